Background: an optimization exercise with open tools, aiming at small area. Do not read the settings as production practice.
Function was checked by simulation only, so behaviour that the tests miss may differ from the original.
Order is by start time. A run may have started before the one above it ended, and the first run may already hold edits.
Some runs may be left out. An edit can pass the tests and still lose a function that they never use.
The clock cells of runs 8 to 13 come from the design's own scripts or RTL, not from TritonCTS.
No driver is modelled on the clock port, so clock power and skew are understated where the tree is cut down; a real chip needs a root buffer or a tree.
Power is estimated from default activity; no workload was simulated.

File: design/flow/design.v
`timescale 1ns / 1ps
module tp_ram
#(				
    parameter   ADDR_WIDTH   =   9 ,
    parameter   DATA_WIDTH   =   8   
)
(
    input                               rst_n       ,
    input                               clka        ,
    input                               clkb        ,
    input                               wr_en       ,
    input   [ADDR_WIDTH - 1:0]          wr_addr     ,
    input   [DATA_WIDTH - 1:0]          din         ,        
    input                               rd_en       ,
    input   [ADDR_WIDTH - 1:0]          rd_addr     ,
    output  [DATA_WIDTH - 1:0]          dout        
);
localparam  depth   =   1 << ADDR_WIDTH ;
integer     i   ;
reg     [DATA_WIDTH - 1:0]  data_buffer[depth - 1:0]   ;                    
reg                         wr_conflict                ;
reg     [DATA_WIDTH - 1:0]  din_d1                     ;  
reg     [DATA_WIDTH - 1:0]  dout_buff                  ;
assign  dout = (wr_conflict == 1'b1) ? din_d1 : dout_buff   ;
always @(posedge clkb or negedge rst_n)begin
if(!rst_n)
    din_d1                   <= 0                 ;       
else
    din_d1                   <= din               ;   
end
always @(posedge clkb or negedge rst_n)begin
if(!rst_n)
    wr_conflict              <= 1'b0              ;       
else if(wr_en && rd_en && (wr_addr == rd_addr) )
    wr_conflict              <= 1'b1              ;  
else
    wr_conflict              <= 1'b0              ;  
end
always @(posedge clka or negedge rst_n)begin
if(!rst_n)
    for(i = 0; i < depth ;i = i + 1)
        data_buffer[i]          <= 0                   ;
else if(wr_en) 
    data_buffer[wr_addr]     <= din                 ;
else
    data_buffer[wr_addr]     <= data_buffer[wr_addr];  
end
always @(posedge clkb or negedge rst_n)begin
if(!rst_n)
    dout_buff             <=  0                   ;
else if(rd_en)   
    dout_buff             <= data_buffer[rd_addr] ;
else
    dout_buff             <=  dout_buff           ;  
end
endmodule
`timescale 1ns / 1ps
module sync_fifo
#(				
    parameter   ADDR_WIDTH   =   4 ,
    parameter   DATA_WIDTH   =   8   
)
(
    input                               i_rst_n  		,
    input                               i_clk    		,
    input                               i_wr_en  		,
    input                               i_rd_en  		,			 
    input   [DATA_WIDTH - 1:0]          i_din    		,
    output  [DATA_WIDTH - 1:0]     		o_dout   		,
	output   						    o_empty			,
  	output   						    o_full		 
);
localparam  depth   =   1 << ADDR_WIDTH ;
integer     i   ;
reg		[ADDR_WIDTH    :0]	count					   ;
reg		[ADDR_WIDTH - 1:0]	wr_addr					   ;
reg		[ADDR_WIDTH - 1:0]	rd_addr					   ;
wire						ram_wr_en				   ;
wire							ram_rd_en				   ;
wire						full					   ;
wire						empty					   ;
tp_ram
#(				
    .ADDR_WIDTH   (ADDR_WIDTH			) ,
    .DATA_WIDTH   (DATA_WIDTH			)   
)
u_tp_ram( 
    .rst_n       (i_rst_n	),
    .clka        (i_clk		),
    .clkb        (i_clk		),
    .wr_en       (ram_wr_en	),
    .wr_addr     (wr_addr	),
    .din         (i_din		),       
    .rd_en       (ram_rd_en	),
    .rd_addr     (rd_addr	),
    .dout        (o_dout	)
);
assign empty = (count == 0) ? 1'b1 : 1'b0 		;
assign full  = (count == depth) ? 1'b1 : 1'b0 	;
assign ram_wr_en = (i_wr_en && (~full))  ? 1'b1 : 1'b0 ;
assign ram_rd_en = (i_rd_en && (~empty)) ? 1'b1 : 1'b0 ;
assign o_empty   = empty ;
assign o_full    = full  ;
always @(posedge i_clk or negedge i_rst_n)begin
if(!i_rst_n)
    count             <=  0                   ;
else if(ram_wr_en && ram_rd_en)
    count             <= count   			  ;
else if(ram_wr_en)
    count             <= count   + 1'b1		  ;
else if(ram_rd_en)
    count             <= count   - 1'b1		  ;
else    
    count             <= count   			  ;	
end
always @(posedge i_clk or negedge i_rst_n)begin
if(!i_rst_n) 
    wr_addr          <=  0                    ;	 
else if(full == 0 && i_wr_en == 1 )   
    wr_addr          <=  wr_addr  + 1'b1      ; 
else    
    wr_addr          <=  wr_addr              ;
end
always @(posedge i_clk or negedge i_rst_n)begin
if(!i_rst_n) 
    rd_addr          <=  0                    ;	 
else if(empty == 0 && i_rd_en == 1 )   
    rd_addr          <=  rd_addr  + 1'b1      ; 
else    
    rd_addr          <=  rd_addr              ;
end
endmodule
module sync_fifo_top (
    input         i_clk,
    input         i_rst_n,
    input         i_wr_en,
    input         i_rd_en,
    input  [15:0] i_din,
    output [15:0] o_dout,
    output        o_empty,
    output        o_full
);
sync_fifo #(
    .ADDR_WIDTH (5),
    .DATA_WIDTH (16)
) u_fifo (
    .i_rst_n (i_rst_n),
    .i_clk   (i_clk),
    .i_wr_en (i_wr_en),
    .i_rd_en (i_rd_en),
    .i_din   (i_din),
    .o_dout  (o_dout),
    .o_empty (o_empty),
    .o_full  (o_full)
);
endmodule
File: design/flow/config.mk
export PLATFORM = sky130hd
export DESIGN_NAME = sync_fifo_top
export DESIGN_NICKNAME = sync_fifo_top
export VERILOG_FILES = /design/flow/design.v
export SDC_FILE = /design/flow/constraint.sdc
export NUM_CORES = 4
export LEC_CHECK = 0
export CAP_MARGIN = 20
export CORE_MARGIN = 2
export CORE_UTILIZATION = 30
export SLEW_MARGIN = 20
File: design/flow/constraint.sdc
create_clock -name core_clock -period 10.0 [get_ports {i_clk}]
set_input_delay 2.0000 -clock core_clock [delete_from_list [all_inputs] [get_ports {i_clk}]]
set_output_delay 2.0000 -clock core_clock [all_outputs]
set_load 0.01 [all_outputs]
File: design/flow/run.sh
#!/bin/bash
# synth_recipe.tcl (not shown) runs the flow's synth.tcl, then flattens the netlist and writes it again
# the make line also repeats each setting of config.mk as NAME=value (left out here)
make -C /OpenROAD-flow-scripts/flow DESIGN_CONFIG=/design/flow/config.mk WORK_HOME=/design/flow/orfs CLKGATE_MAP_FILE= SYNTH_SCRIPT=/design/flow/synth_recipe.tcl finish
==> qor.yml, run 1 <==
crit_cells: 8
cts_tree: "built"
path_clk_slew_ns: 0.06
final_core_util: 0.3462
p_int_uw: 7061
swShare: 0.4906
power.leakage_uw: 0.01428
nets: 3039
ant_nets: 0
drive_above_1_share: 0.1206
cts_root_buffer: "clkbuf_16"
setup_ws_ns: 4.742
critical-path-top-delay-family: "compound AO/OA/AOI/OAI gates"
wire_per_inst_um: 33.12
dpl.cell_count: 4206
timing.hold.ws_ns: 0.4836
synth_cells: 3088
hold_buffers: 0
clockBufferDepth: 3
power_switching_uw: 6802
synth_edf_count: 0
die_height_um: 315.0
layout_commonest_cell: "nand2_1"
synth.avg_cell_area_um2: 9.395
crit_path_start_kind: "flip-flop"
num-fill-cells: 9810
pre_cts_ws_ns: 5.002
post-route-min-period_ns: 5.258
rsz0062_at_grt: "false"
via_per_inst: 6.374
syn_to_final_growth_pct: 14.90
ys_ff_latch: 561
drtIter0Drc: 4786
fin_crit_sh: 0.5258
reg2regPathDepth: 8
cts_resized: 0
clock-sinks: 561
pwr_density_cell_nw_per_um2: 415.9
crit_buf_inv: 2
pwr-share-clk: 0.182
grt-ovfl-total: 0
clk_latency_ns: 0.67
track_usage: 0.2832
syn-cell-area_um2: 29010
vias: 27590
pwr-share-seq: 0.335
crit_path_end_kind: "flip-flop"
start_util: 0.3013
die_w_um: 315.0
synth_async_sr_flop_share: 1.000
synth-main-ff-cell: "dfrtp_1"
worstHoldPathType: "reg2reg"
dieArea_um2: 99210
ys_types: 80
grt_pass1_wl_um: 199900
min_path_cells: 2
yosysSeqAreaShare: 0.4839
slew_violations: 0
final_cells: 4329
antenna_found_initial: 6
timing.fmax_mhz: 190.2
cp_common_cell: "buf_4"
required_ns: 10.50
grt_max_degree: 163
ctsHtreeMaxLevel: 2
grt_pass1_vias: 25610
fin_setup_tns_ns: 0
crit_chain: "buf_4 -> nand3b_1 -> buf_4 -> o22ai_1 -> a2111oi_0 -> o2111ai_1 -> o32ai_4 -> o21ai_0"
drt_first_pass_iters: 9
finClkSkew_ns: 0.02793
std_cell_rows: 114
portBuffers: 37
power_frac_comb: 0.483
critPathArrivalTime_ns: 5.76
crit_fanout: 48
setup_viol: 0
drc: 0
io_pins: 38
criticalPathCategory: "reg2reg"
layout_common_cells: "nand2_1 (593), dfrtp_1 (555), o21ai_0 (500)"
max_cap_violations: 0
gp_congestion: 1.017
outcome: "finished clean"
hpwlAfterDp_um: 88650
core_um2: 96280
finalHoldViolCount: 0
numCtsBuffers: 61
critPathMaxStageDelay_ns: 1.01
drt_wl_total_um: 143400
irDropWorstVdd_v: 0.0002093
relSlewSlack: 0.1490
worst_slew_pin_slew_ns: 1.258
postCtsSetupRepairBufs: 0
ys_warn_count: 3
crit_slowest_cell: "dfrtp_4"
-- final timing paths --
check                                              from  slack, ns                             endpoint
min in group asynchronous                       i_rst_n       1.33                    u_fifo.wr_addr[1]
setup reg to reg                      u_fifo.wr_addr[3]       4.74  u_fifo.u_tp_ram.data_buffer[10][10]
hold / removal             u_fifo.u_tp_ram.dout_buff[4]       0.48         u_fifo.u_tp_ram.dout_buff[4]
setup / recovery                      u_fifo.wr_addr[3]       4.74  u_fifo.u_tp_ram.data_buffer[10][10]
hold reg to reg            u_fifo.u_tp_ram.dout_buff[4]       0.48         u_fifo.u_tp_ram.dout_buff[4]
max in group asynchronous                       i_rst_n       7.00                    u_fifo.rd_addr[2]
-- flip-flops by register name, indices dropped and copies added (netlist names) --
| signal | flops |
|---|---|
| u_fifo.count | 6 |
| u_fifo.rd_addr | 5 |
| u_fifo.u_tp_ram.wr_conflict | 1 |
| u_fifo.wr_addr | 5 |
| u_fifo.u_tp_ram.din_d1 | 16 |
| u_fifo.u_tp_ram.dout_buff | 16 |
| u_fifo.u_tp_ram.data_buffer | 512 |
-- final cells by class --
class	count	area [µm²]	area share
inverters	51	191.4	0.005743
flip-flops and latches	561	14060	0.4217
clock inverters	27	379.1	0.01137
repair buffers	163	1424	0.04271
well taps	1276	1597	0.04789
clock buffers	86	1833	0.05499
diodes	2	5.005	0.0001501
multi-input cells	2163	13850	0.4154
-- layer usage --
metal,vias to the layer above,track usage,share of wire
met4,6,0.1856,0.081
met1,13440,0.3600,0.37
met5,-,0.004836,0.00038
li1,11110,-,-
met3,641,0.1173,0.15
met2,2394,0.3910,0.40
-- worst reg2reg max path, delay by kind of cell (launching register included) --
family                 cells  cell delay (ns)
flip-flops                 1             1.01
AO/OA/AOI/OAI              5             2.27
buffers and inverters      2             1.24
AND/OR/NAND/NOR            1             0.60
-- kinds of logic (layout without fill, tap and decap cells) --
group	after synthesis	in the layout	synth area share
simple gates	855	855	0.1335
flops	561	561	0.4839
buf+inv	364	327	0.05326
fa+ha+maj	18	18	0.008022
compound gates	1082	1082	0.2451
other cells	0	2	0
mux	191	191	0.07107
xor+xnor	17	17	0.005132
-- power by group through the flow --
| stage | Clock (µW) | Combinational (µW) | Sequential [µW] |
|---|---|---|---|
| after floorplan | 0 | 3990 | 3990 |
| after global placement | 0 | 6150 | 4570 |
| after detailed placement | 0 | 6260 | 4590 |
| after CTS | 2520 | 6260 | 4560 |
| after global routing | 2610 | 6920 | 4720 |
| final | 2520 | 6700 | 4650 |
-- synthesized netlist by cell type (21+ instances only) --
cell type	count	area, µm²
buf_2	40	200.2
a22o_1	49	429.2
a22oi_1	162	1216
a21oi_1	55	275.3
dfrtp_1	561	14040
mux2_2	50	563.0
inv_1	48	180.2
o22ai_1	42	262.8
nand2_1	593	2226
nand4_1	23	143.9
and3_1	21	131.4
o221ai_1	24	210.2
o21ai_1	24	120.1
o21ai_0	500	2502
mux2i_1	134	1341
nor2_1	41	153.9
a32oi_1	37	324.1
nand3_1	47	235.2
clkbuf_1	237	889.6
-- per-stage QoR --
| stage | total power (µW) | area (µm²) |
|---|---|---|
| floorplan | 7986 | 29010 |
| global placement | 10710 | 30940 |
| detailed placement | 10850 | 30980 |
| CTS | 13340 | 33190 |
| global route | 14250 | 33330 |
| finish | 13860 | 33330 |
==> run 2: changes to the inputs <==
==> design/flow/design.v (replaced) <==
module sync_fifo_top (
    input         i_clk,
    input         i_rst_n,
    input         i_wr_en,
    input         i_rd_en,
    input  [15:0] i_din,
    output [15:0] o_dout,
    output        o_empty,
    output        o_full
);
reg  [511:0] mem;    
reg          p;      
reg  [5:0]   c;      
reg  [15:0]  dq;     
wire empty = c[5];
wire full  = ~c[5] & (&c[4:0]);
wire wr    = i_wr_en & ~full;
wire rd    = i_rd_en & ~empty;
assign o_empty = empty;
assign o_full  = full;
assign o_dout  = dq ^ {16{p}};
wire [511:0] above = {mem[495:0], i_din ^ {16{p}}};
wire [511:0] mem_nxt;
fifo_hold #(.W(512)) u_mem_nxt (
    .q(mem), .d(above), .ld(wr), .hd(~wr), .nxt(mem_nxt));
wire [32:0] sel;
genvar k, b;
generate
    for (k = 0; k < 32; k = k + 1) begin : g_sel
        assign sel[k] = rd & (c[4:0] == k);
    end
endgenerate
assign sel[32] = 1'b0;
wire [15:0] dq_nxt;
generate
    for (b = 0; b < 16; b = b + 1) begin : g_bit
        wire [32:0] col;
        wire [10:0] y;
        for (k = 0; k < 32; k = k + 1) begin : g_col
            assign col[k] = mem[16*k + b];
        end
        assign col[32] = 1'b0;
        for (k = 0; k < 11; k = k + 1) begin : g_aoi
            fifo_aoi3 u_aoi (.s(sel[3*k +: 3]), .d(col[3*k +: 3]), .y(y[k]));
        end
        fifo_dqn u_dqn (.y(y), .q(dq[b]), .hd(~rd), .nxt(dq_nxt[b]));
    end
endgenerate
always @(posedge i_clk)
    mem <= mem_nxt;
always @(posedge i_clk or negedge i_rst_n) begin
    if (!i_rst_n) begin
        p  <= 1'b0;
        c  <= 6'h3f;
        dq <= 16'h0000;
    end else begin
        p  <= ~p;
        c  <= c + {5'b0, wr} - {5'b0, rd};
        dq <= dq_nxt;
    end
end
endmodule
module fifo_hold #(parameter W = 16) (
    input  [W-1:0] q,
    input  [W-1:0] d,
    input          ld,
    input          hd,
    output [W-1:0] nxt
);
assign nxt = ~((q | {W{ld}}) & (d | {W{hd}}));
endmodule
module fifo_aoi3 (
    input  [2:0] s,
    input  [2:0] d,
    output       y
);
assign y = ~|(s & d);
endmodule
module fifo_dqn (
    input  [10:0] y,
    input         q,
    input         hd,
    output        nxt
);
assign nxt = ~((hd & q) | ~&y[3:0] | ~&y[7:4] | ~&y[10:8]);
endmodule
--- a/design/flow/config.mk
+++ b/design/flow/config.mk
@@ -7,5 +7,7 @@
 export LEC_CHECK = 0
 export CAP_MARGIN = 20
 export CORE_MARGIN = 2
-export CORE_UTILIZATION = 30
+export CORE_UTILIZATION = 60
 export SLEW_MARGIN = 20
+export SYNTH_HIERARCHICAL = 1
+export SYNTH_MINIMUM_KEEP_SIZE = 0
==> qor.yml, run 2 <==
crit_fanout: 233  # +390%
layout_common_cells: "o22ai_1 (512), dfxtp_1 (512), a222oi_1 (176)"
swShare: 0.2954  # -0.1953
fin_setup_tns_ns: 0  # unchanged
syn-cell-area_um2: 18060  # -38%
antenna_found_initial: 0  # -6
grt_max_degree: 281  # +72%
top_register: "mem"
drt_first_pass_iters: 6  # -3
slew_violations: 0  # unchanged
synth_edf_count: 0  # unchanged
ys_warn_count: 7  # +4
synth_top_cells_by_count: "dfxtp_1 (512), o22ai_1 (512), a222oi_1 (176)"
drt_wl_total_um: 49390  # -66%
outcome: "finished clean"
track_usage: 0.3101  # +0.02696
cts_tree: "built"
io_pins: 38  # unchanged
ctsHtreeMaxLevel: 2  # unchanged
criticalPathCategory: "in2reg"
irDropWorstVdd_v: 0.0002061  # -1.5%
synth.avg_cell_area_um2: 11.84  # +26%
synth-main-ff-cell: "dfxtp_1"
vias: 13990  # -49%
power_switching_uw: 1889  # -72%
crit_path_end_kind: "flip-flop"
final_core_util: 0.6810  # +0.3348
finClkSkew_ns: 0.02428  # -0.003641 ns
setup_viol: 0  # unchanged
crit_slowest_cell: "clkinv_8"
critical-path-top-delay-family: "buffers and inverters"
critPathArrivalTime_ns: 5.57  # -0.19 ns
nets: 1578  # -48%
power_frac_comb: 0.167  # -0.316
synth_async_sr_flop_share: 0.04299  # -0.9570
finalHoldViolCount: 0  # unchanged
max_cap_violations: 0  # unchanged
crit_path_start_kind: "primary input"
power.total_uw: 6397  # -54%
portBuffers: 37  # unchanged
wire_per_inst_um: 24.92  # -25%
required_ns: 10.48  # -0.02 ns
die_w_um: 177.5  # -44%
cts_resized: 0  # unchanged
grt_pass1_vias: 12700  # -50%
worstHoldPathType: "reg2reg"
drc: 0  # unchanged
cts_root_buffer: "clkbuf_16"
pwr-share-clk: 0.310  # +0.128
start_util: 0.6094  # +0.3081
post-route-min-period_ns: 5.095  # -0.1627 ns
dieArea_um2: 31510  # -68%
relSlewSlack: 0.2010  # +0.05198
worst_slew_pin_slew_ns: 1.197  # -0.06119 ns
pre_cts_ws_ns: 4.394  # -0.6088 ns
crit_chain: "clkdlybuf4s50_1 -> nand2_8 -> clkinv_8 -> buf_12 -> buf_16 -> o22ai_1"
largest_reg_flops: 512  # unchanged
synth_top_area_frac: 0.5675  # +0.08362
fin_crit_sh: 0.5095  # -0.01627
grt-ovfl-total: 0  # unchanged
path_clk_slew_ns: 0.06  # about the same
setup_ws_ns: 4.905  # +0.1627 ns
pwr-share-seq: 0.522  # +0.187
ys_ff_latch: 535  # -4.6%
ys_types: 32  # -60%
p_int_uw: 4508  # -36%
layout_top_registers: "mem: 512 flops, dq: 16 flops, c: 6 flops"
numCtsBuffers: 52  # -15%
via_per_inst: 7.060  # +11%
grt_pass1_wl_um: 75110  # -62%
postCtsSetupRepairBufs: 0  # unchanged
drive_above_1_share: 0.1030  # -0.01760
num-fill-cells: 2287  # -77%
crit_buf_inv: 4  # +2
rsz0062_at_grt: "false"
drtIter0Drc: 2005  # -58%
core_um2: 29640  # -69%
gp_congestion: 0.8235  # -19%
hpwlAfterDp_um: 27810  # -69%
yosysSeqAreaShare: 0.5998  # +0.1159
die_height_um: 177.5  # -44%
ant_nets: 0  # unchanged
power.leakage_uw: 0.007331  # -49%
pwr_density_cell_nw_per_um2: 317.0  # -24%
critPathMaxStageDelay_ns: 0.80  # -0.21 ns
syn_to_final_growth_pct: 11.75
antennaDiodeCount: 0  # -2
clockBufferDepth: 3  # unchanged
std_cell_rows: 63  # -45%
hold_buffers: 0  # unchanged
yosys.area.top_type: "dfxtp_1"
synth.area.top_cells: "dfxtp_1 (57%), o22ai_1 (18%), a222oi_1 (9.8%)"
clock-sinks: 535  # -4.6%
clk_latency_ns: 0.58  # -0.09 ns
synth_cells: 1525  # -51%
timing.fmax_mhz: 196.3  # +3.2%
==> run 2: layout make-up <==
cell class / count / area [µm²] / area share
clock buffers: 85 / 1608 / 0.07966
clock inverters: 13 / 157.7 / 0.007811
inverters: 11 / 53.80 / 0.002666
multi-input cells: 889 / 6474 / 0.3207
flip-flops and latches: 535 / 10830 / 0.5368
well taps: 390 / 488.0 / 0.02418
repair buffers: 59 / 568.0 / 0.02814
==> run 2: per-module statistics from Yosys (local to each module, per instance), a selection <==
| module | area (µm²) | cells |
|---|---|---|
| fifo_aoi3 | 10.01 | 1 |
| sync_fifo_top | 11640 | 659 |
| fifo_dqn | 32.53 | 4 |
==> run 2: logic make-up after synthesis <==
| kind of cell | share of synthesized area |
|---|---|
| buffers and inverters | 0.05611 |
| adder cells (fa/ha/maj) | 0.007343 |
| flip-flops | 0.5998 |
| AND/OR/NAND/NOR | 0.02778 |
| XOR/XNOR | 0.01794 |
| other | 0.0002076 |
| AO/OA/AOI/OAI | 0.2908 |
==> run 2: worst paths after layout <==
path	depth (start not counted)	slack [ns]	start	endpoint
setup / recovery	6	4.90	i_wr_en	mem[87]
setup reg to reg	8	5.53	c[2]	mem[87]
hold / removal	1	0.44	mem[511]	mem[511]
hold reg to reg	1	0.44	mem[511]	mem[511]
max in group asynchronous	2	7.77	i_rst_n	p
min in group asynchronous	2	1.86	i_rst_n	dq[13]
==> run 2: per-layer routing <==
layer / routed length [µm] / vias to the layer above / global-route usage / part of all wire
met5: 0 / - / 0 / 0
met3: 4161 / 87 / 0.06512 / 0.084
met4: 1134 / 0 / 0.08709 / 0.023
li1: - / 6503 / - / -
met1: 21360 / 6824 / 0.4340 / 0.43
met2: 22730 / 579 / 0.4871 / 0.46
==> run 2: worst reg2reg max path, stage by stage (launching register included) <==
cell and delay [ns]:
dfstp_2 0.55, ha_1 0.20, nand3_1 0.16, or3_4 0.40
nand2_8 0.63, clkinv_8 0.86, buf_12 0.70, buf_16 0.34
o22ai_1 0.54
==> run 2: stage by stage <==
| stage | hold WS, ns | cell area (µm²) | cells |
|---|---|---|---|
| after CTS | 0.4453 | 20150 | 1981 |
| after detailed placement | 0.4384 | 18390 | 1883 |
| after floorplan | 0.4219 | 18180 | 1556 |
| after global routing | 0.4561 | 20180 | 1982 |
| after global placement | 0.4301 | 18390 | 1883 |
| final | 0.4424 | 20180 | 1982 |
==> run 2: power by group through the flow <==
stage | combinational, µW | sequential, µW | clock, µW
6_report | 1070 | 3340 | 1990
5_1_grt | 1170 | 3430 | 2100
4_1_cts | 1060 | 3330 | 2010
3_5_place_dp | 1060 | 3360 | 0
3_3_place_gp | 1020 | 3350 | 0
2_1_floorplan | 824 | 3220 | 0
==> run 3: changes to the inputs <==
--- a/design/flow/design.v
+++ b/design/flow/design.v
@@ -30,7 +30,7 @@
         assign sel[k] = rd & (c[4:0] == k);
     end
 endgenerate
-assign sel[32] = 1'b0;
+assign sel[32] = ~rd;
 wire [15:0] dq_nxt;
 generate
     for (b = 0; b < 16; b = b + 1) begin : g_bit
@@ -39,11 +39,11 @@
         for (k = 0; k < 32; k = k + 1) begin : g_col
             assign col[k] = mem[16*k + b];
         end
-        assign col[32] = 1'b0;
+        assign col[32] = dq[b];
         for (k = 0; k < 11; k = k + 1) begin : g_aoi
             fifo_aoi3 u_aoi (.s(sel[3*k +: 3]), .d(col[3*k +: 3]), .y(y[k]));
         end
-        fifo_dqn u_dqn (.y(y), .q(dq[b]), .hd(~rd), .nxt(dq_nxt[b]));
+        fifo_and11 u_and (.y(y), .a(dq_nxt[b]));
     end
 endgenerate
 always @(posedge i_clk)
@@ -76,11 +76,9 @@
 );
 assign y = ~|(s & d);
 endmodule
-module fifo_dqn (
+module fifo_and11 (
     input  [10:0] y,
-    input         q,
-    input         hd,
-    output        nxt
+    output        a
 );
-assign nxt = ~((hd & q) | ~&y[3:0] | ~&y[7:4] | ~&y[10:8]);
+assign a = ~(~&y[3:0] | ~&y[7:4] | ~&y[10:8]);
 endmodule
--- a/design/flow/config.mk
+++ b/design/flow/config.mk
@@ -8,6 +8,9 @@
 export CAP_MARGIN = 20
 export CORE_MARGIN = 2
 export CORE_UTILIZATION = 60
+export CTS_BUF_LIST = sky130_fd_sc_hd__clkbuf_8
+export CTS_CLUSTER_DIAMETER = 50
+export CTS_CLUSTER_SIZE = 20
 export SLEW_MARGIN = 20
 export SYNTH_HIERARCHICAL = 1
 export SYNTH_MINIMUM_KEEP_SIZE = 0
==> qor.yml, run 3 <==
portBuffers: 37  # unchanged
fin_crit_sh: 0.5547  # +0.04513
crit_path_end_kind: "flip-flop"
drive_above_1_share: 0.09682  # -0.006199
via_per_inst: 7.068  # +0.11%
grt_pass1_wl_um: 72220  # -3.8%
die_w_um: 177.1  # -0.23%
crit_chain: "clkdlybuf4s50_1 -> nand2_8 -> buf_4 -> buf_12 -> buf_4 -> o22ai_1"
crit_cells: 6  # unchanged
die_height_um: 177.1  # -0.23%
track_usage: 0.2976  # -0.01254
syn_to_final_growth_pct: 6.591
slew_violations: 0  # unchanged
outcome: "finished clean"
std_cell_rows: 63  # unchanged
ctsHtreeMaxLevel: 2  # unchanged
power.leakage_uw: 0.006859  # -6.4%
rsz0062_at_grt: "false"
clk_latency_ns: 0.60  # +0.02 ns
drt_wl_total_um: 47590  # -3.6%
setup_viol: 0  # unchanged
critical-path-top-delay-family: "buffers and inverters"
criticalPathCategory: "in2reg"
drt_first_pass_iters: 9  # +3
max_cap_violations: 0  # unchanged
reg2regPathDepth: 8  # unchanged
synth_top_area_frac: 0.5702  # +0.002646
io_pins: 38  # unchanged
worst_slew_pin_slew_ns: 1.194  # -0.003660 ns
min_path_cells: 1  # unchanged
top_register: "mem"
path_clk_slew_ns: 0.12  # +0.06 ns
pwr_density_cell_nw_per_um2: 304.1  # -4.0%
wire_per_inst_um: 24.66  # -1.0%
post-route-min-period_ns: 5.547  # +0.4513 ns
crit_buf_inv: 4  # unchanged
cts_root_buffer: "clkbuf_8"
final-seq-area_um2: 10830  # unchanged
r2r_slack_ns: 5.05  # -0.48 ns
vias: 13640  # -2.5%
fin_setup_tns_ns: 0  # unchanged
finalHoldViolCount: 0  # unchanged
drc: 0  # unchanged
core_um2: 29560  # -0.27%
synth_cells: 1524  # -0.066%
relSlewSlack: 0.2035  # +0.002443
timing.fmax_mhz: 180.3  # -8.1%
finClkSkew_ns: 0.03717  # +0.01288 ns
pre_cts_ws_ns: 4.039  # -0.3547 ns
start_util: 0.6082  # -0.001211
cts_tree: "built"
crit_path_start_kind: "primary input"
synth.avg_cell_area_um2: 11.80  # -0.40%
ys_ff_latch: 535  # unchanged
critPathMaxStageDelay_ns: 0.90  # +0.10 ns
yosysSeqAreaShare: 0.6026  # +0.002797
gp_congestion: 0.8023  # -2.6%
hold_buffers: 0  # unchanged
crit_slowest_cell: "buf_4"
postCtsSetupRepairBufs: 0  # unchanged
ys_warn_count: 7  # unchanged
clockBufferDepth: 3  # unchanged
largest_reg_flops: 512  # unchanged
cts_resized: 0  # unchanged
layout_top_registers: "mem: 512 flops, dq: 16 flops, c: 6 flops"
grt_max_degree: 230  # -18%
hpwlAfterDp_um: 28820  # +3.7%
dieArea_um2: 31360  # -0.46%
synth_top_cells_by_count: "dfxtp_1 (512), o22ai_1 (512), a222oi_1 (176)"
clock-sinks: 535  # unchanged
nets: 1538  # -2.5%
crit_fanout: 229  # -1.7%
ant_nets: 0  # unchanged
layout_common_cells: "o22ai_1 (512), dfxtp_1 (512), a222oi_1 (176)"
synth_edf_count: 0  # unchanged
drtIter0Drc: 2129  # +6.2%
synth.area.top_cells: "dfxtp_1 (57%), o22ai_1 (18%), a222oi_1 (9.8%)"
grt-ovfl-total: 0  # unchanged
cp_common_cell: "buf_4"
num-fill-cells: 2373  # +3.8%
required_ns: 10.44  # -0.04 ns
setup_ws_ns: 4.453  # -0.4513 ns
ys_types: 31  # -3.1%
yosys.area.top_type: "dfxtp_1"
antenna_found_initial: 2  # +2
numCtsBuffers: 43  # -17%
grt_pass1_vias: 12060  # -5.1%
synth_async_sr_flop_share: 0.04299  # unchanged
worstHoldPathType: "reg2reg"
syn-cell-area_um2: 17980  # -0.46%
multi_input_area_um2: 6213  # -4.0%
synth-main-ff-cell: "dfxtp_1"
critPathArrivalTime_ns: 5.99  # +0.42 ns
irDropWorstVdd_v: 0.0001560  # -24%
## run 3: changes by cell type in the layout (fill, tap and decap cells not counted), moves of 7 or more
cell,delta
nor3_2,+16
nor2_4,-8
clkbuf_1,-17
conb_1,-32
a2111oi_2,-16
nor2_1,+7
clkbuf_8,+30
clkbuf_16,-54
inv_6,+7
## run 3: worst paths after layout
check	start	to
worst max-delay path	i_wr_en	mem[328]
min in group asynchronous	i_rst_n	dq[5]
worst min-delay path	mem[124]	mem[140]
max in group asynchronous	i_rst_n	c[3]
worst max register to register	c[2]	mem[328]
worst min register to register	mem[124]	mem[140]
## run 3: kinds of logic (layout without fill, tap and decap cells)
logic type               Yosys count  count (layout)  share of synthesized area
buffers and inverters            132             147                    0.05638
AND/OR/NAND/NOR                  115             115                    0.03682
adder cells (fa/ha/maj)           10              10                   0.007378
XOR/XNOR                          37              37                    0.01803
flip-flops                       535             535                     0.6026
AO/OA/AOI/OAI                    695             695                     0.2788
other                              0               1                          0
## run 3: area by class of cell
type	count	share of cell area
Antenna cell	1	0.0001306
Multi-Input combinational cell	857	0.3243
Sequential cell	535	0.5654
Clock buffer	44	0.03160
Timing Repair Buffer	60	0.02984
Clock inverter	32	0.02050
Inverter	11	0.002808
Tap cell	390	0.02547
## run 3: power breakdown
| part | internal [µW] | switching, µW | leakage [µW] | total, µW |
|---|---|---|---|---|
| Clock | 582 | 765 | 0.000502 | 1350 |
| Sequential | 2810 | 530 | 0.00457 | 3340 |
| Combinational | 528 | 618 | 0.00178 | 1150 |
| Total | 3920 | 1910 | 0.00686 | 5830 |
## run 3: stage by stage
stage	util	hold slack (ns)	instance area, µm²	std cells	power [µW]
floorplan	-	0.4219	17980	1524	4055
global placement	0.6138	0.4326	18140	1852	4436
detailed placement	0.6138	0.4370	18140	1852	4496
CTS	0.6476	0.4517	19140	1928	5824
global route	0.6482	0.4648	19160	1929	6114
finish	0.6483	0.4510	19160	1930	5828
## run 3: worst register-to-register path, cell delays in order (launching register included)
cell     delay [ns]
dfstp_2        0.57
ha_1           0.20
nand3_1        0.16
or3_4          0.41
nand2_8        0.39
buf_4          0.92
buf_12         0.76
buf_4          1.14
o22ai_1        0.26
## run 3: layer usage
layer | up-vias | track usage | wire [µm] | part of all wire
li1 | 6409 | - | - | -
met1 | 6588 | 0.4575 | 21840 | 0.46
met2 | 590 | 0.4306 | 20240 | 0.43
met3 | 54 | 0.06830 | 4889 | 0.10
met4 | 0 | 0.04959 | 618 | 0.013
met5 | - | 0 | 0 | 0
## run 3: modules after synthesis (local to each module, per instance), a selection
| module | copies in the design | flip-flops and latches | cell area (µm²) |
|---|---|---|---|
| fifo_aoi3 | 176 | 0 | 10.01 |
| fifo_and11 | 16 | 0 | 27.53 |
| sync_fifo_top | 1 | 535 | 11640 |
==> run 4: changes to the inputs <==
==> design/flow/flow/run.sh (new file) <==
#!/bin/bash
# Layout: the standard flow (standard.sh), with two changes passed to
# ORFS through its own variables:
#  - clock tree synthesis without dummy loads,
#  - port buffers of the smallest buffer cell.
# The full output goes to flow.log; ORFS's per-step logs are under orfs/logs.
set -euo pipefail
export CTS_ARGS="-sink_clustering_enable -repair_clock_nets -dont_use_dummy_load -buf_list sky130_fd_sc_hd__clkbuf_8 -sink_clustering_size 20 -sink_clustering_max_diameter 50"
export BUFFER_PORTS_ARGS="-buffer_cell sky130_fd_sc_hd__buf_1"
bash standard.sh finish > flow.log 2>&1
==> design/flow/standard.sh (new file) <==
#!/bin/bash
# synth_recipe.tcl (not shown) runs the flow's synth.tcl, then flattens the netlist and writes it again
# the make line also repeats each setting of config.mk as NAME=value (left out here)
make -C /OpenROAD-flow-scripts/flow DESIGN_CONFIG=/design/flow/config.mk WORK_HOME=/design/flow/orfs CLKGATE_MAP_FILE= SYNTH_SCRIPT=/design/flow/synth_recipe.tcl "${@:-finish}"
removed: design/flow/run.sh
==> qor.yml, run 4 <==
outcome: "finished clean"
die_w_um: 177.1  # unchanged
timing.fmax_mhz: 243.4  # +35%
clk_latency_ns: 0.59  # about the same
postCtsSetupRepairBufs: 0  # unchanged
crit_chain: "ha_1 -> nand3_1 -> or3_4 -> inv_1 -> buf_1"
track_usage: 0.3095  # +0.01194
critPathMaxStageDelay_ns: 0.56  # -0.34 ns
dieArea_um2: 31360  # unchanged
rsz0062_at_grt: "false"
rr_endpoint: "mem[270]"
pwr_density_cell_nw_per_um2: 295.0  # -3.0%
antennaDiodeCount: 0  # -1
worstHoldPathType: "reg2reg"
wl_met1_um: 22390  # +2.5%
met2_wirelength_um: 21050  # +4.0%
drt_wl_total_um: 48970  # +2.9%
min_path_cells: 1  # unchanged
nets: 1536  # -0.13%
grt_pass1_vias: 12300  # +2.0%
max_cap_violations: 0  # unchanged
yosysSeqAreaShare: 0.6026  # unchanged
routed-wl-met3_um: 4570  # -6.5%
r2r_start: "c[3]"
die_height_um: 177.1  # unchanged
start_util: 0.6082  # unchanged
drive_above_1_share: 0.07979  # -0.01703
gp_congestion: 0.8120  # +1.2%
crit_path_end_kind: "output port"
reg2regPathDepth: 7  # -1
fin_setup_tns_ns: 0  # unchanged
synth_async_sr_flop_share: 0.04299  # unchanged
synth.avg_cell_area_um2: 11.80  # unchanged
pre_cts_ws_ns: 5.483  # +1.444 ns
synth-main-ff-cell: "dfxtp_1"
multi_input_area_um2: 6236  # +0.36%
worst_slew_pin_slew_ns: 1.218  # +0.02439 ns
r2r_slack_ns: 6.42  # +1.37 ns
setup_ws_ns: 5.892  # +1.439 ns
largest_reg_flops: 512  # unchanged
portBuffers: 37  # unchanged
drt_first_pass_iters: 8  # -1
critPathArrivalTime_ns: 2.11  # -3.88 ns
syn_to_final_growth_pct: 3.083
layout_top_registers: "mem: 512 flops, dq: 16 flops, c: 6 flops"
clock-sinks: 535  # unchanged
grt_pass1_wl_um: 74620  # +3.3%
relSlewSlack: 0.1880  # -0.01541
cts_root_buffer: "clkbuf_8"
core_um2: 29560  # unchanged
hold_buffers: 0  # unchanged
criticalPathCategory: "reg2out"
std_cell_rows: 63  # unchanged
cts_tree: "built"
yosys.area.top_type: "dfxtp_1"
synth_top_area_frac: 0.5702  # unchanged
ys_types: 31  # unchanged
setup_viol: 0  # unchanged
slew_violations: 0  # unchanged
irDropWorstVdd_v: 0.0001371  # -12%
grt-ovfl-total: 0  # unchanged
numCtsBuffers: 41  # -4.7%
worstHoldEndpoint: "mem[399]"
clockBufferDepth: 3  # unchanged
synth_edf_count: 0  # unchanged
crit_slowest_cell: "dfstp_2"
power.leakage_uw: 0.006558  # -4.4%
wire_per_inst_um: 25.85  # +4.8%
ctsHtreeMaxLevel: 2  # unchanged
ys_warn_count: 7  # unchanged
finalHoldViolCount: 0  # unchanged
drc: 0  # unchanged
syn-cell-area_um2: 17980  # unchanged
via_per_inst: 7.198  # +1.8%
routed.top_layer: "met5"
final-seq-area_um2: 10830  # unchanged
layout_common_cells: "o22ai_1 (512), dfxtp_1 (512), a222oi_1 (176)"
grt_max_degree: 223  # -3.0%
synth_cells: 1524  # unchanged
finClkSkew_ns: 0.04927  # +0.01210 ns
ant_nets: 0  # unchanged
io_pins: 38  # unchanged
vias: 13630  # -0.059%
min_from: "mem[383]"
required_ns: 8.00  # -2.44 ns
post-route-min-period_ns: 4.108  # -1.439 ns
fin_crit_sh: 0.4108  # -0.1439
hpwlAfterDp_um: 29720  # +3.1%
ys_ff_latch: 535  # unchanged
path_clk_slew_ns: 0.11  # about the same
synth_top_cells_by_count: "dfxtp_1 (512), o22ai_1 (512), a222oi_1 (176)"
cts_resized: 0  # unchanged
crit_fanout: 4  # -98%
synth.area.top_cells: "dfxtp_1 (57%), o22ai_1 (18%), a222oi_1 (9.8%)"
drtIter0Drc: 2253  # +5.8%
antenna_found_initial: 2  # unchanged
num-fill-cells: 2453  # +3.4%
crit_path_start_kind: "flip-flop"
top_register: "mem"
## run 4: worst max-delay path by stage
stage	start	endpoint	slack [ns]
finish	c[3]	o_full	5.89
global route	p	o_dout[0]	5.81
CTS	p	o_dout[0]	5.84
floorplan	i_rd_en	c[4]	6.04
global placement	i_rd_en	c[4]	5.57
detailed placement	i_rd_en	c[4]	5.48
## run 4: worst max-delay path: cells and delay by family (launching register included)
kind,cells,cell delay (ns)
DFF,1,0.56
adders and majority gates,1,0.21
buffers and inverters,2,0.22
and+or+nand+nor,2,0.57
## run 4: Yosys stat by module, one instance, submodules excluded, a selection
module / cells inside / flip-flops and latches / times used / cell area [µm²]
fifo_and11: 4 / 0 / 16 / 27.53
fifo_aoi3: 1 / 0 / 176 / 10.01
sync_fifo_top: 658 / 535 / 1 / 11640
## run 4: where the power goes
| group | leakage (µW) | total, µW | internal [µW] | switching (µW) |
|---|---|---|---|---|
| Clock | 0.000295 | 1000 | 369 | 636 |
| Combinational | 0.00169 | 1110 | 482 | 626 |
| Sequential | 0.00457 | 3350 | 2810 | 547 |
| Total | 0.00656 | 5470 | 3660 | 1810 |
## run 4: logic make-up (layout without fill, tap and decap cells)
kind of cell,after synthesis,count (layout),synth area share
flops,535,535,0.6026
simple gates,115,115,0.03682
xor+xnor,37,37,0.01803
compound gates,695,695,0.2788
fa+ha+maj,10,10,0.007378
buf+inv,132,112,0.05638
## run 4: area by class of cell
type | instances | share of cell area
sequential | 535 | 0.5846
multi-input combinational | 857 | 0.3365
clock buffer | 41 | 0.03045
tap | 390 | 0.02633
timing repair buffer | 60 | 0.01945
inverter | 11 | 0.002633
## run 4: routing by layer
layer,vias to the layer above,global-route usage
met5,-,0
met4,2,0.06543
met3,78,0.06529
met2,584,0.4538
met1,6606,0.4692
li1,6363,-
## run 4: through the flow
stage	utilization	hold slack, ns	std cells	power, µW	instance area (µm²)
after global routing	0.6269	0.4353	1894	5751	18530
after floorplan	-	0.4219	1524	4055	17980
final	0.6269	0.4333	1894	5466	18530
after detailed placement	0.6065	0.4377	1851	4466	17930
after CTS	0.6256	0.4355	1892	5447	18490
after global placement	0.6060	0.4319	1851	4412	17910
==> run 5: changes to the inputs <==
--- a/design/flow/design.v
+++ b/design/flow/design.v
@@ -43,7 +43,9 @@
         for (k = 0; k < 11; k = k + 1) begin : g_aoi
             fifo_aoi3 u_aoi (.s(sel[3*k +: 3]), .d(col[3*k +: 3]), .y(y[k]));
         end
-        fifo_and11 u_and (.y(y), .a(dq_nxt[b]));
+        wire [2:0] z;
+        fifo_nand u_nand (.y(y), .z(z));
+        assign dq_nxt[b] = ~|z;
     end
 endgenerate
 always @(posedge i_clk)
@@ -76,9 +78,9 @@
 );
 assign y = ~|(s & d);
 endmodule
-module fifo_and11 (
+module fifo_nand (
     input  [10:0] y,
-    output        a
+    output [2:0]  z
 );
-assign a = ~(~&y[3:0] | ~&y[7:4] | ~&y[10:8]);
+assign z = {~&y[10:8], ~&y[7:4], ~&y[3:0]};
 endmodule
==> design/flow/flow/run.sh (replaced) <==
#!/bin/bash
# Layout: the standard flow (standard.sh), with two changes passed to
# ORFS through its own variables:
#  - clock tree synthesis without dummy loads,
#  - port buffers of the smallest buffer cell.
# The full output goes to flow.log; ORFS's per-step logs are under orfs/logs.
set -euo pipefail
export CTS_ARGS="-sink_clustering_enable -repair_clock_nets -dont_use_dummy_load -buf_list sky130_fd_sc_hd__clkbuf_16 -sink_clustering_size 35 -sink_clustering_max_diameter 60"
export BUFFER_PORTS_ARGS="-buffer_cell sky130_fd_sc_hd__buf_1"
bash standard.sh finish > flow.log 2>&1
==> qor.yml, run 5 <==
ctsHtreeMaxLevel: 2  # unchanged
ant_nets: 0  # unchanged
gp_congestion: 0.7959  # -2.0%
die_w_um: 176.7  # -0.22%
rsz0062_at_grt: "false"
cts_resized: 0  # unchanged
pwr_density_cell_nw_per_um2: 304.9  # +3.4%
fin_setup_tns_ns: 0  # unchanged
fin_crit_sh: 0.4160  # +0.005204
syn_to_final_growth_pct: 4.873
postCtsSetupRepairBufs: 0  # unchanged
drt_first_pass_iters: 9  # +1
die_height_um: 176.7  # -0.22%
layout_top_registers: "mem: 512 flops, dq: 16 flops, c: 6 flops"
irDropWorstVdd_v: 0.0002029  # +48%
cts_tree: "built"
critPathArrivalTime_ns: 4.52  # +2.41 ns
ys_types: 30  # -3.2%
ys_warn_count: 7  # unchanged
slew_violations: 0  # unchanged
drc: 0  # unchanged
yosysSeqAreaShare: 0.6053  # +0.002696
via_per_inst: 7.143  # -0.76%
yosys.area.top_type: "dfxtp_1"
track_usage: 0.2866  # -0.02290
grt_pass1_wl_um: 70090  # -6.1%
grt_max_degree: 226  # +1.3%
synth_cells: 1524  # unchanged
synth_async_sr_flop_share: 0.04299  # unchanged
clockBufferDepth: 3  # unchanged
antenna_found_initial: 0  # -2
synth_top_cells_by_count: "dfxtp_1 (512), o22ai_1 (512), a222oi_1 (176)"
setup_viol: 0  # unchanged
ys_ff_latch: 535  # unchanged
layout_common_cells: "o22ai_1 (512), dfxtp_1 (512), a222oi_1 (176)"
core_um2: 29480  # -0.27%
finalHoldViolCount: 0  # unchanged
clk_latency_ns: 0.53  # -0.06 ns
hpwlAfterDp_um: 27590  # -7.2%
worst_slew_pin_slew_ns: 1.100  # -0.1177 ns
crit_path_start_kind: "primary input"
post-route-min-period_ns: 4.160  # +0.05204 ns
max_cap_violations: 0  # unchanged
drt_wl_total_um: 45950  # -6.2%
wire_per_inst_um: 24.26  # -6.2%
hold_buffers: 0  # unchanged
cts_root_buffer: "clkbuf_16"
synth.avg_cell_area_um2: 11.74  # -0.45%
crit_path_end_kind: "flip-flop"
vias: 13530  # -0.76%
pre_cts_ws_ns: 5.395  # -0.08852 ns
drtIter0Drc: 1966  # -13%
timing.hold.ws_ns: 0.4441  # +0.01077 ns
outcome: "finished clean"
path_clk_slew_ns: 0.09  # -0.02 ns
worstHoldPathType: "reg2reg"
io_pins: 38  # unchanged
dpl.cell_count: 1857  # +0.32%
portBuffers: 37  # unchanged
setup_ws_ns: 5.840  # -0.05204 ns
synth-main-ff-cell: "dfxtp_1"
synth.area.top_cells: "dfxtp_1 (57%), o22ai_1 (18%), a222oi_1 (9.8%)"
final_cells: 1894  # unchanged
required_ns: 10.36  # +2.36 ns
std_cell_rows: 63  # unchanged
crit_fanout: 225  # +221
criticalPathCategory: "in2reg"
synth_edf_count: 0  # unchanged
syn-cell-area_um2: 17900  # -0.45%
top_register: "mem"
grt_pass1_vias: 12080  # -1.7%
final_core_util: 0.6367  # +0.009740
num-fill-cells: 2399  # -2.2%
numCtsBuffers: 37  # -9.8%
clock-sinks: 535  # unchanged
grt-ovfl-total: 0  # unchanged
antennaDiodeCount: 0  # unchanged
dieArea_um2: 31230  # -0.43%
nets: 1536  # unchanged
relSlewSlack: 0.2665  # +0.07844
start_util: 0.6071  # -0.001090
finClkSkew_ns: 0.03409  # -0.01517 ns
power.leakage_uw: 0.006695  # +2.1%
timing.fmax_mhz: 240.4  # -1.3%
largest_reg_flops: 512  # unchanged
drive_above_1_share: 0.05984  # -0.01995
synth_top_area_frac: 0.5727  # +0.002551
run 5: area by class of cell:
cell class | instances | area [µm²] | share of cell area
tap | 390 | 488.0 | 0.02600
sequential | 535 | 10830 | 0.5772
multi-input combinational | 857 | 6106 | 0.3253
inverter | 11 | 48.80 | 0.002600
clock buffer | 37 | 925.9 | 0.04933
timing repair buffer | 64 | 366.6 | 0.01953
run 5: layer usage:
layer	share of wire	vias to the layer above	track usage	wire length [µm]
met4	0.027	0	0.08884	1243
met3	0.068	61	0.03501	3113
met2	0.46	461	0.4523	21280
met1	0.44	6633	0.4129	20310
li1	-	6374	-	-
met5	0	-	0	0
run 5: metrics by stage:
step                power (µW)  instance area [µm²]
global placement          4370                17840
global route              6009                18770
CTS                       5733                18770
finish                    5724                18770
detailed placement        4422                17840
floorplan                 4032                17900
run 5: power by group:
group / switching (µW) / total (µW) / internal, µW
registers: 541 / 3350 / 2810
logic: 578 / 1050 / 470
clock network: 669 / 1330 / 657
run 5: worst max-delay path, cell delays in order:
cell and delay, ns:
buf_1 0.19, nand2_8 0.28, inv_8 0.80, buf_12 0.64
o22ai_1 0.21
run 5: path summary, 6_finish.rpt:
kind                           from        to  slack [ns]  cells past startpoint
max                         i_wr_en   mem[34]        5.84                      5
min reg2reg                mem[268]  mem[284]        0.44                      1
min in group asynchronous   i_rst_n    dq[10]        1.46                      2
max reg2reg                    c[3]  mem[119]        6.33                      7
max in group asynchronous   i_rst_n      c[5]        8.18                      2
min                        mem[268]  mem[284]        0.44                      1
run 5: cells by family after synthesis:
family	count (synthesis)	synth area share
compound gates	695	0.2801
xor+xnor	37	0.01811
flops	535	0.6053
simple gates	115	0.03251
buf+inv	132	0.05663
fa+ha+maj	10	0.007411
run 5: per-module statistics from Yosys, one instance, submodules excluded, a selection:
module         cells  flip-flops and latches  area [µm²]  copies in the design
sync_fifo_top    674                     535       11720                     1
fifo_aoi3          1                       0       10.01                   176
fifo_nand          3                       0       17.52                    16
==> run 6: changes to the inputs <==
==> design/flow/flow/run.sh (replaced) <==
#!/bin/bash
# Layout: the standard flow (standard.sh), with these changes passed to
# ORFS through its own variables:
#  - clock tree synthesis without dummy loads, with clkbuf_8 leaf buffers of
#    up to 24 flip-flops, then post_cts.tcl sizes up clock buffers whose
#    flip-flop clock slew would be high,
#  - port buffers of the smallest buffer cell.
# The full output goes to flow.log; ORFS's per-step logs are under orfs/logs.
set -euo pipefail
export CTS_ARGS="-sink_clustering_enable -repair_clock_nets -dont_use_dummy_load -buf_list sky130_fd_sc_hd__clkbuf_8 -sink_clustering_size 24 -sink_clustering_max_diameter 60"
export BUFFER_PORTS_ARGS="-buffer_cell sky130_fd_sc_hd__buf_1"
export POST_CTS_TCL="$PWD/flow/post_cts.tcl"
bash standard.sh finish > flow.log 2>&1
==> design/flow/flow/post_cts.tcl (new file) <==
set clk_slew_limit 0.110
set big sky130_fd_sc_hd__clkbuf_16

proc clk_sink_slew { inst } {
  set opin [get_pins -of_objects $inst -filter "direction == output"]
  set net [get_nets -of_objects $opin]
  set m 0.0
  set leaf 1
  foreach p [get_pins -of_objects $net -filter "direction == input"] {
    set s [get_property $p slew_max]
    if { $s > $m } { set m $s }
    set c [get_cells -of_objects $p]
    if { [string match "sky130_fd_sc_hd__clkbuf*" [get_property $c ref_name]] } {
      set leaf 0
    }
  }
  return [list $m $leaf]
}

estimate_parasitics -placement
set bufs [get_cells -filter "ref_name =~ sky130_fd_sc_hd__clkbuf_*"]
foreach inst $bufs {
  lassign [clk_sink_slew $inst] m leaf
  if { !$leaf && [get_property $inst ref_name] ne $big } {
    puts "post_cts: [get_full_name $inst] (not a leaf) -> $big"
    replace_cell $inst $big
  }
}
estimate_parasitics -placement
foreach inst $bufs {
  lassign [clk_sink_slew $inst] m leaf
  if { $leaf && $m > $clk_slew_limit && [get_property $inst ref_name] ne $big } {
    puts "post_cts: [get_full_name $inst] sink slew [format %.4f $m] -> $big"
    replace_cell $inst $big
  }
}
estimate_parasitics -placement
set worst 0.0
foreach inst $bufs {
  lassign [clk_sink_slew $inst] m leaf
  if { $leaf && $m > $worst } { set worst $m }
}
puts "post_cts: worst estimated flip-flop clock slew [format %.4f $worst]"
detailed_placement
check_placement -verbose
==> design/flow/config.mk (replaced) <==
export PLATFORM = sky130hd
export DESIGN_NAME = sync_fifo_top
export DESIGN_NICKNAME = sync_fifo_top
export VERILOG_FILES = /design/flow/design.v
export SDC_FILE = /design/flow/constraint.sdc
export NUM_CORES = 4
export LEC_CHECK = 0
export CAP_MARGIN = 20
export CORE_MARGIN = 2
export CORE_UTILIZATION = 70
export PLACE_DENSITY = 0.72
export SLEW_MARGIN = 20
export SYNTH_HIERARCHICAL = 1
export SYNTH_MINIMUM_KEEP_SIZE = 0
==> qor.yml, run 6 <==
post-route-min-period_ns: 4.306  # +0.1457 ns
syn_to_final_growth_pct: 2.517
fin_setup_tns_ns: 0  # unchanged
crit_slowest_cell: "nor3_4"
io_pins: 38  # unchanged
portBuffers: 37  # unchanged
drtIter0Drc: 2528  # +29%
setup_viol: 0  # unchanged
synth_cells: 1524  # unchanged
finalHoldViolCount: 0  # unchanged
cts_tree: "built"
crit_buf_inv: 1  # -2
max_cap_violations: 0  # unchanged
layout_common_cells: "o22ai_1 (512), dfxtp_1 (512), a222oi_1 (176)"
worst_slew_pin_slew_ns: 1.129  # +0.02876 ns
ys_ff_latch: 535  # unchanged
std_cell_rows: 58  # -7.9%
drc: 0  # unchanged
synth_top_area_frac: 0.5727  # unchanged
track_usage: 0.3276  # +0.04096
synth_top_cells_by_count: "dfxtp_1 (512), o22ai_1 (512), a222oi_1 (176)"
largest_reg_flops: 512  # unchanged
critPathArrivalTime_ns: 4.74  # +0.22 ns
synth_edf_count: 0  # unchanged
clk_latency_ns: 0.57  # +0.04 ns
synth_top_family_by_area: "compound AO/OA/AOI/OAI gates"
synth.area.top_cells: "dfxtp_1 (57%), o22ai_1 (18%), a222oi_1 (9.8%)"
grt_max_degree: 260  # +15%
die_w_um: 163.9  # -7.2%
fin_crit_sh: 0.4306  # +0.01457
rsz0062_at_grt: "false"
grt_pass1_vias: 12340  # +2.1%
relSlewSlack: 0.2473  # -0.01917
start_util: 0.7128  # +0.1057
crit_fanout: 18  # -92%
gp_congestion: 0.8711  # +9.4%
synth_async_sr_flop_share: 0.04299  # unchanged
grt-ovfl-total: 0  # unchanged
dieArea_um2: 26860  # -14%
path_clk_slew_ns: 0.09  # about the same
synth_compound_area_frac: 0.2801  # unchanged
dpl.cell_count: 1794  # -3.4%
pwr_density_cell_nw_per_um2: 295.5  # -3.1%
drive_above_1_share: 0.05418  # -0.005660
pwr-share-clk: 0.191  # -0.041
yosys.area.top_type: "dfxtp_1"
critical-path-top-delay-family: "simple AND/OR/NAND/NOR gates"
core_um2: 25110  # -15%
via_per_inst: 7.487  # +4.8%
slew_violations: 0  # unchanged
synth.avg_cell_area_um2: 11.74  # unchanged
muxShareOfSynthArea: 0  # unchanged
ys_warn_count: 7  # unchanged
worstHoldPathType: "reg2reg"
yosysSeqAreaShare: 0.6053  # unchanged
synth-xor-area-share: 0.01811  # unchanged
layout_top_registers: "mem: 512 flops, dq: 16 flops, c: 6 flops"
final_core_util: 0.7307  # +0.09406
wire_per_inst_um: 24.64  # +1.6%
nets: 1527  # -0.59%
vias: 13670  # +1.1%
top_register: "mem"
critPathMaxStageDelay_ns: 1.02  # +0.22 ns
yosys.area_share.simple: 0.03251  # unchanged
syn-cell-area_um2: 17900  # unchanged
required_ns: 10.43  # +0.07 ns
crit_path_end_kind: "flip-flop"
crit_path_start_kind: "primary input"
antenna_found_initial: 1  # +1
power_switching_uw: 1736  # -2.9%
final-seq-area_um2: 10830  # unchanged
crit_chain: "buf_1 -> nand2b_1 -> nor3_4 -> a222oi_1 -> nand4_1 -> nor3_1"
power_frac_comb: 0.190  # +0.007
p_int_uw: 3686  # -6.3%
power.leakage_uw: 0.006526  # -2.5%
yosys.area_share.adder: 0.007411  # unchanged
grt_pass1_wl_um: 69200  # -1.3%
hpwlAfterDp_um: 27100  # -1.8%
swShare: 0.3202  # +0.007651
timing.fmax_mhz: 232.3  # -3.4%
die_height_um: 163.9  # -7.2%
multi_input_area_um2: 6106  # unchanged
clock-sinks: 535  # unchanged
num-fill-cells: 1802  # -25%
drt_wl_total_um: 44990  # -2.1%
pwr-share-seq: 0.619  # +0.034
ant_nets: 0  # unchanged
synth-main-ff-cell: "dfxtp_1"
finClkSkew_ns: 0.02773  # -0.006361 ns
irDropWorstVdd_v: 0.0002166  # +6.8%
drt_first_pass_iters: 10  # +1
final_cells: 1826  # -3.6%
outcome: "finished clean"
criticalPathCategory: "in2reg"
ys_types: 30  # unchanged
[run 6: changes by cell type in the layout (fill, tap and decap cells not counted), sizes merged]
cell | previous run | this run
clkbuf | 37 | 31
diode | 0 | 1
buf | 64 | 61
[run 6: through the flow]
step                      setup WS, ns  hold WS (ns)  power, µW  cell area [µm²]
after floorplan                  6.043        0.4219       4032            17900
after global placement           5.209        0.4296       4337            17750
after detailed placement         5.135        0.4378       4409            17750
after global routing             5.415        0.4597       5686            18350
final                            5.694        0.4509       5422            18350
[run 6: modules after synthesis (local to each module, per instance), excerpt]
| module | copies in the design | cell area (µm²) |
|---|---|---|
| fifo_nand | 16 | 17.52 |
| fifo_aoi3 | 176 | 10.01 |
| sync_fifo_top | 1 | 11720 |
[run 6: logic make-up (layout without fill, tap and decap cells)]
family | count (synthesis) | count (layout)
adders and majority gates | 10 | 10
other | 0 | 1
DFF | 535 | 535
buffers and inverters | 132 | 103
AOI/OAI and AO/OA | 695 | 695
and+or+nand+nor | 115 | 115
xor gates and xnor gates | 37 | 37
[run 6: power by group through the flow]
stage	Clock, µW	Combinational, µW	Sequential, µW
after global routing	1120	1130	3440
final	1030	1030	3360
after detailed placement	0	1020	3390
after global placement	0	975	3360
after floorplan	0	821	3210
[run 6: cell type report]
| type | instances | share of cell area |
|---|---|---|
| Timing Repair Buffer | 61 | 0.01896 |
| Sequential cell | 535 | 0.5905 |
| Tap cell | 330 | 0.02250 |
| Clock buffer | 31 | 0.03246 |
| Multi-Input combinational cell | 857 | 0.3328 |
| Antenna cell | 1 | 0.0001364 |
| Inverter | 11 | 0.002660 |
[run 6: worst paths after layout]
path	start	end	slack (ns)	cells past startpoint
min in group asynchronous	i_rst_n	dq[0]	1.43	2
hold / removal	mem[508]	mem[508]	0.45	1
setup / recovery	i_rd_en	dq[11]	5.69	6
setup reg to reg	c[2]	mem[457]	6.37	7
hold reg to reg	mem[508]	mem[508]	0.45	1
max in group asynchronous	i_rst_n	c[3]	8.25	2
[run 6: layer usage]
layer,share of wire,routed length (µm),track usage
met1,0.41,18600,0.4567
met5,0,0,0
met3,0.079,3561,0.04242
met4,0.046,2067,0.1443
met2,0.46,20760,0.5155
==> run 7: changes to the inputs <==
==> design/flow/flow/run.sh (replaced) <==
#!/bin/bash
# Layout: the standard flow (standard.sh), with these changes passed to
# ORFS through its own variables:
#  - clock tree synthesis without dummy loads, with clkbuf_8 leaf buffers of
#    up to 24 flip-flops, then post_cts.tcl sizes up clock buffers whose
#    flip-flop clock slew would be high,
#  - port buffers of the smallest buffer cell,
#  - power recovery (downsizing gates off the critical paths) after global
#    routing.
# The full output goes to flow.log; ORFS's per-step logs are under orfs/logs.
set -euo pipefail
export CTS_ARGS="-sink_clustering_enable -repair_clock_nets -dont_use_dummy_load -buf_list sky130_fd_sc_hd__clkbuf_8 -sink_clustering_size 24 -sink_clustering_max_diameter 60"
export BUFFER_PORTS_ARGS="-buffer_cell sky130_fd_sc_hd__buf_1"
export POST_CTS_TCL="$PWD/flow/post_cts.tcl"
export RECOVER_POWER=100
bash standard.sh finish > flow.log 2>&1
--- a/design/flow/flow/post_cts.tcl
+++ b/design/flow/flow/post_cts.tcl
@@ -1,4 +1,4 @@
-set clk_slew_limit 0.110
+set clk_slew_limit 0.122
 set big sky130_fd_sc_hd__clkbuf_16
 
 proc clk_sink_slew { inst } {
@@ -21,7 +21,7 @@
 set bufs [get_cells -filter "ref_name =~ sky130_fd_sc_hd__clkbuf_*"]
 foreach inst $bufs {
   lassign [clk_sink_slew $inst] m leaf
-  if { !$leaf && [get_property $inst ref_name] ne $big } {
+  if { !$leaf && $m > 0.1 && [get_property $inst ref_name] ne $big } {
     puts "post_cts: [get_full_name $inst] (not a leaf) -> $big"
     replace_cell $inst $big
   }
==> qor.yml, run 7 <==
dpl.cell_count: 1794  # unchanged
slew_violations: 165  # +165
crit_chain: "buf_1 -> nand2_8 -> inv_8 -> clkbuf_1 -> o22ai_1"
required_ns: 10.31  # -0.12 ns
path_clk_slew_ns: 0.12  # +0.03 ns
criticalPathCategory: "in2reg"
r2r_start: "c[5]"
setup_viol: 0  # unchanged
antennaDiodeCount: 0  # -1
clk_latency_ns: 0.58  # about the same
drt_wl_total_um: 44860  # -0.28%
crit_path_start_kind: "primary input"
relSlewSlack: -1.365  # -1.612
drive_above_1_share: 0.04950  # -0.004682
yosys.area_share.adder: 0.007411  # unchanged
largest_reg_flops: 512  # unchanged
clock-sinks: 535  # unchanged
critPathArrivalTime_ns: 6.57  # +1.83 ns
core_um2: 25110  # unchanged
final_cells: 1825  # -0.055%
synth_top_family_by_area: "compound AO/OA/AOI/OAI gates"
synth.area.top_cells: "dfxtp_1 (57%), o22ai_1 (18%), a222oi_1 (9.8%)"
drtIter0Drc: 2416  # -4.4%
critPathMaxStageDelay_ns: 2.55  # +1.53 ns
muxShareOfSynthArea: 0  # unchanged
violatedChecks: "capacitance limit, slew limit"
multi_input_area_um2: 6085  # -0.35%
die_height_um: 163.9  # unchanged
io_pins: 38  # unchanged
ys_types: 30  # unchanged
reg2regPathDepth: 5  # -2
worst_slew_pin_slew_ns: 3.548  # +2.418 ns
synth.avg_cell_area_um2: 11.74  # unchanged
final-seq-area_um2: 10830  # about the same
crit_path_end_kind: "flip-flop"
top_register: "mem"
ys_warn_count: 7  # unchanged
finalHoldViolCount: 0  # unchanged
syn-cell-area_um2: 17900  # unchanged
cts_tree: "built"
rsz0062_at_grt: "false"
std_cell_rows: 58  # unchanged
syn_to_final_growth_pct: 2.146
drt_first_pass_iters: 9  # -1
critPathCapture: "mem[342]"
num-fill-cells: 1814  # +0.67%
max_cap_violations: 4  # +4
synth_compound_area_frac: 0.2801  # unchanged
yosys.area_share.simple: 0.03251  # unchanged
nets: 1527  # unchanged
via_per_inst: 7.515  # +0.37%
synth_top_area_frac: 0.5727  # unchanged
timing.fmax_mhz: 159.9  # -31%
ys_ff_latch: 535  # unchanged
yosysSeqAreaShare: 0.6053  # unchanged
hpwlAfterDp_um: 27100  # unchanged
synth_top_cells_by_count: "dfxtp_1 (512), o22ai_1 (512), a222oi_1 (176)"
grt_max_degree: 260  # unchanged
crit_fanout: 166  # +148
pwr_density_cell_nw_per_um2: 294.7  # -0.28%
track_usage: 0.3269  # -0.0006574
outcome: "failed layout checks"
power.leakage_uw: 0.006494  # -0.49%
synth-main-ff-cell: "dfxtp_1"
crit_slowest_cell: "clkbuf_1"
synth_cells: 1524  # unchanged
synth_async_sr_flop_share: 0.04299  # unchanged
ant_nets: 0  # unchanged
start_util: 0.7128  # unchanged
grt_pass1_wl_um: 69140  # about the same
fin_setup_tns_ns: 0  # unchanged
cp-startpoint: "i_wr_en"
r2r_slack_ns: 4.31  # -2.06 ns
rr_endpoint: "mem[342]"
grt_pass1_vias: 12350  # +0.057%
drc: 0  # unchanged
vias: 13720  # +0.31%
antenna_found_initial: 1  # unchanged
yosys.area.top_type: "dfxtp_1"
gp_congestion: 0.8711  # unchanged
worstHoldPathType: "reg2reg"
post-route-min-period_ns: 6.255  # +1.950 ns
wire_per_inst_um: 24.58  # -0.23%
portBuffers: 37  # unchanged
fin_crit_sh: 0.6255  # +0.1950
layout_top_registers: "mem: 512 flops, dq: 16 flops, c: 6 flops"
finClkSkew_ns: 0.03324  # +0.005509 ns
synth_edf_count: 0  # unchanged
grt-ovfl-total: 0  # unchanged
synth-xor-area-share: 0.01811  # unchanged
irDropWorstVdd_v: 0.0002183  # +0.79%
layout_common_cells: "o22ai_1 (512), dfxtp_1 (512), a222oi_1 (176)"
die_w_um: 163.9  # unchanged
dieArea_um2: 26860  # unchanged
## run 7: worst min path at each step
stage | from | to | slack (ns) | cells after the start
2_1_floorplan | mem[496] | mem[496] | 0.42 | 1
3_3_place_gp | mem[498] | mem[498] | 0.43 | 1
3_5_place_dp | mem[499] | mem[499] | 0.44 | 1
5_1_grt | mem[420] | mem[436] | 0.44 | 1
6_report | mem[420] | mem[436] | 0.45 | 1
## run 7: metrics by stage
stage,instance area (µm²),worst slack (ns),util,hold slack (ns),power (µW)
finish,18280,3.745,0.7281,0.4451,5387
global route,18280,3.236,0.7281,0.4368,5651
detailed placement,17750,5.135,0.7067,0.4378,4409
global placement,17750,5.209,0.7067,0.4296,4337
floorplan,17900,6.043,-,0.4219,4032
## run 7: Yosys stat by module (local to each module, per instance), a selection
| module | area (µm²) | flip-flops and latches | times used | cells inside |
|---|---|---|---|---|
| fifo_aoi3 | 10.01 | 0 | 176 | 1 |
| fifo_nand | 17.52 | 0 | 16 | 3 |
| sync_fifo_top | 11720 | 535 | 1 | 674 |
## run 7: routing by layer
metal  vias up  global-route usage  wire [µm]
met2       616              0.5124      20670
met1      6661              0.4548      18250
li1       6335                   -          -
met5         -                   0          0
met3       103             0.04545       3803
met4         0              0.1459       2137
## run 7: cell type report
| class | instances | area share |
|---|---|---|
| sequential | 535 | 0.5926 |
| tap | 330 | 0.02259 |
| inverter | 11 | 0.002669 |
| clock buffer | 31 | 0.03073 |
| multi-input combinational | 857 | 0.3328 |
| timing repair buffer | 61 | 0.01862 |
## run 7: critical path, delay by kind of cell
family	cells	cell delay, ns
AOI/OAI and AO/OA	1	0.36
buffers and inverters	3	3.54
and+or+nand+nor	1	0.46
## run 7: kinds of logic (layout without fill, tap and decap cells)
kind of cell / count (synthesis) / count (layout)
buffers and inverters: 132 / 103
AOI/OAI and AO/OA: 695 / 695
DFF: 535 / 535
adders and majority gates: 10 / 10
xor gates and xnor gates: 37 / 37
and+or+nand+nor: 115 / 115
## run 7: power by group
group	internal, µW	total (µW)	leakage (µW)	switching [µW]
clock network	386	1000	0.000284	617
logic	466	1030	0.00164	561
registers	2810	3360	0.00457	551
total	3660	5390	0.00649	1730
==> run 8: changes to the inputs <==
==> design/flow/flow/run.sh (replaced) <==
#!/bin/bash
# Layout: the standard flow (standard.sh), with these changes passed to
# ORFS through its own variables:
#  - after clock_tree_synthesis, clock_tree.tcl (POST_CTS_TCL) replaces its
#    tree with a two-level tree of clkbuf_8 group buffers under a clkbuf_16,
#  - port buffers of the smallest buffer cell,
#  - power recovery (downsizing gates off the critical paths) after global
#    routing.
# The full output goes to flow.log; ORFS's per-step logs are under orfs/logs.
set -euo pipefail
export CTS_ARGS="-sink_clustering_enable -repair_clock_nets -dont_use_dummy_load -buf_list sky130_fd_sc_hd__clkbuf_8 -sink_clustering_size 20 -sink_clustering_max_diameter 60"
export BUFFER_PORTS_ARGS="-buffer_cell sky130_fd_sc_hd__buf_1"
export POST_CTS_TCL="$PWD/flow/clock_tree.tcl"
export RECOVER_POWER=100
bash standard.sh finish > flow.log 2>&1
==> design/flow/flow/clock_tree.tcl (new file) <==
# Runs at the end of ORFS's CTS step (POST_CTS_TCL): replaces the clock tree
# that clock_tree_synthesis built with a two-level tree.
#  - The flip-flops are split into compact groups of at most clk_group_size:
#    vertical strips of equal count, each cut into groups along y.
#  - A group buffer whose estimated flip-flop clock slew is over
#    clk_slew_limit becomes a clkbuf_16.
set clk_group_size 20
set clk_roots 1
set clk_slew_limit 0.118
if { [info exists ::env(CLK_GROUP_SIZE)] } { set clk_group_size $::env(CLK_GROUP_SIZE) }
if { [info exists ::env(CLK_ROOTS)] } { set clk_roots $::env(CLK_ROOTS) }
if { [info exists ::env(CLK_SLEW_LIMIT)] } { set clk_slew_limit $::env(CLK_SLEW_LIMIT) }
set leaf_master sky130_fd_sc_hd__clkbuf_8
if { [info exists ::env(CLK_LEAF)] } { set leaf_master $::env(CLK_LEAF) }
set big_master sky130_fd_sc_hd__clkbuf_16

set db [ord::get_db]
set block [ord::get_db_block]
set clk_port_net [$block findNet i_clk]

# Walk the existing tree from the clock port: its buffers, their nets and the
# flip-flop clock pins it reaches.
set old_bufs {}
set old_nets {}
set sinks {}
set todo [list $clk_port_net]
while { [llength $todo] > 0 } {
  set net [lindex $todo 0]
  set todo [lrange $todo 1 end]
  foreach it [$net getITerms] {
    if { [$it getIoType] ne "INPUT" } { continue }
    set inst [$it getInst]
    set mname [[$inst getMaster] getName]
    if { [string match "sky130_fd_sc_hd__clkbuf_*" $mname] } {
      lappend old_bufs $inst
      set onet [[$inst findITerm X] getNet]
      lappend old_nets $onet
      lappend todo $onet
    } else {
      lappend sinks $it
    }
  }
}
puts "clock_tree: [llength $old_bufs] old buffers, [llength $sinks] sinks"

foreach it $sinks { $it disconnect }
foreach inst $old_bufs { odb::dbInst_destroy $inst }
foreach net $old_nets { odb::dbNet_destroy $net }

# Sink positions (centre of each flip-flop).
set pts {}
foreach it $sinks {
  set bb [[$it getInst] getBBox]
  set x [expr { ([$bb xMin] + [$bb xMax]) / 2 }]
  set y [expr { ([$bb yMin] + [$bb yMax]) / 2 }]
  lappend pts [list $x $y $it]
}
set n [llength $pts]
set k [expr { int(ceil(double($n) / $clk_group_size)) }]
set ncol [expr { int(round(sqrt($k))) }]
set groups {}
set sorted [lsort -integer -index 0 $pts]
for { set c 0 } { $c < $ncol } { incr c } {
  # strip c holds groups g0..g1-1 of the k, and their share of the sinks
  set g0 [expr { $c * $k / $ncol }]
  set g1 [expr { ($c + 1) * $k / $ncol }]
  set lo [expr { $g0 * $n / $k }]
  set hi [expr { $g1 * $n / $k }]
  set strip [lsort -integer -index 1 [lrange $sorted $lo [expr { $hi - 1 }]]]
  set m [llength $strip]
  set g [expr { $g1 - $g0 }]
  for { set j 0 } { $j < $g } { incr j } {
    set glo [expr { $j * $m / $g }]
    set ghi [expr { ($j + 1) * $m / $g }]
    lappend groups [lrange $strip $glo [expr { $ghi - 1 }]]
  }
}
puts "clock_tree: [llength $groups] groups"

set leaf_m [$db findMaster $leaf_master]
set big_m [$db findMaster $big_master]
set leaves {}
set lpos {}
set i 0
foreach grp $groups {
  set gx 0
  set gy 0
  foreach p $grp {
    incr gx [lindex $p 0]
    incr gy [lindex $p 1]
  }
  set gx [expr { $gx / [llength $grp] }]
  set gy [expr { $gy / [llength $grp] }]
  set inst [odb::dbInst_create $block $leaf_m clk_leaf_$i]
  set net [odb::dbNet_create $block clk_leaf_net_$i]
  $net setSigType CLOCK
  [$inst findITerm X] connect $net
  foreach p $grp { [lindex $p 2] connect $net }
  $inst setLocation $gx $gy
  $inst setPlacementStatus PLACED
  lappend leaves $inst
  lappend lpos [list $gx $gy]
  incr i
}
# The group buffers, in strip order, are split into clk_roots runs; each run
# is driven by a clkbuf_16 at its centre, and the clock port drives those.
set nl [llength $leaves]
for { set r 0 } { $r < $clk_roots } { incr r } {
  set lo [expr { $r * $nl / $clk_roots }]
  set hi [expr { ($r + 1) * $nl / $clk_roots }]
  set rnet [odb::dbNet_create $block clk_root_net_$r]
  $rnet setSigType CLOCK
  set sx 0
  set sy 0
  for { set j $lo } { $j < $hi } { incr j } {
    [[lindex $leaves $j] findITerm A] connect $rnet
    incr sx [lindex $lpos $j 0]
    incr sy [lindex $lpos $j 1]
  }
  set root [odb::dbInst_create $block $big_m clk_root_$r]
  [$root findITerm A] connect $clk_port_net
  [$root findITerm X] connect $rnet
  $root setLocation [expr { $sx / ($hi - $lo) }] [expr { $sy / ($hi - $lo) }]
  $root setPlacementStatus PLACED
}

detailed_placement

proc clk_leaf_slew { inst } {
  set m 0.0
  set net [get_nets -of_objects [get_pins -of_objects [get_cells [$inst getName]] -filter "direction == output"]]
  foreach p [get_pins -of_objects $net -filter "direction == input"] {
    set s [get_property $p slew_max]
    if { $s > $m } { set m $s }
  }
  return $m
}

set_propagated_clock [all_clocks]
estimate_parasitics -placement
set resized 0
foreach inst $leaves {
  set m [clk_leaf_slew $inst]
  if { $m > $clk_slew_limit } {
    if { [[$inst getMaster] getName] ne $big_master } {
      puts "clock_tree: [$inst getName] slew [format %.4f $m] -> $big_master"
      replace_cell [get_cells [$inst getName]] $big_master
      incr resized
    }
  }
}
if { $resized > 0 } {
  detailed_placement
  estimate_parasitics -placement
}
set worst 0.0
foreach inst $leaves {
  set m [clk_leaf_slew $inst]
  if { $m > $worst } { set worst $m }
}
puts "clock_tree: worst estimated flip-flop clock slew [format %.4f $worst]"
report_clock_skew
check_placement -verbose
removed: design/flow/flow/post_cts.tcl
==> qor.yml, run 8 <==
outcome: "failed layout checks"
violatedChecks: "capacitance limit, slew limit"
antenna_found_initial: 0  # -1
portBuffers: 37  # unchanged
ys_types: 30  # unchanged
crit_chain: "buf_1 -> nand2_8 -> clkbuf_2 -> o22ai_1"
setup_ws_ns: 3.417  # -0.3273 ns
reg2regPathDepth: 6  # +1
wl_met1_um: 18360  # +0.62%
irDropWorstVdd_v: 0.0001793  # -18%
core_um2: 25110  # unchanged
final_core_util: 0.7213  # -0.006728
start_util: 0.7128  # unchanged
die_w_um: 163.9  # unchanged
r2r_slack_ns: 3.61  # -0.70 ns
synth_top_cells_by_count: "dfxtp_1 (512), o22ai_1 (512), a222oi_1 (176)"
synth_cells: 1524  # unchanged
crit_buf_inv: 2  # -1
max_cap_violations: 5  # +1
crit_cells: 4  # -1
synth-main-ff-cell: "dfxtp_1"
wire_per_inst_um: 24.50  # -0.34%
met2_wirelength_um: 20660  # about the same
synth.area.top_cells: "dfxtp_1 (57%), o22ai_1 (18%), a222oi_1 (9.8%)"
fin_setup_tns_ns: 0  # unchanged
worstHoldEndpoint: "mem[474]"
post-route-min-period_ns: 6.583  # +0.3273 ns
crit_slowest_cell: "clkbuf_2"
pre_cts_ws_ns: 5.135  # unchanged
timing.fmax_mhz: 151.9  # -5.0%
final-seq-area_um2: 10830  # unchanged
synth.avg_cell_area_um2: 11.74  # unchanged
layout_common_cells: "o22ai_1 (512), dfxtp_1 (512), a222oi_1 (176)"
via_per_inst: 7.471  # -0.59%
pwr_density_cell_nw_per_um2: 289.7  # -1.7%
routed-wl-met3_um: 3564  # -6.3%
grt_pass1_wl_um: 68720  # -0.62%
rsz0062_at_grt: "false"
routed.top_layer: "met4"
slew_violations: 423  # +160%
clock-sinks: 535  # unchanged
path_clk_slew_ns: 0.11  # about the same
antennaDiodeCount: 0  # unchanged
finalHoldViolCount: 0  # unchanged
critPathMaxStageDelay_ns: 3.40  # +0.85 ns
die_height_um: 163.9  # unchanged
ant_nets: 0  # unchanged
io_pins: 38  # unchanged
setup_viol: 0  # unchanged
required_ns: 10.20  # -0.11 ns
crit_fanout: 257  # +55%
syn-cell-area_um2: 17900  # unchanged
rr_endpoint: "mem[388]"
relSlewSlack: -2.322  # -0.9574
power.leakage_uw: 0.006416  # -1.2%
std_cell_rows: 58  # unchanged
multi_input_area_um2: 6085  # unchanged
synth_top_area_frac: 0.5727  # unchanged
syn_to_final_growth_pct: 1.203
crit_path_end_kind: "flip-flop"
grt-ovfl-total: 0  # unchanged
synth_edf_count: 0  # unchanged
grt_pass1_vias: 12290  # -0.47%
dieArea_um2: 26860  # unchanged
clk_latency_ns: 0.54  # -0.04 ns
crit_path_start_kind: "primary input"
vias: 13610  # -0.75%
synth_async_sr_flop_share: 0.04299  # unchanged
ys_warn_count: 7  # unchanged
yosys.area.top_type: "dfxtp_1"
largest_reg_flops: 512  # unchanged
critical-path-top-delay-family: "buffers and inverters"
drive_above_1_share: 0.04759  # -0.001911
hpwlAfterDp_um: 27100  # unchanged
num-fill-cells: 1850  # +2.0%
finClkSkew_ns: 0.02782  # -0.005424 ns
worst_slew_pin_slew_ns: 4.984  # +1.436 ns
criticalPathCategory: "in2reg"
worstHoldPathType: "reg2reg"
drt_wl_total_um: 44640  # -0.51%
min_from: "mem[458]"
drc: 0  # unchanged
nets: 1524  # -0.20%
top_register: "mem"
critPathArrivalTime_ns: 6.78  # +0.21 ns
drtIter0Drc: 2156  # -11%
track_usage: 0.3240  # -0.002923
grt_max_degree: 260  # unchanged
layout_top_registers: "mem: 512 flops, dq: 16 flops, c: 6 flops"
r2r_start: "c[3]"
ys_ff_latch: 535  # unchanged
drt_first_pass_iters: 9  # unchanged
gp_congestion: 0.8711  # unchanged
fin_crit_sh: 0.6583  # +0.03273
yosysSeqAreaShare: 0.6053  # unchanged
min_path_cells: 1  # unchanged
## run 8: cell count changes in the layout (fill, tap and decap cells not counted), sizes merged
cell | before | now
clkbuf | 34 | 32
buf | 58 | 57
## run 8: per-layer routing
layer,GRT usage,vias up
met2,0.5120,561
met4,0.1340,0
met3,0.03333,106
met5,0,-
met1,0.4592,6625
li1,-,6320
## run 8: modules after synthesis, one instance, submodules excluded, excerpt
module	times used	cells inside
sync_fifo_top	1	674
fifo_nand	16	3
fifo_aoi3	176	1
## run 8: layout make-up
cell class	instances	share of cell area
buffer	28	0.02252
tap	330	0.02280
inverter	11	0.002694
multi-input combinational	857	0.3359
sequential	535	0.5981
timing repair buffer	61	0.01796
## run 8: cells by family after synthesis
group	after synthesis	share of synthesized area
buffers and inverters	132	0.05663
AND/OR/NAND/NOR	115	0.03251
adder cells (fa/ha/maj)	10	0.007411
AO/OA/AOI/OAI	695	0.2801
XOR/XNOR	37	0.01811
flip-flops	535	0.6053
## run 8: power by group
group | internal (µW) | switching [µW] | total, µW | leakage (µW)
Clock | 268 | 588 | 856 | 0.000212
Sequential | 2810 | 550 | 3360 | 0.00457
Combinational | 474 | 559 | 1030 | 0.00163
Total | 3550 | 1700 | 5250 | 0.00642
## run 8: worst max-delay path by stage
stage / from / to
final: i_wr_en / mem[388]
after global routing: i_wr_en / mem[276]
after detailed placement: i_wr_en / mem[353]
after global placement: i_wr_en / mem[323]
after floorplan: i_rd_en / c[4]
## run 8: stage by stage
stage / total power, µW / area (µm²) / hold WS [ns] / std cells
floorplan: 4032 / 17900 / 0.4219 / 1524
global placement: 4337 / 17750 / 0.4296 / 1794
detailed placement: 4409 / 17750 / 0.4378 / 1794
global route: 5513 / 18110 / 0.4641 / 1822
finish: 5248 / 18110 / 0.4516 / 1822
## run 8: worst reg2reg max path, stage by stage (launching register included)
cell      delay, ns
dfstp_2        0.57
ha_1           0.21
nand3_1        0.13
or3_1          0.46
nand2_8        0.62
clkbuf_2       3.52
o22ai_1        0.56
==> run 9: changes to the inputs <==
==> design/flow/flow/run.sh (replaced) <==
#!/bin/bash
# Layout: the standard flow (standard.sh), with these changes passed to
# ORFS through its own variables:
#  - after clock_tree_synthesis, clock_tree.tcl (POST_CTS_TCL) replaces its
#    tree with a two-level tree of clkbuf_8 group buffers under a clkbuf_16,
#  - port buffers of the smallest buffer cell.
# The full output goes to flow.log; ORFS's per-step logs are under orfs/logs.
set -euo pipefail
export CTS_ARGS="-sink_clustering_enable -repair_clock_nets -dont_use_dummy_load -buf_list sky130_fd_sc_hd__clkbuf_8 -sink_clustering_size 20 -sink_clustering_max_diameter 60"
export BUFFER_PORTS_ARGS="-buffer_cell sky130_fd_sc_hd__buf_1"
export POST_CTS_TCL="$PWD/flow/clock_tree.tcl"
bash standard.sh finish > flow.log 2>&1
--- a/design/flow/config.mk
+++ b/design/flow/config.mk
@@ -7,8 +7,8 @@
 export LEC_CHECK = 0
 export CAP_MARGIN = 20
 export CORE_MARGIN = 2
-export CORE_UTILIZATION = 70
-export PLACE_DENSITY = 0.72
+export CORE_UTILIZATION = 76
+export PLACE_DENSITY = 0.8
 export SLEW_MARGIN = 20
 export SYNTH_HIERARCHICAL = 1
 export SYNTH_MINIMUM_KEEP_SIZE = 0
==> qor.yml, run 9 <==
outcome: "finished clean"
yosysSeqAreaShare: 0.6053  # unchanged
yosys.area.top_type: "dfxtp_1"
pwr_density_cell_nw_per_um2: 288.8  # -0.31%
synth-main-ff-cell: "dfxtp_1"
synth.avg_cell_area_um2: 11.74  # unchanged
gp_congestion: 0.9020  # +3.5%
setup_ws_ns: 5.709  # +2.292 ns
timing.hold.ws_ns: 0.4556  # +0.004000 ns
core_um2: 23260  # -7.4%
syn-cell-area_um2: 17900  # unchanged
critPathMaxStageDelay_ns: 0.84  # -2.56 ns
slew_violations: 0  # -100%
synth_top_cells_by_count: "dfxtp_1 (512), o22ai_1 (512), a222oi_1 (176)"
largest_reg_flops: 512  # unchanged
grt_max_degree: 220  # -15%
crit_path_end_kind: "flip-flop"
drt_first_pass_iters: 8  # -1
layout_top_registers: "mem: 512 flops, dq: 16 flops, c: 6 flops"
io_pins: 38  # unchanged
clock-sinks: 535  # unchanged
finClkSkew_ns: 0.02815  # +0.0003349 ns
post-route-min-period_ns: 4.291  # -2.292 ns
crit_chain: "buf_1 -> nand2_8 -> inv_8 -> buf_4 -> o22ai_1"
relSlewSlack: 0.2321  # +2.555
antennaDiodeCount: 0  # unchanged
nets: 1521  # -0.20%
grt_pass1_wl_um: 67210  # -2.2%
setup_viol: 0  # unchanged
dieArea_um2: 24790  # -7.7%
synth_cells: 1524  # unchanged
synth_edf_count: 0  # unchanged
crit_path_start_kind: "primary input"
antenna_found_initial: 0  # unchanged
top_register: "mem"
grt-ovfl-total: 0  # unchanged
ant_nets: 0  # unchanged
drive_above_1_share: 0.05440  # +0.006812
clk_latency_ns: 0.54  # about the same
synth_async_sr_flop_share: 0.04299  # unchanged
fin_crit_sh: 0.4291  # -0.2292
finalHoldViolCount: 0  # unchanged
layout_common_cells: "o22ai_1 (512), dfxtp_1 (512), a222oi_1 (176)"
die_height_um: 157.5  # -3.9%
crit_slowest_cell: "buf_4"
max_cap_violations: 0  # -5
hpwlAfterDp_um: 26760  # -1.3%
track_usage: 0.3448  # +0.02080
rsz0062_at_grt: "false"
criticalPathCategory: "in2reg"
wire_per_inst_um: 24.29  # -0.83%
start_util: 0.7694  # +0.05659
std_cell_rows: 56  # -3.4%
required_ns: 10.36  # +0.16 ns
vias: 13690  # +0.54%
grt_pass1_vias: 12260  # -0.22%
worst_slew_pin_slew_ns: 1.151  # -3.833 ns
num-fill-cells: 1600  # -14%
drc: 0  # unchanged
pre_cts_ws_ns: 5.182  # +0.04695 ns
timing.fmax_mhz: 233.1  # +53%
crit_fanout: 197  # -23%
drt_wl_total_um: 43920  # -1.6%
critPathArrivalTime_ns: 4.65  # -2.13 ns
path_clk_slew_ns: 0.11  # about the same
syn_to_final_growth_pct: 1.265  # about the same
via_per_inst: 7.570  # +1.3%
ys_ff_latch: 535  # unchanged
worstHoldPathType: "reg2reg"
synth.area.top_cells: "dfxtp_1 (57%), o22ai_1 (18%), a222oi_1 (9.8%)"
die_w_um: 157.5  # -3.9%
portBuffers: 37  # unchanged
ys_warn_count: 7  # unchanged
fin_setup_tns_ns: 0  # unchanged
drtIter0Drc: 2244  # +4.1%
synth_top_area_frac: 0.5727  # unchanged
irDropWorstVdd_v: 0.0001752  # -2.3%
ys_types: 30  # unchanged
power.leakage_uw: 0.006413  # about the same
run 9: cell counts after synthesis:
Identical to the previous run, type by type.
run 9: layout make-up:
| type | count | area [µm²] | share of cell area |
|---|---|---|---|
| buffer | 28 | 407.9 | 0.02251 |
| sequential | 535 | 10830 | 0.5978 |
| timing repair buffer | 58 | 312.8 | 0.01726 |
| multi-input combinational | 857 | 6121 | 0.3377 |
| inverter | 11 | 48.80 | 0.002692 |
| tap | 319 | 399.1 | 0.02202 |
run 9: layer usage:
| metal | up-vias | GRT usage | share of wire | routed length, µm |
|---|---|---|---|---|
| met5 | - | 0 | 0 | 0 |
| met4 | 0 | 0.1238 | 0.045 | 1983 |
| met3 | 111 | 0.04130 | 0.082 | 3603 |
| met2 | 623 | 0.5625 | 0.47 | 20610 |
| met1 | 6642 | 0.4777 | 0.40 | 17730 |
| li1 | 6310 | - | - | - |
run 9: final timing paths:
| kind | slack [ns] | to | startpoint | depth (start not counted) |
|---|---|---|---|---|
| setup reg to reg | 6.15 | mem[37] | c[2] | 7 |
| hold reg to reg | 0.46 | mem[507] | mem[507] | 1 |
| hold / removal | 0.46 | mem[507] | mem[507] | 1 |
| max in group asynchronous | 8.20 | c[3] | i_rst_n | 2 |
| min in group asynchronous | 1.45 | dq[14] | i_rst_n | 2 |
| setup / recovery | 5.71 | mem[280] | i_wr_en | 5 |
run 9: power by group:
group          internal [µW]  total [µW]  leakage [µW]  switching (µW)
combinational            468        1030       0.00163             560
clock                    268         850      0.000212             582
sequential              2800        3360       0.00457             552
run 9: cell families after synthesis:
logic type / synth area share
AO/OA/AOI/OAI: 0.2801
flip-flops: 0.6053
buffers and inverters: 0.05663
AND/OR/NAND/NOR: 0.03251
XOR/XNOR: 0.01811
adder cells (fa/ha/maj): 0.007411
run 9: stage by stage:
| stage | utilization | instances | power [µW] | cell area, µm² |
|---|---|---|---|---|
| finish | 0.7791 | 1808 | 5235 | 18120 |
| detailed placement | 0.7614 | 1780 | 4395 | 17710 |
| global placement | 0.7614 | 1780 | 4315 | 17710 |
| global route | 0.7791 | 1808 | 5489 | 18120 |
| floorplan | - | 1524 | 4032 | 17900 |
run 9: worst max-delay path: cells and delay by family:
kind,cells,cell delay (ns)
buffers and inverters,3,1.86
AO/OA/AOI/OAI,1,0.23
AND/OR/NAND/NOR,1,0.38
run 9: Yosys stat by module, one instance, submodules excluded, excerpt:
module         flops+latches  times used  cells inside
fifo_nand                  0          16             3
fifo_aoi3                  0         176             1
sync_fifo_top            535           1           674
==> run 10: changes to the inputs <==
--- a/design/flow/config.mk
+++ b/design/flow/config.mk
@@ -7,8 +7,8 @@
 export LEC_CHECK = 0
 export CAP_MARGIN = 20
 export CORE_MARGIN = 2
-export CORE_UTILIZATION = 76
-export PLACE_DENSITY = 0.8
+export CORE_UTILIZATION = 70
+export PLACE_DENSITY = 0.72
 export SLEW_MARGIN = 20
 export SYNTH_HIERARCHICAL = 1
 export SYNTH_MINIMUM_KEEP_SIZE = 0
==> qor.yml, run 10 <==
portBuffers: 37  # unchanged
crit_path_end_kind: "flip-flop"
synth-xor-area-share: 0.01811  # unchanged
largest_reg_flops: 512  # unchanged
ys_warn_count: 7  # unchanged
path_clk_slew_ns: 0.11  # about the same
relSlewSlack: 0.2404  # +0.008322
die_height_um: 163.9  # +4.1%
yosys.area_share.adder: 0.007411  # unchanged
critPathArrivalTime_ns: 4.68  # +0.03 ns
post-route-min-period_ns: 4.319  # +0.02860 ns
synth_edf_count: 0  # unchanged
synth_async_sr_flop_share: 0.04299  # unchanged
synth_compound_area_frac: 0.2801  # unchanged
grt-ovfl-total: 0  # unchanged
start_util: 0.7128  # -0.05659
criticalPathCategory: "in2reg"
synth_top_family_by_area: "compound AO/OA/AOI/OAI gates"
syn_to_final_growth_pct: 1.454
yosys.area.top_type: "dfxtp_1"
num-fill-cells: 1844  # +15%
worst_slew_pin_slew_ns: 1.139  # -0.01124 ns
place_area_um2: 17750  # +0.19%
layout_common_cells: "o22ai_1 (512), dfxtp_1 (512), a222oi_1 (176)"
r2r_slack_ns: 6.39  # +0.24 ns
crit_path_start_kind: "primary input"
power.leakage_uw: 0.006437  # +0.38%
dieArea_um2: 26860  # +8.4%
drtIter0Drc: 2130  # -5.1%
die_w_um: 163.9  # +4.1%
yosys.area_share.simple: 0.03251  # unchanged
wire_per_inst_um: 24.46  # +0.70%
pwr_density_cell_nw_per_um2: 288.7  # about the same
grt_pass1_wl_um: 68720  # +2.2%
std_cell_rows: 58  # +3.6%
track_usage: 0.3240  # -0.02080
grt_max_degree: 260  # +18%
setup_ws_ns: 5.681  # -0.02860 ns
synth.avg_cell_area_um2: 11.74  # unchanged
synth_top_area_frac: 0.5727  # unchanged
gp_congestion: 0.8711  # -3.4%
timing.hold.ws_ns: 0.4517  # -0.003935 ns
finalInstanceArea_um2: 18160  # +0.19%
ys_types: 30  # unchanged
io_pins: 38  # unchanged
outcome: "finished clean"
clock-sinks: 535  # unchanged
syn-cell-area_um2: 17900  # unchanged
synth.area.top_cells: "dfxtp_1 (57%), o22ai_1 (18%), a222oi_1 (9.8%)"
drive_above_1_share: 0.05228  # -0.002120
drt_wl_total_um: 44570  # +1.5%
fin_crit_sh: 0.4319  # +0.002860
timing.fmax_mhz: 231.5  # -0.66%
rr_endpoint: "mem[388]"
core_um2: 25110  # +7.9%
rsz0062_at_grt: "false"
ys_ff_latch: 535  # unchanged
synth_cells: 1524  # unchanged
finalHoldViolCount: 0  # unchanged
slew_violations: 0  # unchanged
required_ns: 10.36  # about the same
antennaDiodeCount: 0  # unchanged
critPathCapture: "mem[388]"
fin_setup_tns_ns: 0  # unchanged
pre_cts_ws_ns: 5.135  # -0.04695 ns
via_per_inst: 7.475  # -1.2%
reg2regPathDepth: 7  # unchanged
clk_latency_ns: 0.54  # about the same
drc: 0  # unchanged
irDropWorstVdd_v: 0.0001797  # +2.6%
hpwlAfterDp_um: 27100  # +1.3%
max_cap_violations: 0  # unchanged
r2r_start: "c[2]"
synth-main-ff-cell: "dfxtp_1"
crit_fanout: 259  # +31%
drt_first_pass_iters: 8  # unchanged
nets: 1524  # +0.20%
grt_pass1_vias: 12290  # +0.22%
vias: 13620  # -0.48%
top_register: "mem"
min_from: "mem[458]"
worstHoldPathType: "reg2reg"
muxShareOfSynthArea: 0  # unchanged
cp-startpoint: "i_wr_en"
antenna_found_initial: 0  # unchanged
layout_top_registers: "mem: 512 flops, dq: 16 flops, c: 6 flops"
synth_top_cells_by_count: "dfxtp_1 (512), o22ai_1 (512), a222oi_1 (176)"
ant_nets: 0  # unchanged
setup_viol: 0  # unchanged
finClkSkew_ns: 0.02779  # -0.0003584 ns
yosysSeqAreaShare: 0.6053  # unchanged
[run 10: cells by family after synthesis]
kind of cell / count (synthesis)
AOI/OAI and AO/OA: 695
xor gates and xnor gates: 37
adders and majority gates: 10
buffers and inverters: 132
DFF: 535
and+or+nand+nor: 115
[run 10: Yosys stat by module (local to each module, per instance), a selection]
module / cells / flops+latches
fifo_nand: 3 / 0
fifo_aoi3: 1 / 0
sync_fifo_top: 674 / 535
[run 10: how the worst min path moves through the flow]
stage                           to  slack, ns  depth (start not counted)
after floorplan           mem[496]       0.42                          1
after detailed placement  mem[499]       0.44                          1
final                     mem[474]       0.45                          1
after global placement    mem[498]       0.43                          1
after global routing      mem[474]       0.46                          1
[run 10: power breakdown]
group	leakage [µW]	switching (µW)	internal [µW]	total [µW]
combinational	0.00165	564	468	1030
clock	0.000212	586	268	854
sequential	0.00457	551	2810	3360
total	0.00644	1700	3540	5240
[run 10: critical path, cell delays in order]
cell and delay, ns:
buf_1 0.18, nand2_8 0.46, inv_8 0.80, buf_12 0.69, o22ai_1 0.22
[run 10: metrics by stage]
step                      instances  utilization  total power [µW]
after floorplan                1524            -              4032
after global placement         1794       0.7067              4337
after detailed placement       1794       0.7067              4409
after global routing           1822       0.7231              5507
final                          1822       0.7231              5242
[run 10: per-layer routing]
metal / wire length (µm) / vias to the layer above / GRT usage
li1: - / 6332 / -
met1: 18340 / 6613 / 0.4592
met2: 20540 / 567 / 0.5120
met3: 3628 / 108 / 0.03333
met4: 2067 / 0 / 0.1340
met5: 0 / - / 0
[run 10: area by class of cell]
cell class                      count  area, µm²  area share
Sequential cell                   535      10830      0.5967
Tap cell                          330      412.9     0.02274
Buffer                             28      407.9     0.02246
Inverter                           11      48.80    0.002687
Timing Repair Buffer               61      347.8     0.01916
Multi-Input combinational cell    857       6106      0.3363
==> run 11: changes to the inputs <==
==> design/flow/flow/run.sh (replaced) <==
#!/bin/bash
# Layout: the standard flow (standard.sh), with these changes passed to
# ORFS through its own variables:
#  - after clock_tree_synthesis, clock_tree.tcl (POST_CTS_TCL) replaces its
#    tree with a two-level tree of clkbuf_8 group buffers under a clkbuf_16,
#  - port buffers of the smallest buffer cell,
#  - the buffers Yosys/ABC inserted are removed at floorplan (the placement
#    is not timing driven, so global placement does not remove them).
# The full output goes to flow.log; ORFS's per-step logs are under orfs/logs.
set -euo pipefail
export CTS_ARGS="-sink_clustering_enable -repair_clock_nets -dont_use_dummy_load -buf_list sky130_fd_sc_hd__clkbuf_8 -sink_clustering_size 20 -sink_clustering_max_diameter 60"
export BUFFER_PORTS_ARGS="-buffer_cell sky130_fd_sc_hd__buf_1"
export REMOVE_ABC_BUFFERS=1
export POST_CTS_TCL="$PWD/flow/clock_tree.tcl"
bash standard.sh finish > flow.log 2>&1
==> design/flow/config.mk (replaced) <==
export PLATFORM = sky130hd
export DESIGN_NAME = sync_fifo_top
export DESIGN_NICKNAME = sync_fifo_top
export VERILOG_FILES = /design/flow/design.v
export SDC_FILE = /design/flow/constraint.sdc
export NUM_CORES = 4
export LEC_CHECK = 0
export CAP_MARGIN = 5
export CORE_MARGIN = 2
export CORE_UTILIZATION = 76
export GPL_TIMING_DRIVEN = 0
export PLACE_DENSITY = 0.8
export SLEW_MARGIN = 5
export SYNTH_HIERARCHICAL = 1
export SYNTH_MINIMUM_KEEP_SIZE = 0
==> qor.yml, run 11 <==
ys_warn_count: 7  # unchanged
vias: 13210  # -3.0%
dpl.cell_count: 1769  # -1.4%
fin_crit_sh: 0.5210  # +0.08907
finalHoldViolCount: 0  # unchanged
critical-path-top-delay-family: "buffers and inverters"
r2r_start: "c[3]"
relSlewSlack: 0.1025  # -0.1379
clock-sinks: 535  # unchanged
drt_wl_total_um: 38320  # -14%
synth_top_area_frac: 0.5727  # unchanged
portBuffers: 37  # unchanged
core_um2: 23260  # -7.4%
yosys.area.top_type: "dfxtp_1"
ant_nets: 0  # unchanged
largest_reg_flops: 512  # unchanged
max_cap_violations: 0  # unchanged
synth_edf_count: 0  # unchanged
io_pins: 38  # unchanged
grt_pass1_wl_um: 60700  # -12%
dieArea_um2: 24790  # -7.7%
critPathArrivalTime_ns: 5.58  # +0.90 ns
min_from: "mem[496]"
worstHoldEndpoint: "mem[496]"
crit_path_end_kind: "flip-flop"
drc: 0  # unchanged
std_cell_rows: 56  # -3.4%
slew_violations: 0  # unchanged
drive_above_1_share: 0.04601  # -0.006271
grt-ovfl-total: 0  # unchanged
criticalPathCategory: "in2reg"
synth_cells: 1524  # unchanged
synth.area.top_cells: "dfxtp_1 (57%), o22ai_1 (18%), a222oi_1 (9.8%)"
gp_congestion: 0.8463  # -2.8%
setup_ws_ns: 4.790  # -0.8906 ns
pre_cts_ws_ns: 4.444  # -0.6911 ns
synth-main-ff-cell: "dfxtp_1"
rsz0062_at_grt: "false"
timing.fmax_mhz: 191.9  # -17%
final_cells: 1797  # -1.4%
setup_viol: 0  # unchanged
drtIter0Drc: 2117  # -0.61%
syn_to_final_growth_pct: 1.321
critPathMaxStageDelay_ns: 0.54  # -0.26 ns
reg2regPathDepth: 11  # +4
pwr_density_cell_nw_per_um2: 284.3  # -1.5%
cp-startpoint: "i_wr_en"
worst_slew_pin_slew_ns: 1.341  # +0.2019 ns
power.leakage_uw: 0.006394  # -0.67%
antennaDiodeCount: 0  # unchanged
rr_endpoint: "mem[488]"
r2r_slack_ns: 5.37  # -1.02 ns
irDropWorstVdd_v: 0.0001749  # -2.7%
path_clk_slew_ns: 0.12  # about the same
synth_async_sr_flop_share: 0.04299  # unchanged
nets: 1510  # -0.92%
crit_fanout: 181  # -30%
cp_common_cell: "buf_16"
outcome: "finished clean"
antenna_found_initial: 0  # unchanged
die_height_um: 157.5  # -3.9%
min_path_cells: 1  # unchanged
clk_latency_ns: 0.52  # -0.02 ns
via_per_inst: 7.352  # -1.7%
synth_top_cells_by_count: "dfxtp_1 (512), o22ai_1 (512), a222oi_1 (176)"
start_util: 0.7694  # +0.05659
post-route-min-period_ns: 5.210  # +0.8906 ns
track_usage: 0.2989  # -0.02506
worstHoldPathType: "reg2reg"
grt_pass1_vias: 11650  # -5.2%
top_register: "mem"
hpwlAfterDp_um: 24000  # -11%
ys_types: 30  # unchanged
yosysSeqAreaShare: 0.6053  # unchanged
crit_chain: "buf_1 -> nand2_8 -> buf_16 -> buf_16 -> inv_8 -> buf_16 -> buf_16 -> buf_16 -> o22ai_1"
syn-cell-area_um2: 17900  # unchanged
synth.avg_cell_area_um2: 11.74  # unchanged
wire_per_inst_um: 21.33  # -13%
timing.hold.ws_ns: 0.4523  # +0.0006530 ns
ys_ff_latch: 535  # unchanged
grt_max_degree: 182  # -30%
layout_top_registers: "mem: 512 flops, dq: 16 flops, c: 6 flops"
drt_first_pass_iters: 14  # +6
required_ns: 10.37  # about the same
crit_path_start_kind: "primary input"
layout_common_cells: "o22ai_1 (512), dfxtp_1 (512), a222oi_1 (176)"
crit_buf_inv: 7  # +4
crit_slowest_cell: "buf_16"
die_w_um: 157.5  # -3.9%
finClkSkew_ns: 0.01194  # -0.01585 ns
[run 11: cell counts after synthesis]
Identical to the previous run, type by type.
[run 11: layout make-up]
cell class                      count  area [µm²]
Inverter                           11       48.80
Multi-Input combinational cell    857        6107
Fill cell                        1595        5129
Buffer                             28       396.6
Sequential cell                   535       10830
Timing Repair Buffer               47       347.8
Tap cell                          319       399.1
[run 11: worst register-to-register path, cell delays in order, from the launching register on]
cell and delay (ns):
dfstp_2 0.58, ha_1 0.20, nand3_1 0.13, or3_4 0.39
nand2_8 0.27, buf_16 0.51, buf_16 0.52, inv_8 0.38
buf_16 0.32, buf_16 0.43, buf_16 0.41, o22ai_1 0.43
[run 11: routing by layer]
layer | part of all wire | wire [µm] | track usage | vias up
met5 | 0 | 0 | 0 | -
met4 | 0.015 | 576 | 0.06320 | 0
met3 | 0.068 | 2608 | 0.02588 | 44
met2 | 0.46 | 17500 | 0.4650 | 485
met1 | 0.46 | 17640 | 0.4589 | 6347
li1 | - | - | - | 6335
[run 11: cells by family (layout without fill, tap and decap cells)]
| group | Yosys count | count (layout) | synth area share |
|---|---|---|---|
| flops | 535 | 535 | 0.6053 |
| buf+inv | 132 | 86 | 0.05663 |
| fa+ha+maj | 10 | 10 | 0.007411 |
| xor+xnor | 37 | 37 | 0.01811 |
| simple gates | 115 | 115 | 0.03251 |
| compound gates | 695 | 695 | 0.2801 |
[run 11: per-stage QoR]
stage                TNS, ns    util  total power [µW]  cell area (µm²)
floorplan           -2490.73       -              4005            16930
global placement    -6326.94  0.7507              4270            17460
detailed placement         0  0.7613              4331            17710
global route               0  0.7795              5426            18130
finish                     0  0.7795              5155            18130
[run 11: power breakdown]
| part | total, µW | switching [µW] | internal, µW |
|---|---|---|---|
| clock | 836 | 576 | 260 |
| combinational | 1020 | 545 | 471 |
| sequential | 3300 | 499 | 2800 |
| total | 5150 | 1620 | 3530 |
[run 11: worst max-delay path by stage]
stage | to | slack [ns] | cells after the start
finish | mem[379] | 4.79 | 9
global route | mem[488] | 4.62 | 9
detailed placement | mem[379] | 4.44 | 9
global placement | mem[448] | -12.42 | 4
floorplan | mem[0] | -4.86 | 3
[run 11: per-module statistics from Yosys, one instance, submodules excluded, excerpt]
| module | times used | area, µm² |
|---|---|---|
| fifo_aoi3 | 176 | 10.01 |
| fifo_nand | 16 | 17.52 |
| sync_fifo_top | 1 | 11720 |
==> run 12: changes to the inputs <==
==> design/flow/flow/run.sh (replaced) <==
#!/bin/bash
# Layout: the standard flow (standard.sh), with these changes passed to
# ORFS through its own variables:
#  - after clock_tree_synthesis, clock_tree.tcl (POST_CTS_TCL) replaces its
#    tree with a two-level tree of clkbuf_8 group buffers under a clkbuf_16,
#  - port buffers of the smallest buffer cell.
# The full output goes to flow.log; ORFS's per-step logs are under orfs/logs.
set -euo pipefail
export CTS_ARGS="-sink_clustering_enable -repair_clock_nets -dont_use_dummy_load -buf_list sky130_fd_sc_hd__clkbuf_8 -sink_clustering_size 20 -sink_clustering_max_diameter 60"
export BUFFER_PORTS_ARGS="-buffer_cell sky130_fd_sc_hd__buf_1"
export POST_CTS_TCL="$PWD/flow/clock_tree.tcl"
bash standard.sh finish > flow.log 2>&1
--- a/design/flow/flow/clock_tree.tcl
+++ b/design/flow/flow/clock_tree.tcl
@@ -4,7 +4,7 @@
 #    vertical strips of equal count, each cut into groups along y.
 #  - A group buffer whose estimated flip-flop clock slew is over
 #    clk_slew_limit becomes a clkbuf_16.
-set clk_group_size 20
+set clk_group_size 21
 set clk_roots 1
 set clk_slew_limit 0.118
 if { [info exists ::env(CLK_GROUP_SIZE)] } { set clk_group_size $::env(CLK_GROUP_SIZE) }
--- a/design/flow/config.mk
+++ b/design/flow/config.mk
@@ -8,7 +8,6 @@
 export CAP_MARGIN = 5
 export CORE_MARGIN = 2
 export CORE_UTILIZATION = 76
-export GPL_TIMING_DRIVEN = 0
 export PLACE_DENSITY = 0.8
 export SLEW_MARGIN = 5
 export SYNTH_HIERARCHICAL = 1
==> qor.yml, run 12 <==
outcome: "finished clean"
synth_async_sr_flop_share: 0.04299  # unchanged
yosys.area.top_type: "dfxtp_1"
via_per_inst: 7.574  # +3.0%
final_cells: 1807  # +0.56%
worstHoldPathType: "reg2reg"
start_util: 0.7694  # unchanged
timing.hold.ws_ns: 0.4439  # -0.008377 ns
reg2regPathDepth: 7  # -4
synth_compound_area_frac: 0.2801  # unchanged
power.leakage_uw: 0.006410  # +0.24%
pwr_density_cell_nw_per_um2: 289.4  # +1.8%
rsz0062_at_grt: "false"
crit_chain: "buf_1 -> nand2_8 -> buf_4 -> buf_4 -> o22ai_1"
io_pins: 38  # unchanged
top_register: "mem"
grt_pass1_vias: 12240  # +5.1%
portBuffers: 37  # unchanged
drt_first_pass_iters: 9  # -5
nets: 1520  # +0.66%
syn_to_final_growth_pct: 1.231  # about the same
gp_congestion: 0.9020  # +6.6%
crit_fanout: 120  # -34%
crit_path_end_kind: "flip-flop"
clock-sinks: 535  # unchanged
synth_top_family_by_area: "compound AO/OA/AOI/OAI gates"
die_height_um: 157.5  # unchanged
yosys.area_share.simple: 0.03251  # unchanged
synth_top_cells_by_count: "dfxtp_1 (512), o22ai_1 (512), a222oi_1 (176)"
synth.area.top_cells: "dfxtp_1 (57%), o22ai_1 (18%), a222oi_1 (9.8%)"
track_usage: 0.3445  # +0.04556
clk_latency_ns: 0.54  # +0.02 ns
max_cap_violations: 0  # unchanged
antennaDiodeCount: 0  # unchanged
timing.fmax_mhz: 229.6  # +20%
synth_edf_count: 0  # unchanged
grt-ovfl-total: 0  # unchanged
critPathMaxStageDelay_ns: 0.99  # +0.45 ns
ant_nets: 0  # unchanged
irDropWorstVdd_v: 0.0001800  # +2.9%
crit_slowest_cell: "buf_4"
wire_per_inst_um: 24.37  # +14%
slew_violations: 0  # unchanged
synth.avg_cell_area_um2: 11.74  # unchanged
num-fill-cells: 1594  # -0.063%
yosys.area_share.adder: 0.007411  # unchanged
yosysSeqAreaShare: 0.6053  # unchanged
synth-main-ff-cell: "dfxtp_1"
final-seq-area_um2: 10830  # unchanged
multi_input_area_um2: 6121  # +0.23%
drtIter0Drc: 2325  # +9.8%
ys_ff_latch: 535  # unchanged
layout_top_registers: "mem: 512 flops, dq: 16 flops, c: 6 flops"
drive_above_1_share: 0.05376  # +0.007755
synth_cells: 1524  # unchanged
crit_path_start_kind: "primary input"
setup_viol: 0  # unchanged
synth_top_area_frac: 0.5727  # unchanged
antenna_found_initial: 0  # unchanged
largest_reg_flops: 512  # unchanged
path_clk_slew_ns: 0.12  # about the same
syn-cell-area_um2: 17900  # unchanged
post-route-min-period_ns: 4.355  # -0.8548 ns
cp_common_cell: "buf_4"
ys_warn_count: 7  # unchanged
hpwlAfterDp_um: 26760  # +12%
grt_pass1_wl_um: 67030  # +10%
finalHoldViolCount: 0  # unchanged
required_ns: 10.34  # -0.03 ns
muxShareOfSynthArea: 0  # unchanged
drt_wl_total_um: 44040  # +15%
core_um2: 23260  # unchanged
min_path_cells: 1  # unchanged
dpl.cell_count: 1780  # +0.62%
drc: 0  # unchanged
power.total_uw: 5242  # +1.7%
fin_setup_tns_ns: 0  # unchanged
critPathArrivalTime_ns: 4.70  # -0.88 ns
relSlewSlack: 0.2153  # +0.1128
dieArea_um2: 24790  # unchanged
finClkSkew_ns: 0.03103  # +0.01909 ns
layout_common_cells: "o22ai_1 (512), dfxtp_1 (512), a222oi_1 (176)"
criticalPathCategory: "in2reg"
worst_slew_pin_slew_ns: 1.176  # -0.1655 ns
fin_crit_sh: 0.4355  # -0.08548
vias: 13690  # +3.6%
grt_max_degree: 220  # +21%
die_w_um: 157.5  # unchanged
synth-xor-area-share: 0.01811  # unchanged
final_core_util: 0.7788  # about the same
std_cell_rows: 56  # unchanged
ys_types: 30  # unchanged
==> run 12: cell counts after synthesis <==
No cell type changed its count.
==> run 12: area by class of cell <==
type                    count  share of cell area
repair buffers             58             0.01706
plain buffers              27             0.02238
well taps                 319             0.02203
multi-input cells         857              0.3378
flip-flops and latches    535              0.5980
inverters                  11            0.002693
==> run 12: worst paths after layout <==
| check | from | endpoint | slack (ns) |
|---|---|---|---|
| worst max-delay path | i_wr_en | mem[165] | 5.64 |
| worst min-delay path | mem[284] | mem[300] | 0.44 |
| worst max register to register | c[3] | mem[165] | 5.88 |
| worst min register to register | mem[284] | mem[300] | 0.44 |
| max in group asynchronous | i_rst_n | c[0] | 8.20 |
| min in group asynchronous | i_rst_n | dq[13] | 1.45 |
==> run 12: power by group <==
part	switching, µW	internal, µW
clock network	587	268
registers	553	2800
logic	561	468
total	1700	3540
==> run 12: metal layers <==
metal,up-vias,part of all wire,global-route usage
met5,-,0,0
met4,0,0.043,0.1268
met3,101,0.087,0.04323
met2,623,0.47,0.5606
met1,6651,0.40,0.4759
li1,6312,-,-
==> run 12: stage by stage <==
step	setup WS [ns]	instance area (µm²)
6_report	5.645	18120
3_3_place_gp	5.274	17710
5_1_grt	5.461	18120
2_1_floorplan	6.043	17900
3_5_place_dp	5.182	17710
==> run 12: worst max-delay path: cells and delay by family <==
family                 cells  cell delay [ns]
AND/OR/NAND/NOR            1             0.45
buffers and inverters      3             1.96
AO/OA/AOI/OAI              1             0.17
==> run 12: logic make-up after synthesis <==
kind of cell | count (synthesis)
buffers and inverters | 132
xor gates and xnor gates | 37
AOI/OAI and AO/OA | 695
adders and majority gates | 10
DFF | 535
and+or+nand+nor | 115
==> run 12: Yosys stat by module, one instance, submodules excluded, excerpt <==
module         cells inside  flip-flops and latches
fifo_aoi3                 1                       0
fifo_nand                 3                       0
sync_fifo_top           674                     535
==> run 13: changes to the inputs <==
--- a/design/flow/flow/clock_tree.tcl
+++ b/design/flow/flow/clock_tree.tcl
@@ -4,7 +4,7 @@
 #    vertical strips of equal count, each cut into groups along y.
 #  - A group buffer whose estimated flip-flop clock slew is over
 #    clk_slew_limit becomes a clkbuf_16.
-set clk_group_size 21
+set clk_group_size 20
 set clk_roots 1
 set clk_slew_limit 0.118
 if { [info exists ::env(CLK_GROUP_SIZE)] } { set clk_group_size $::env(CLK_GROUP_SIZE) }
==> qor.yml, run 13 <==
vias: 13720  # +0.20%
largest_reg_flops: 512  # unchanged
pre_cts_ws_ns: 5.182  # unchanged
worstHoldPathType: "reg2reg"
required_ns: 10.37  # +0.03 ns
max_cap_violations: 0  # unchanged
syn_to_final_growth_pct: 1.245  # about the same
antenna_found_initial: 0  # unchanged
synth_edf_count: 0  # unchanged
setup_ws_ns: 5.662  # +0.01729 ns
worst_slew_pin_slew_ns: 1.187  # +0.01166 ns
portBuffers: 37  # unchanged
grt_max_degree: 220  # unchanged
wire_per_inst_um: 24.23  # -0.59%
ant_nets: 0  # unchanged
start_util: 0.7694  # unchanged
yosys.area.top_type: "dfxtp_1"
layout_top_registers: "mem: 512 flops, dq: 16 flops, c: 6 flops"
ys_types: 30  # unchanged
irDropWorstVdd_v: 0.0001746  # -3.0%
syn-cell-area_um2: 17900  # unchanged
synth-main-ff-cell: "dfxtp_1"
finalInstanceArea_um2: 18120  # about the same
grt_pass1_wl_um: 67210  # +0.27%
die_w_um: 157.5  # unchanged
grt_pass1_vias: 12260  # +0.17%
synth.avg_cell_area_um2: 11.74  # unchanged
crit_path_end_kind: "flip-flop"
drt_first_pass_iters: 9  # unchanged
setup_viol: 0  # unchanged
drtIter0Drc: 2185  # -6.0%
post-route-min-period_ns: 4.338  # -0.01729 ns
synth_top_cells_by_count: "dfxtp_1 (512), o22ai_1 (512), a222oi_1 (176)"
io_pins: 38  # unchanged
drt_wl_total_um: 43800  # -0.54%
timing.fmax_mhz: 230.5  # +0.40%
place_area_um2: 17710  # unchanged
clk_latency_ns: 0.54  # about the same
top_register: "mem"
power.leakage_uw: 0.006412  # about the same
std_cell_rows: 56  # unchanged
crit_path_start_kind: "primary input"
via_per_inst: 7.586  # +0.15%
ys_ff_latch: 535  # unchanged
critPathArrivalTime_ns: 4.70  # about the same
relSlewSlack: 0.2075  # -0.007783
pwr_density_cell_nw_per_um2: 289.1  # about the same
fin_crit_sh: 0.4338  # -0.001729
synth_top_area_frac: 0.5727  # unchanged
crit_fanout: 197  # +64%
drive_above_1_share: 0.05440  # +0.0006355
yosysSeqAreaShare: 0.6053  # unchanged
slew_violations: 0  # unchanged
grt-ovfl-total: 0  # unchanged
core_um2: 23260  # unchanged
path_clk_slew_ns: 0.12  # about the same
layout_common_cells: "o22ai_1 (512), dfxtp_1 (512), a222oi_1 (176)"
track_usage: 0.3448  # about the same
power.total_uw: 5239  # about the same
antennaDiodeCount: 0  # unchanged
outcome: "finished clean"
gp_congestion: 0.9020  # unchanged
nets: 1521  # +0.066%
fin_setup_tns_ns: 0  # unchanged
ys_warn_count: 7  # unchanged
clock-sinks: 535  # unchanged
finClkSkew_ns: 0.02649  # -0.004536 ns
synth_cells: 1524  # unchanged
criticalPathCategory: "in2reg"
hpwlAfterDp_um: 26760  # unchanged
die_height_um: 157.5  # unchanged
synth.area.top_cells: "dfxtp_1 (57%), o22ai_1 (18%), a222oi_1 (9.8%)"
dieArea_um2: 24790  # unchanged
finalHoldViolCount: 0  # unchanged
drc: 0  # unchanged
synth_async_sr_flop_share: 0.04299  # unchanged
rsz0062_at_grt: "false"
## run 13: cell counts after synthesis
No cell type changed its count.
## run 13: routing by layer
| layer | global-route usage | routed length [µm] | vias to the layer above |
|---|---|---|---|
| met1 | 0.4777 | 17550 | 6626 |
| li1 | - | - | 6308 |
| met3 | 0.04130 | 3784 | 117 |
| met5 | 0 | 0 | - |
| met4 | 0.1238 | 1974 | 0 |
| met2 | 0.5625 | 20490 | 664 |
## run 13: cell type report
class / count / area [µm²]
flip-flops and latches: 535 / 10830
multi-input cells: 857 / 6121
fillers: 1600 / 5142
plain buffers: 28 / 407.9
well taps: 319 / 399.1
repair buffers: 58 / 309.0
inverters: 11 / 48.80
## run 13: metrics by stage
stage | cells | utilization | hold slack, ns
floorplan | 1524 | - | 0.4219
global placement | 1780 | 0.7614 | 0.4290
detailed placement | 1780 | 0.7614 | 0.4397
global route | 1808 | 0.7789 | 0.4623
finish | 1808 | 0.7789 | 0.4526
## run 13: cells by family (layout without fill, tap and decap cells)
| family | count (synthesis) | in the layout | synth area share |
|---|---|---|---|
| AOI/OAI and AO/OA | 695 | 695 | 0.2801 |
| and+or+nand+nor | 115 | 115 | 0.03251 |
| adders and majority gates | 10 | 10 | 0.007411 |
| xor gates and xnor gates | 37 | 37 | 0.01811 |
| buffers and inverters | 132 | 97 | 0.05663 |
| DFF | 535 | 535 | 0.6053 |
## run 13: critical path: stages
cell     delay (ns)
buf_1          0.19
nand2_8        0.37
inv_8          0.84
buf_4          0.84
o22ai_1        0.24
## run 13: worst paths after layout
path	slack, ns	startpoint	depth (start not counted)	end
max in group asynchronous	8.20	i_rst_n	2	c[3]
worst max register to register	5.86	c[2]	7	mem[86]
worst min register to register	0.45	mem[506]	1	mem[506]
min in group asynchronous	1.45	i_rst_n	2	dq[14]
worst max-delay path	5.66	i_wr_en	5	mem[280]
worst min-delay path	0.45	mem[506]	1	mem[506]
## run 13: report_power, final
part	leakage (µW)	internal [µW]	total [µW]	switching, µW
Clock	0.000212	268	853	585
Combinational	0.00163	468	1030	560
Sequential	0.00457	2800	3360	553
Total	0.00641	3540	5240	1700
## run 13: per-module statistics from Yosys, one instance, submodules excluded, excerpt
| module | area, µm² | cells | flip-flops and latches | copies in the design |
|---|---|---|---|---|
| fifo_aoi3 | 10.01 | 1 | 0 | 176 |
| fifo_nand | 17.52 | 3 | 0 | 16 |
| sync_fifo_top | 11720 | 674 | 535 | 1 |

[port drivers added, routing unchanged]
How much do the figures lean on ideal ports? The routed layouts below were timed once more, with nothing changed but the port constraints. Step 1 (the two cells are an assumption about what drives the block):
set clk [get_ports {i_clk}]
set_driving_cell -lib_cell sky130_fd_sc_hd__clkbuf_16 $clk
set_driving_cell -lib_cell sky130_fd_sc_hd__buf_2 [delete_from_list [all_inputs] $clk]
Step 2 adds t to the input delays and takes it off the output delays; t is the mean of the earliest and latest rising clock arrival at the registers after step 1. Input paths then give back, and output paths get back, about the clock's delay inside the block. Slacks: no drivers / after step 1 / after step 2; pairs: no drivers / after step 1.
| run | t (ns) | slack for setup (ns) | hold WS [ns] | worst setup path after step 2 |
|---|---|---|---|---|
| run 1 | 0.738 | 4.742 / 4.742 / 4.742 | 0.484 / 0.484 / 0.484 | register to register |
| run 2 | 0.623 | 4.905 / 4.938 / 4.315 | 0.442 / 0.442 / 0.442 | input to register |
| run 3 | 0.628 | 4.453 / 4.483 / 3.855 | 0.451 / 0.451 / 0.451 | input to register |
| run 4 | 0.613 | 5.892 / 5.844 / 5.425 | 0.433 / 0.433 / 0.433 | input to register |
| run 5 | 0.566 | 5.840 / 5.819 / 5.298 | 0.444 / 0.444 / 0.444 | input to register |
| run 6 | 0.609 | 5.694 / 5.718 / 5.109 | 0.451 / 0.451 / 0.451 | input to register |
| run 7 | 0.609 | 3.745 / 3.767 / 3.159 | 0.445 / 0.445 / 0.445 | input to register |
| run 8 | 0.577 | 3.417 / 3.446 / 2.869 | 0.452 / 0.452 / 0.452 | input to register |
| run 9 | 0.574 | 5.709 / 5.729 / 5.155 | 0.456 / 0.456 / 0.456 | input to register |
| run 10 | 0.576 | 5.681 / 5.707 / 5.132 | 0.452 / 0.452 / 0.452 | input to register |
| run 11 | 0.560 | 4.790 / 4.818 / 4.258 | 0.452 / 0.452 / 0.452 | input to register |
| run 12 | 0.576 | 5.645 / 5.669 / 5.093 | 0.444 / 0.444 / 0.444 | input to register |
| run 13 | 0.577 | 5.662 / 5.681 / 5.104 | 0.453 / 0.453 / 0.453 | input to register |
For run 3, which loses most, drivers alone change the setup slack by +0.030 ns; drivers and shift together by -0.598 ns.
